Source: an optimization exercise on an open RTL-to-GDS flow (aim: small area and a short achievable clock period). Production flows keep margins and buffers that such runs may drop.
In this exercise RTL edits were held to simulation tests only and were not proved equivalent to the original.
Runs are listed by start time; runs that overlapped did not see each other's results, and the first one shown may already differ from the original design.
Some runs may be left out. An edit can pass the tests and still lose a function that they never use.
Power and IR drop assume default switching activity.

==> design/flow/design.v <==
module divider_unsigned (
	input  wire        clk,
	input  wire        reset,
	input  wire        flush,
	input  wire [31:0] beichu,
	input  wire [31:0] chushu,
	output reg  [31:0] quotient,
	output reg  [31:0] remainder
);
	wire [0:0] i1_c = beichu[31];
	wire [1:0] i1_s = {1'b0, i1_c} - {1'b0, chushu[0:0]};
	wire i1_g = ~i1_s[1] & ~|chushu[31:1];
	wire [0:0] i1_r = i1_g ? i1_s[0:0] : i1_c;
	wire [1:0] i2_c = {i1_r, beichu[30]};
	wire [2:0] i2_s = {1'b0, i2_c} - {1'b0, chushu[1:0]};
	wire i2_g = ~i2_s[2] & ~|chushu[31:2];
	wire [1:0] i2_r = i2_g ? i2_s[1:0] : i2_c;
	reg  [1:0] s0_r;
	reg  [29:0] s0_n;
	reg  [1:0] s0_q;
	reg  [31:0] s0_d;
	reg         s0_v;
	always @(posedge clk) begin
		s0_r <= i2_r;
		s0_q <= {i1_g, i2_g};
		s0_n <= beichu[29:0];
		s0_d <= chushu;
	end
	always @(posedge clk or negedge reset) begin
		if (!reset) s0_v <= 1'b0;
		else s0_v <= ~flush & 1'b1;
	end
	wire [2:0] i3_c = {s0_r, s0_n[29]};
	wire [3:0] i3_s = {1'b0, i3_c} - {1'b0, s0_d[2:0]};
	wire i3_g = ~i3_s[3] & ~|s0_d[31:3];
	wire [2:0] i3_r = i3_g ? i3_s[2:0] : i3_c;
	wire [3:0] i4_c = {i3_r, s0_n[28]};
	wire [4:0] i4_s = {1'b0, i4_c} - {1'b0, s0_d[3:0]};
	wire i4_g = ~i4_s[4] & ~|s0_d[31:4];
	wire [3:0] i4_r = i4_g ? i4_s[3:0] : i4_c;
	reg  [3:0] s1_r;
	reg  [27:0] s1_n;
	reg  [3:0] s1_q;
	reg  [31:0] s1_d;
	reg         s1_v;
	always @(posedge clk) begin
		s1_r <= i4_r;
		s1_q <= {{s0_q, i3_g}, i4_g};
		s1_n <= s0_n[27:0];
		s1_d <= s0_d;
	end
	always @(posedge clk or negedge reset) begin
		if (!reset) s1_v <= 1'b0;
		else s1_v <= ~flush & s0_v & (|s0_d);
	end
	wire [4:0] i5_c = {s1_r, s1_n[27]};
	wire [5:0] i5_s = {1'b0, i5_c} - {1'b0, s1_d[4:0]};
	wire i5_g = ~i5_s[5] & ~|s1_d[31:5];
	wire [4:0] i5_r = i5_g ? i5_s[4:0] : i5_c;
	wire [5:0] i6_c = {i5_r, s1_n[26]};
	wire [6:0] i6_s = {1'b0, i6_c} - {1'b0, s1_d[5:0]};
	wire i6_g = ~i6_s[6] & ~|s1_d[31:6];
	wire [5:0] i6_r = i6_g ? i6_s[5:0] : i6_c;
	reg  [5:0] s2_r;
	reg  [25:0] s2_n;
	reg  [5:0] s2_q;
	reg  [31:0] s2_d;
	reg         s2_v;
	always @(posedge clk) begin
		s2_r <= i6_r;
		s2_q <= {{s1_q, i5_g}, i6_g};
		s2_n <= s1_n[25:0];
		s2_d <= s1_d;
	end
	always @(posedge clk or negedge reset) begin
		if (!reset) s2_v <= 1'b0;
		else s2_v <= ~flush & s1_v;
	end
	wire [6:0] i7_c = {s2_r, s2_n[25]};
	wire [7:0] i7_s = {1'b0, i7_c} - {1'b0, s2_d[6:0]};
	wire i7_g = ~i7_s[7] & ~|s2_d[31:7];
	wire [6:0] i7_r = i7_g ? i7_s[6:0] : i7_c;
	wire [7:0] i8_c = {i7_r, s2_n[24]};
	wire [8:0] i8_s = {1'b0, i8_c} - {1'b0, s2_d[7:0]};
	wire i8_g = ~i8_s[8] & ~|s2_d[31:8];
	wire [7:0] i8_r = i8_g ? i8_s[7:0] : i8_c;
	reg  [7:0] s3_r;
	reg  [23:0] s3_n;
	reg  [7:0] s3_q;
	reg  [31:0] s3_d;
	reg         s3_v;
	always @(posedge clk) begin
		s3_r <= i8_r;
		s3_q <= {{s2_q, i7_g}, i8_g};
		s3_n <= s2_n[23:0];
		s3_d <= s2_d;
	end
	always @(posedge clk or negedge reset) begin
		if (!reset) s3_v <= 1'b0;
		else s3_v <= ~flush & s2_v;
	end
	wire [8:0] i9_c = {s3_r, s3_n[23]};
	wire [9:0] i9_s = {1'b0, i9_c} - {1'b0, s3_d[8:0]};
	wire i9_g = ~i9_s[9] & ~|s3_d[31:9];
	wire [8:0] i9_r = i9_g ? i9_s[8:0] : i9_c;
	wire [9:0] i10_c = {i9_r, s3_n[22]};
	wire [10:0] i10_s = {1'b0, i10_c} - {1'b0, s3_d[9:0]};
	wire i10_g = ~i10_s[10] & ~|s3_d[31:10];
	wire [9:0] i10_r = i10_g ? i10_s[9:0] : i10_c;
	reg  [9:0] s4_r;
	reg  [21:0] s4_n;
	reg  [9:0] s4_q;
	reg  [31:0] s4_d;
	reg         s4_v;
	always @(posedge clk) begin
		s4_r <= i10_r;
		s4_q <= {{s3_q, i9_g}, i10_g};
		s4_n <= s3_n[21:0];
		s4_d <= s3_d;
	end
	always @(posedge clk or negedge reset) begin
		if (!reset) s4_v <= 1'b0;
		else s4_v <= ~flush & s3_v;
	end
	wire [10:0] i11_c = {s4_r, s4_n[21]};
	wire [11:0] i11_s = {1'b0, i11_c} - {1'b0, s4_d[10:0]};
	wire i11_g = ~i11_s[11] & ~|s4_d[31:11];
	wire [10:0] i11_r = i11_g ? i11_s[10:0] : i11_c;
	wire [11:0] i12_c = {i11_r, s4_n[20]};
	wire [12:0] i12_s = {1'b0, i12_c} - {1'b0, s4_d[11:0]};
	wire i12_g = ~i12_s[12] & ~|s4_d[31:12];
	wire [11:0] i12_r = i12_g ? i12_s[11:0] : i12_c;
	reg  [11:0] s5_r;
	reg  [19:0] s5_n;
	reg  [11:0] s5_q;
	reg  [31:0] s5_d;
	reg         s5_v;
	always @(posedge clk) begin
		s5_r <= i12_r;
		s5_q <= {{s4_q, i11_g}, i12_g};
		s5_n <= s4_n[19:0];
		s5_d <= s4_d;
	end
	always @(posedge clk or negedge reset) begin
		if (!reset) s5_v <= 1'b0;
		else s5_v <= ~flush & s4_v;
	end
	wire [12:0] i13_c = {s5_r, s5_n[19]};
	wire [13:0] i13_s = {1'b0, i13_c} - {1'b0, s5_d[12:0]};
	wire i13_g = ~i13_s[13] & ~|s5_d[31:13];
	wire [12:0] i13_r = i13_g ? i13_s[12:0] : i13_c;
	wire [13:0] i14_c = {i13_r, s5_n[18]};
	wire [14:0] i14_s = {1'b0, i14_c} - {1'b0, s5_d[13:0]};
	wire i14_g = ~i14_s[14] & ~|s5_d[31:14];
	wire [13:0] i14_r = i14_g ? i14_s[13:0] : i14_c;
	reg  [13:0] s6_r;
	reg  [17:0] s6_n;
	reg  [13:0] s6_q;
	reg  [31:0] s6_d;
	reg         s6_v;
	always @(posedge clk) begin
		s6_r <= i14_r;
		s6_q <= {{s5_q, i13_g}, i14_g};
		s6_n <= s5_n[17:0];
		s6_d <= s5_d;
	end
	always @(posedge clk or negedge reset) begin
		if (!reset) s6_v <= 1'b0;
		else s6_v <= ~flush & s5_v;
	end
	wire [14:0] i15_c = {s6_r, s6_n[17]};
	wire [15:0] i15_s = {1'b0, i15_c} - {1'b0, s6_d[14:0]};
	wire i15_g = ~i15_s[15] & ~|s6_d[31:15];
	wire [14:0] i15_r = i15_g ? i15_s[14:0] : i15_c;
	wire [15:0] i16_c = {i15_r, s6_n[16]};
	wire [16:0] i16_s = {1'b0, i16_c} - {1'b0, s6_d[15:0]};
	wire i16_g = ~i16_s[16] & ~|s6_d[31:16];
	wire [15:0] i16_r = i16_g ? i16_s[15:0] : i16_c;
	reg  [15:0] s7_r;
	reg  [15:0] s7_n;
	reg  [15:0] s7_q;
	reg  [31:0] s7_d;
	reg         s7_v;
	always @(posedge clk) begin
		s7_r <= i16_r;
		s7_q <= {{s6_q, i15_g}, i16_g};
		s7_n <= s6_n[15:0];
		s7_d <= s6_d;
	end
	always @(posedge clk or negedge reset) begin
		if (!reset) s7_v <= 1'b0;
		else s7_v <= ~flush & s6_v;
	end
	wire [16:0] i17_c = {s7_r, s7_n[15]};
	wire [17:0] i17_s = {1'b0, i17_c} - {1'b0, s7_d[16:0]};
	wire i17_g = ~i17_s[17] & ~|s7_d[31:17];
	wire [16:0] i17_r = i17_g ? i17_s[16:0] : i17_c;
	wire [17:0] i18_c = {i17_r, s7_n[14]};
	wire [18:0] i18_s = {1'b0, i18_c} - {1'b0, s7_d[17:0]};
	wire i18_g = ~i18_s[18] & ~|s7_d[31:18];
	wire [17:0] i18_r = i18_g ? i18_s[17:0] : i18_c;
	reg  [17:0] s8_r;
	reg  [13:0] s8_n;
	reg  [17:0] s8_q;
	reg  [31:0] s8_d;
	reg         s8_v;
	always @(posedge clk) begin
		s8_r <= i18_r;
		s8_q <= {{s7_q, i17_g}, i18_g};
		s8_n <= s7_n[13:0];
		s8_d <= s7_d;
	end
	always @(posedge clk or negedge reset) begin
		if (!reset) s8_v <= 1'b0;
		else s8_v <= ~flush & s7_v;
	end
	wire [18:0] i19_c = {s8_r, s8_n[13]};
	wire [19:0] i19_s = {1'b0, i19_c} - {1'b0, s8_d[18:0]};
	wire i19_g = ~i19_s[19] & ~|s8_d[31:19];
	wire [18:0] i19_r = i19_g ? i19_s[18:0] : i19_c;
	wire [19:0] i20_c = {i19_r, s8_n[12]};
	wire [20:0] i20_s = {1'b0, i20_c} - {1'b0, s8_d[19:0]};
	wire i20_g = ~i20_s[20] & ~|s8_d[31:20];
	wire [19:0] i20_r = i20_g ? i20_s[19:0] : i20_c;
	reg  [19:0] s9_r;
	reg  [11:0] s9_n;
	reg  [19:0] s9_q;
	reg  [31:0] s9_d;
	reg         s9_v;
	always @(posedge clk) begin
		s9_r <= i20_r;
		s9_q <= {{s8_q, i19_g}, i20_g};
		s9_n <= s8_n[11:0];
		s9_d <= s8_d;
	end
	always @(posedge clk or negedge reset) begin
		if (!reset) s9_v <= 1'b0;
		else s9_v <= ~flush & s8_v;
	end
	wire [20:0] i21_c = {s9_r, s9_n[11]};
	wire [21:0] i21_s = {1'b0, i21_c} - {1'b0, s9_d[20:0]};
	wire i21_g = ~i21_s[21] & ~|s9_d[31:21];
	wire [20:0] i21_r = i21_g ? i21_s[20:0] : i21_c;
	wire [21:0] i22_c = {i21_r, s9_n[10]};
	wire [22:0] i22_s = {1'b0, i22_c} - {1'b0, s9_d[21:0]};
	wire i22_g = ~i22_s[22] & ~|s9_d[31:22];
	wire [21:0] i22_r = i22_g ? i22_s[21:0] : i22_c;
	reg  [21:0] s10_r;
	reg  [9:0] s10_n;
	reg  [21:0] s10_q;
	reg  [31:0] s10_d;
	reg         s10_v;
	always @(posedge clk) begin
		s10_r <= i22_r;
		s10_q <= {{s9_q, i21_g}, i22_g};
		s10_n <= s9_n[9:0];
		s10_d <= s9_d;
	end
	always @(posedge clk or negedge reset) begin
		if (!reset) s10_v <= 1'b0;
		else s10_v <= ~flush & s9_v;
	end
	wire [22:0] i23_c = {s10_r, s10_n[9]};
	wire [23:0] i23_s = {1'b0, i23_c} - {1'b0, s10_d[22:0]};
	wire i23_g = ~i23_s[23] & ~|s10_d[31:23];
	wire [22:0] i23_r = i23_g ? i23_s[22:0] : i23_c;
	wire [23:0] i24_c = {i23_r, s10_n[8]};
	wire [24:0] i24_s = {1'b0, i24_c} - {1'b0, s10_d[23:0]};
	wire i24_g = ~i24_s[24] & ~|s10_d[31:24];
	wire [23:0] i24_r = i24_g ? i24_s[23:0] : i24_c;
	reg  [23:0] s11_r;
	reg  [7:0] s11_n;
	reg  [23:0] s11_q;
	reg  [31:0] s11_d;
	reg         s11_v;
	always @(posedge clk) begin
		s11_r <= i24_r;
		s11_q <= {{s10_q, i23_g}, i24_g};
		s11_n <= s10_n[7:0];
		s11_d <= s10_d;
	end
	always @(posedge clk or negedge reset) begin
		if (!reset) s11_v <= 1'b0;
		else s11_v <= ~flush & s10_v;
	end
	wire [24:0] i25_c = {s11_r, s11_n[7]};
	wire [25:0] i25_s = {1'b0, i25_c} - {1'b0, s11_d[24:0]};
	wire i25_g = ~i25_s[25] & ~|s11_d[31:25];
	wire [24:0] i25_r = i25_g ? i25_s[24:0] : i25_c;
	wire [25:0] i26_c = {i25_r, s11_n[6]};
	wire [26:0] i26_s = {1'b0, i26_c} - {1'b0, s11_d[25:0]};
	wire i26_g = ~i26_s[26] & ~|s11_d[31:26];
	wire [25:0] i26_r = i26_g ? i26_s[25:0] : i26_c;
	reg  [25:0] s12_r;
	reg  [5:0] s12_n;
	reg  [25:0] s12_q;
	reg  [31:0] s12_d;
	reg         s12_v;
	always @(posedge clk) begin
		s12_r <= i26_r;
		s12_q <= {{s11_q, i25_g}, i26_g};
		s12_n <= s11_n[5:0];
		s12_d <= s11_d;
	end
	always @(posedge clk or negedge reset) begin
		if (!reset) s12_v <= 1'b0;
		else s12_v <= ~flush & s11_v;
	end
	wire [26:0] i27_c = {s12_r, s12_n[5]};
	wire [27:0] i27_s = {1'b0, i27_c} - {1'b0, s12_d[26:0]};
	wire i27_g = ~i27_s[27] & ~|s12_d[31:27];
	wire [26:0] i27_r = i27_g ? i27_s[26:0] : i27_c;
	wire [27:0] i28_c = {i27_r, s12_n[4]};
	wire [28:0] i28_s = {1'b0, i28_c} - {1'b0, s12_d[27:0]};
	wire i28_g = ~i28_s[28] & ~|s12_d[31:28];
	wire [27:0] i28_r = i28_g ? i28_s[27:0] : i28_c;
	reg  [27:0] s13_r;
	reg  [3:0] s13_n;
	reg  [27:0] s13_q;
	reg  [31:0] s13_d;
	reg         s13_v;
	always @(posedge clk) begin
		s13_r <= i28_r;
		s13_q <= {{s12_q, i27_g}, i28_g};
		s13_n <= s12_n[3:0];
		s13_d <= s12_d;
	end
	always @(posedge clk or negedge reset) begin
		if (!reset) s13_v <= 1'b0;
		else s13_v <= ~flush & s12_v;
	end
	wire [28:0] i29_c = {s13_r, s13_n[3]};
	wire [29:0] i29_s = {1'b0, i29_c} - {1'b0, s13_d[28:0]};
	wire i29_g = ~i29_s[29] & ~|s13_d[31:29];
	wire [28:0] i29_r = i29_g ? i29_s[28:0] : i29_c;
	wire [29:0] i30_c = {i29_r, s13_n[2]};
	wire [30:0] i30_s = {1'b0, i30_c} - {1'b0, s13_d[29:0]};
	wire i30_g = ~i30_s[30] & ~|s13_d[31:30];
	wire [29:0] i30_r = i30_g ? i30_s[29:0] : i30_c;
	reg  [29:0] s14_r;
	reg  [1:0] s14_n;
	reg  [29:0] s14_q;
	reg  [31:0] s14_d;
	reg         s14_v;
	always @(posedge clk) begin
		s14_r <= i30_r;
		s14_q <= {{s13_q, i29_g}, i30_g};
		s14_n <= s13_n[1:0];
		s14_d <= s13_d;
	end
	always @(posedge clk or negedge reset) begin
		if (!reset) s14_v <= 1'b0;
		else s14_v <= ~flush & s13_v;
	end
	wire [30:0] i31_c = {s14_r, s14_n[1]};
	wire [31:0] i31_s = {1'b0, i31_c} - {1'b0, s14_d[30:0]};
	wire i31_g = ~i31_s[31] & ~|s14_d[31:31];
	wire [30:0] i31_r = i31_g ? i31_s[30:0] : i31_c;
	wire [31:0] i32_c = {i31_r, s14_n[0]};
	wire [32:0] i32_s = {1'b0, i32_c} - {1'b0, s14_d[31:0]};
	wire i32_g = ~i32_s[32];
	wire [31:0] i32_r = i32_g ? i32_s[31:0] : i32_c;
	wire ok = ~flush & s14_v;
	always @(posedge clk or negedge reset) begin
		if (!reset) begin
			quotient  <= 32'd0;
			remainder <= 32'd0;
		end else begin
			quotient  <= ok ? {{s14_q, i31_g}, i32_g} : 32'd0;
			remainder <= ok ? i32_r : 32'd0;
		end
	end
endmodule
==> design/flow/run.sh <==
#!/bin/bash
# synth_recipe.tcl (not shown) runs the flow's synth.tcl, then flattens the netlist and writes it again
# the make line also repeats each setting of config.mk as NAME=value (left out here)
make -C /OpenROAD-flow-scripts/flow DESIGN_CONFIG=/design/flow/config.mk WORK_HOME=/design/flow/orfs CLKGATE_MAP_FILE= SYNTH_SCRIPT=/design/flow/synth_recipe.tcl finish
==> design/flow/config.mk <==
export PLATFORM = sky130hd
export DESIGN_NAME = divider_unsigned
export DESIGN_NICKNAME = divider_unsigned
export VERILOG_FILES = /design/flow/design.v
export SDC_FILE = /design/flow/constraint.sdc
export NUM_CORES = 4
export LEC_CHECK = 0
export CAP_MARGIN = 20
export CORE_MARGIN = 2
export CORE_UTILIZATION = 45
export PLACE_DENSITY = 0.6
export SETUP_SLACK_MARGIN = 3.0
export SLEW_MARGIN = 20
==> design/flow/constraint.sdc <==
create_clock -name core_clock -period 7.5 [get_ports {clk}]
set_input_delay 1.5000 -clock core_clock [delete_from_list [all_inputs] [get_ports {clk}]]
set_output_delay 1.5000 -clock core_clock [all_outputs]
set_load 0.01 [all_outputs]
==> results of run 1 <==
## synth_stat cells (all sizes together), types with 24 or more instances
cell       n
or3       28
dfxtp   1200
nor2b     90
o21a      81
o21bai    45
o211ai    24
a21boi    33
nand4     31
nand3     79
a31oi     48
nor3      81
xor2     139
ha       527
nand2    295
buf       36
o21ai    307
o31ai     39
dfrtp     79
clkbuf    43
a21oi    386
mux2     298
mux2i     49
a211oi    39
inv      459
and3      41
xnor2    238
nor2     343
a21o     161
nor4      63
nand2b    63
fa        31
and2      55
## stage by stage
stage	instances	total power, mW	hold slack (ns)	utilization (%)
global placement	7389	10.8	0.310	49.1
global route	8158	19.7	0.286	60.8
floorplan	5667	10.1	0.310	-
detailed placement	7389	10.8	0.312	49.1
finish	8159	18.8	0.284	60.8
CTS	8025	18.6	0.279	58.6
## cell families (layout without fill, tap and decap cells)
| family | Yosys count | in the layout | share of synthesized area (%) |
|---|---|---|---|
| DFF | 1279 | 1279 | 45.6 |
| adders and majority gates | 558 | 558 | 12.6 |
| buffers and inverters | 542 | 1375 | 3.68 |
| other | 0 | 1 | 0 |
| muxes | 347 | 347 | 6.80 |
| AOI/OAI and AO/OA | 1338 | 1344 | 15.1 |
| and+or+nand+nor | 1226 | 1228 | 10.4 |
| xor gates and xnor gates | 377 | 377 | 5.79 |
## cell type report
class / count / area [sq um] / area share, %
Clock inverter: 67 / 1070 / 1.40
Sequential cell: 1279 / 26200 / 34.2
Inverter: 463 / 1870 / 2.44
Timing Repair Buffer: 656 / 6440 / 8.42
Timing Repair inverter: 11 / 196 / 0.257
Multi-Input combinational cell: 3854 / 34900 / 45.7
Tap cell: 1650 / 2060 / 2.70
Clock buffer: 178 / 3750 / 4.91
Antenna cell: 1 / 2.50 / 0.00327
## what timing repair did
| action | CTS | global route |
|---|---|---|
| cloned | 34 | 1 |
| buffers inserted | 357 | 132 |
| pin swaps | 261 | 275 |
| endpoints found under the hold margin | 0 | 0 |
| gates resized for setup | 793 | 402 |
| endpoints found under the setup margin | 273 | 277 |
## power breakdown
group	total [mW]	switching (mW)	internal [mW]
combinational	4.51	2.25	2.25
clock	6.97	2.90	4.07
sequential	7.33	0.215	7.11
## cells in the final DEF, fill, tap and decap left out, types with 157 or more instances in the layout
cell / instances
nor2_1: 284
a21oi_1: 295
a21o_1: 161
mux2_4: 174
ha_4: 157
inv_1: 404
buf_4: 374
xnor2_1: 237
dfxtp_1: 1120
ha_1: 343
o21ai_0: 164
nand2_1: 255
## layer usage
layer	GRT usage, %	part of all wire [%]
met3	3.48	4.0
met5	0	0
met1	27.0	44
met2	37.3	49
met4	6.99	3.2
## worst max-delay path: cells and delay by family (launching register included)
family / cells / cell delay, ns
and+or+nand+nor: 4 / 0.92
AOI/OAI and AO/OA: 11 / 2.21
DFF: 1 / 0.33
muxes: 2 / 0.62
buffers and inverters: 5 / 0.66
adders and majority gates: 2 / 0.65
## worst max-delay path by stage
stage          cells after the start      from        end  slack, ns
6_report                          24  s13_d[5]  s14_r[11]       1.98
3_5_place_dp                      23  s13_d[1]  s14_r[11]       1.09
5_1_grt                           25  s13_d[1]  s14_r[15]       1.82
3_3_place_gp                      23  s13_d[1]  s14_r[11]       1.11
4_1_cts                           24  s13_d[5]  s14_r[11]       2.06
2_1_floorplan                     25   s7_d[1]   s8_r[10]       2.44
==> reports/results.tsv, run 1 <==
metric	value	unit
ios	131	
crit_required	8.16	ns
worstReg2RegStart	s13_d[5]	
antenna_found_initial	2	
cts-root-buf	clkbuf_16	
period_share	73.7	%
maxSlewHeadroom	37.7	%
p_leak	33.4	nW
setup_viol	0	
vias_per_cell	5.27	
initial_core_util	45.4	%
synthDistinctLibCells	90	
die_w	360	microns
ant_nets	0	
grt.overflow.total	0	
holdCritStartpoint	s8_q[5]	
synth_area_leaders	dfxtp_1 (42%), ha_1 (12%), mux2_2 (5.6%)	
fin_skew	0.0511	ns
synth_nets	6292	
power_density	246	nW/um^2
status	finished clean	
ys_ff_latch	1279	
yosys.area.top_type	dfxtp_1	
synth_cells	5667	
min_to	s9_q[7]	
crit_path_max_fanout	7	
r2r_end	s14_r[11]	
port_buffers	130	
placed_cell_area	61800	sq um
grt_pass1_wl	224	mm
reg2reg_slack	1.98	ns
wirelength	145	mm
clock_path_buffers	3	
cts_buffers	134	
arrival	6.19	ns
ir_worst_vdd	0.000204	V
setup_slack	1.98	ns
hpwl	96.5	mm
core	126000	sq um
grt_max_degree	53	
yosysWarnings	1	
async_flop_share	6.18	%
core.rowCount	130	
fill_cells	10200	
netlist_area	57000	sq um
seq_area_frac_synth	45.6	%
cts_max_level	4	
drt_iter0_markers	2322	
dr.pass1.iters	5	
crit_path_start_kind	flip-flop	
grt_pass1_vias	42700	
max_stage_delay	0.48	ns
gp_congestion	0.880	
grt.total_usage	21.5	%
drive_above_1_share	29.6	%
clock.fmax	0.181	GHz
drc	0	
dp_slack	1.09	ns
worstSetupEndpointType	flip-flop	
die_area	130000	sq um
cp_slowest_cell	or4_4	
fin_setup_tns	0	ns
synth_edf_count	0	
avgSynthCellArea	10.1	sq um
drt-wirelength-per-cell	17.7	microns
cts_tree	built	
yosysTopAreaCellShare	42.1	%
cp_cell_sequence	inv_2 > ha_4 > or4_4 > o211a_1 > nand4_1 > a21oi_2 > o31ai_2 > o211ai_1 > a22oi_2 > buf_6 > buf_16 > mux2_4 > fa_2 > nor2b_4 > o31ai_4 > a21oi_4 > a21boi_2 > a21bo_2 > o21ai_4 > nand3b_1 > a2111o_2 > buf_12 > inv_16 > mux2_4	
cap_violations	0	
critical_path_class	flip-flop to flip-flop	
fin_nets	7024	
hold_violations	0	
path_clk_slew	0.06	ns
reg2regPathDepth	24	
cts_hold_buf	0	
ys.flop_type	dfxtp_1	
rsz0062_at_grt	yes	
clkLatencyLatePin	0.82	ns
area_growth	34.1	%
final_cell_area	76500	sq um
min_path_type	flip-flop to flip-flop	
crit_top_cell	mux2_4	
cts_sinks	1279	
timing.final.crit_period	5.52	ns
hold_depth	0	
die_h	360	microns
worst_slew_pin_slew	0.930	ns
slew_viol_final	0	
vias	43000	
==> run 2: changes to the inputs <==
==> design/flow/design.v (replaced) <==
module divider_unsigned (
	input  wire        clk,
	input  wire        reset,
	input  wire        flush,
	input  wire [31:0] beichu,
	input  wire [31:0] chushu,
	output reg  [31:0] quotient,
	output reg  [31:0] remainder
);
	wire [0:0] i1_c = beichu[31];
	wire [1:0] i1_x = {1'b0, i1_c} - {1'b0, chushu[0:0]};
	wire i1_b = ~i1_x[1];
	wire [0:0] i1_s = i1_x[0:0];
	wire i1_g = i1_b & ~|chushu[31:1];
	wire [0:0] i1_r = i1_g ? i1_s : i1_c;
	wire [1:0] i2_c = {i1_r, beichu[30]};
	wire [2:0] i2_x = {1'b0, i2_c} - {1'b0, chushu[1:0]};
	wire i2_b = ~i2_x[2];
	wire [1:0] i2_s = i2_x[1:0];
	wire i2_g = i2_b & ~|chushu[31:2];
	wire [1:0] i2_r = i2_g ? i2_s : i2_c;
	reg  [1:0] s0_r;
	reg  [29:0] s0_n;
	reg  [1:0] s0_q;
	reg  [31:0] s0_d;
	reg         s0_v;
	always @(posedge clk) begin
		s0_r <= i2_r;
		s0_q <= {i1_g, i2_g};
		s0_n <= beichu[29:0];
		s0_d <= chushu;
	end
	always @(posedge clk or negedge reset) begin
		if (!reset) s0_v <= 1'b0;
		else s0_v <= ~flush & 1'b1;
	end
	wire [2:0] i3_c = {s0_r, s0_n[29]};
	wire [3:0] i3_x = {1'b0, i3_c} - {1'b0, s0_d[2:0]};
	wire i3_b = ~i3_x[3];
	wire [2:0] i3_s = i3_x[2:0];
	wire i3_g = i3_b & ~|s0_d[31:3];
	wire [2:0] i3_r = i3_g ? i3_s : i3_c;
	wire [3:0] i4_c = {i3_r, s0_n[28]};
	wire [4:0] i4_x = {1'b0, i4_c} - {1'b0, s0_d[3:0]};
	wire i4_b = ~i4_x[4];
	wire [3:0] i4_s = i4_x[3:0];
	wire i4_g = i4_b & ~|s0_d[31:4];
	wire [3:0] i4_r = i4_g ? i4_s : i4_c;
	reg  [3:0] s1_r;
	reg  [27:0] s1_n;
	reg  [3:0] s1_q;
	reg  [31:0] s1_d;
	reg         s1_v;
	always @(posedge clk) begin
		s1_r <= i4_r;
		s1_q <= {{s0_q, i3_g}, i4_g};
		s1_n <= s0_n[27:0];
		s1_d <= s0_d;
	end
	always @(posedge clk or negedge reset) begin
		if (!reset) s1_v <= 1'b0;
		else s1_v <= ~flush & s0_v & (|s0_d);
	end
	wire [4:0] i5_c = {s1_r, s1_n[27]};
	wire [5:0] i5_x = {1'b0, i5_c} - {1'b0, s1_d[4:0]};
	wire i5_b = ~i5_x[5];
	wire [4:0] i5_s = i5_x[4:0];
	wire i5_g = i5_b & ~|s1_d[31:5];
	wire [4:0] i5_r = i5_g ? i5_s : i5_c;
	wire [5:0] i6_c = {i5_r, s1_n[26]};
	wire [6:0] i6_x = {1'b0, i6_c} - {1'b0, s1_d[5:0]};
	wire i6_b = ~i6_x[6];
	wire [5:0] i6_s = i6_x[5:0];
	wire i6_g = i6_b & ~|s1_d[31:6];
	wire [5:0] i6_r = i6_g ? i6_s : i6_c;
	reg  [5:0] s2_r;
	reg  [25:0] s2_n;
	reg  [5:0] s2_q;
	reg  [31:0] s2_d;
	reg         s2_v;
	always @(posedge clk) begin
		s2_r <= i6_r;
		s2_q <= {{s1_q, i5_g}, i6_g};
		s2_n <= s1_n[25:0];
		s2_d <= s1_d;
	end
	always @(posedge clk or negedge reset) begin
		if (!reset) s2_v <= 1'b0;
		else s2_v <= ~flush & s1_v;
	end
	wire [6:0] i7_c = {s2_r, s2_n[25]};
	wire [7:0] i7_x = {1'b0, i7_c} - {1'b0, s2_d[6:0]};
	wire i7_b = ~i7_x[7];
	wire [6:0] i7_s = i7_x[6:0];
	wire i7_g = i7_b & ~|s2_d[31:7];
	wire [6:0] i7_r = i7_g ? i7_s : i7_c;
	wire [7:0] i8_c = {i7_r, s2_n[24]};
	wire [8:0] i8_x = {1'b0, i8_c} - {1'b0, s2_d[7:0]};
	wire i8_b = ~i8_x[8];
	wire [7:0] i8_s = i8_x[7:0];
	wire i8_g = i8_b & ~|s2_d[31:8];
	wire [7:0] i8_r = i8_g ? i8_s : i8_c;
	reg  [7:0] s3_r;
	reg  [23:0] s3_n;
	reg  [7:0] s3_q;
	reg  [31:0] s3_d;
	reg         s3_v;
	always @(posedge clk) begin
		s3_r <= i8_r;
		s3_q <= {{s2_q, i7_g}, i8_g};
		s3_n <= s2_n[23:0];
		s3_d <= s2_d;
	end
	always @(posedge clk or negedge reset) begin
		if (!reset) s3_v <= 1'b0;
		else s3_v <= ~flush & s2_v;
	end
	wire [8:0] i9_c = {s3_r, s3_n[23]};
	wire [9:0] i9_x = {1'b0, i9_c} - {1'b0, s3_d[8:0]};
	wire i9_b = ~i9_x[9];
	wire [8:0] i9_s = i9_x[8:0];
	wire i9_g = i9_b & ~|s3_d[31:9];
	wire [8:0] i9_r = i9_g ? i9_s : i9_c;
	wire [9:0] i10_c = {i9_r, s3_n[22]};
	wire [10:0] i10_x = {1'b0, i10_c} - {1'b0, s3_d[9:0]};
	wire i10_b = ~i10_x[10];
	wire [9:0] i10_s = i10_x[9:0];
	wire i10_g = i10_b & ~|s3_d[31:10];
	wire [9:0] i10_r = i10_g ? i10_s : i10_c;
	reg  [9:0] s4_r;
	reg  [21:0] s4_n;
	reg  [9:0] s4_q;
	reg  [31:0] s4_d;
	reg         s4_v;
	always @(posedge clk) begin
		s4_r <= i10_r;
		s4_q <= {{s3_q, i9_g}, i10_g};
		s4_n <= s3_n[21:0];
		s4_d <= s3_d;
	end
	always @(posedge clk or negedge reset) begin
		if (!reset) s4_v <= 1'b0;
		else s4_v <= ~flush & s3_v;
	end
	wire [10:0] i11_c = {s4_r, s4_n[21]};
	wire [11:0] i11_x = {1'b0, i11_c} - {1'b0, s4_d[10:0]};
	wire i11_b = ~i11_x[11];
	wire [10:0] i11_s = i11_x[10:0];
	wire i11_g = i11_b & ~|s4_d[31:11];
	wire [10:0] i11_r = i11_g ? i11_s : i11_c;
	wire [11:0] i12_c = {i11_r, s4_n[20]};
	wire [12:0] i12_x = {1'b0, i12_c} - {1'b0, s4_d[11:0]};
	wire i12_b = ~i12_x[12];
	wire [11:0] i12_s = i12_x[11:0];
	wire i12_g = i12_b & ~|s4_d[31:12];
	wire [11:0] i12_r = i12_g ? i12_s : i12_c;
	reg  [11:0] s5_r;
	reg  [19:0] s5_n;
	reg  [11:0] s5_q;
	reg  [31:0] s5_d;
	reg         s5_v;
	always @(posedge clk) begin
		s5_r <= i12_r;
		s5_q <= {{s4_q, i11_g}, i12_g};
		s5_n <= s4_n[19:0];
		s5_d <= s4_d;
	end
	always @(posedge clk or negedge reset) begin
		if (!reset) s5_v <= 1'b0;
		else s5_v <= ~flush & s4_v;
	end
	wire [12:0] i13_c = {s5_r, s5_n[19]};
	wire [13:0] i13_x = {1'b0, i13_c} - {1'b0, s5_d[12:0]};
	wire i13_b = ~i13_x[13];
	wire [12:0] i13_s = i13_x[12:0];
	wire i13_g = i13_b & ~|s5_d[31:13];
	wire [12:0] i13_r = i13_g ? i13_s : i13_c;
	wire [13:0] i14_c = {i13_r, s5_n[18]};
	wire [14:0] i14_x = {1'b0, i14_c} - {1'b0, s5_d[13:0]};
	wire i14_b = ~i14_x[14];
	wire [13:0] i14_s = i14_x[13:0];
	wire i14_g = i14_b & ~|s5_d[31:14];
	wire [13:0] i14_r = i14_g ? i14_s : i14_c;
	reg  [13:0] s6_r;
	reg  [17:0] s6_n;
	reg  [13:0] s6_q;
	reg  [31:0] s6_d;
	reg         s6_v;
	always @(posedge clk) begin
		s6_r <= i14_r;
		s6_q <= {{s5_q, i13_g}, i14_g};
		s6_n <= s5_n[17:0];
		s6_d <= s5_d;
	end
	always @(posedge clk or negedge reset) begin
		if (!reset) s6_v <= 1'b0;
		else s6_v <= ~flush & s5_v;
	end
	wire [14:0] i15_c = {s6_r, s6_n[17]};
	wire [15:0] i15_x = {1'b0, i15_c} - {1'b0, s6_d[14:0]};
	wire i15_b = ~i15_x[15];
	wire [14:0] i15_s = i15_x[14:0];
	wire i15_g = i15_b & ~|s6_d[31:15];
	wire [14:0] i15_r = i15_g ? i15_s : i15_c;
	wire [15:0] i16_c = {i15_r, s6_n[16]};
	wire [16:0] i16_x = {1'b0, i16_c} - {1'b0, s6_d[15:0]};
	wire i16_b = ~i16_x[16];
	wire [15:0] i16_s = i16_x[15:0];
	wire i16_g = i16_b & ~|s6_d[31:16];
	wire [15:0] i16_r = i16_g ? i16_s : i16_c;
	reg  [15:0] s7_r;
	reg  [15:0] s7_n;
	reg  [15:0] s7_q;
	reg  [31:0] s7_d;
	reg         s7_v;
	always @(posedge clk) begin
		s7_r <= i16_r;
		s7_q <= {{s6_q, i15_g}, i16_g};
		s7_n <= s6_n[15:0];
		s7_d <= s6_d;
	end
	always @(posedge clk or negedge reset) begin
		if (!reset) s7_v <= 1'b0;
		else s7_v <= ~flush & s6_v;
	end
	wire [16:0] i17_c = {s7_r, s7_n[15]};
	wire [17:0] i17_x = {1'b0, i17_c} - {1'b0, s7_d[16:0]};
	wire i17_b = ~i17_x[17];
	wire [16:0] i17_s = i17_x[16:0];
	wire i17_g = i17_b & ~|s7_d[31:17];
	wire [16:0] i17_r = i17_g ? i17_s : i17_c;
	wire [17:0] i18_c = {i17_r, s7_n[14]};
	wire [18:0] i18_x = {1'b0, i18_c} - {1'b0, s7_d[17:0]};
	wire i18_b = ~i18_x[18];
	wire [17:0] i18_s = i18_x[17:0];
	wire i18_g = i18_b & ~|s7_d[31:18];
	wire [17:0] i18_r = i18_g ? i18_s : i18_c;
	reg  [17:0] s8_r;
	reg  [13:0] s8_n;
	reg  [17:0] s8_q;
	reg  [31:0] s8_d;
	reg         s8_v;
	always @(posedge clk) begin
		s8_r <= i18_r;
		s8_q <= {{s7_q, i17_g}, i18_g};
		s8_n <= s7_n[13:0];
		s8_d <= s7_d;
	end
	always @(posedge clk or negedge reset) begin
		if (!reset) s8_v <= 1'b0;
		else s8_v <= ~flush & s7_v;
	end
	wire [18:0] i19_c = {s8_r, s8_n[13]};
	wire [19:0] i19_x = {1'b0, i19_c} - {1'b0, s8_d[18:0]};
	wire i19_b = ~i19_x[19];
	wire [18:0] i19_s = i19_x[18:0];
	wire i19_g = i19_b & ~|s8_d[31:19];
	wire [18:0] i19_r = i19_g ? i19_s : i19_c;
	wire [19:0] i20_c = {i19_r, s8_n[12]};
	wire [20:0] i20_x = {1'b0, i20_c} - {1'b0, s8_d[19:0]};
	wire i20_b = ~i20_x[20];
	wire [19:0] i20_s = i20_x[19:0];
	wire i20_g = i20_b & ~|s8_d[31:20];
	wire [19:0] i20_r = i20_g ? i20_s : i20_c;
	reg  [19:0] s9_r;
	reg  [11:0] s9_n;
	reg  [19:0] s9_q;
	reg  [31:0] s9_d;
	reg         s9_v;
	always @(posedge clk) begin
		s9_r <= i20_r;
		s9_q <= {{s8_q, i19_g}, i20_g};
		s9_n <= s8_n[11:0];
		s9_d <= s8_d;
	end
	always @(posedge clk or negedge reset) begin
		if (!reset) s9_v <= 1'b0;
		else s9_v <= ~flush & s8_v;
	end
	wire [20:0] i21_c = {s9_r, s9_n[11]};
	wire [21:0] i21_x = {1'b0, i21_c} - {1'b0, s9_d[20:0]};
	wire i21_b = ~i21_x[21];
	wire [20:0] i21_s = i21_x[20:0];
	wire i21_g = i21_b & ~|s9_d[31:21];
	wire [20:0] i21_r = i21_g ? i21_s : i21_c;
	wire [21:0] i22_c = {i21_r, s9_n[10]};
	wire [22:0] i22_x = {1'b0, i22_c} - {1'b0, s9_d[21:0]};
	wire i22_b = ~i22_x[22];
	wire [21:0] i22_s = i22_x[21:0];
	wire i22_g = i22_b & ~|s9_d[31:22];
	wire [21:0] i22_r = i22_g ? i22_s : i22_c;
	reg  [21:0] s10_r;
	reg  [9:0] s10_n;
	reg  [21:0] s10_q;
	reg  [31:0] s10_d;
	reg         s10_v;
	always @(posedge clk) begin
		s10_r <= i22_r;
		s10_q <= {{s9_q, i21_g}, i22_g};
		s10_n <= s9_n[9:0];
		s10_d <= s9_d;
	end
	always @(posedge clk or negedge reset) begin
		if (!reset) s10_v <= 1'b0;
		else s10_v <= ~flush & s9_v;
	end
	wire [22:0] i23_c = {s10_r, s10_n[9]};
	wire [23:0] i23_x = {1'b0, i23_c} - {1'b0, s10_d[22:0]};
	wire i23_b = ~i23_x[23];
	wire [22:0] i23_s = i23_x[22:0];
	wire i23_g = i23_b & ~|s10_d[31:23];
	wire [22:0] i23_r = i23_g ? i23_s : i23_c;
	wire [23:0] i24_c = {i23_r, s10_n[8]};
	wire [24:0] i24_x = {1'b0, i24_c} - {1'b0, s10_d[23:0]};
	wire i24_b = ~i24_x[24];
	wire [23:0] i24_s = i24_x[23:0];
	wire i24_g = i24_b & ~|s10_d[31:24];
	wire [23:0] i24_r = i24_g ? i24_s : i24_c;
	reg  [23:0] s11_r;
	reg  [7:0] s11_n;
	reg  [23:0] s11_q;
	reg  [31:0] s11_d;
	reg         s11_v;
	always @(posedge clk) begin
		s11_r <= i24_r;
		s11_q <= {{s10_q, i23_g}, i24_g};
		s11_n <= s10_n[7:0];
		s11_d <= s10_d;
	end
	always @(posedge clk or negedge reset) begin
		if (!reset) s11_v <= 1'b0;
		else s11_v <= ~flush & s10_v;
	end
	wire [24:0] i25_c = {s11_r, s11_n[7]};
	wire [25:0] i25_x = {1'b0, i25_c} - {1'b0, s11_d[24:0]};
	wire i25_b = ~i25_x[25];
	wire [24:0] i25_s = i25_x[24:0];
	wire i25_g = i25_b & ~|s11_d[31:25];
	wire [24:0] i25_r = i25_g ? i25_s : i25_c;
	wire [25:0] i26_c = {i25_r, s11_n[6]};
	wire [26:0] i26_x = {1'b0, i26_c} - {1'b0, s11_d[25:0]};
	wire i26_b = ~i26_x[26];
	wire [25:0] i26_s = i26_x[25:0];
	wire i26_g = i26_b & ~|s11_d[31:26];
	wire [25:0] i26_r = i26_g ? i26_s : i26_c;
	reg  [25:0] s12_r;
	reg  [5:0] s12_n;
	reg  [25:0] s12_q;
	reg  [31:0] s12_d;
	reg         s12_v;
	always @(posedge clk) begin
		s12_r <= i26_r;
		s12_q <= {{s11_q, i25_g}, i26_g};
		s12_n <= s11_n[5:0];
		s12_d <= s11_d;
	end
	always @(posedge clk or negedge reset) begin
		if (!reset) s12_v <= 1'b0;
		else s12_v <= ~flush & s11_v;
	end
	wire [26:0] i27_c = {s12_r, s12_n[5]};
	wire [27:0] i27_x = {1'b0, i27_c} - {1'b0, s12_d[26:0]};
	wire i27_b = ~i27_x[27];
	wire [26:0] i27_s = i27_x[26:0];
	wire i27_g = i27_b & ~|s12_d[31:27];
	wire [26:0] i27_r = i27_g ? i27_s : i27_c;
	wire [27:0] i28_c = {i27_r, s12_n[4]};
	wire [28:0] i28_x = {1'b0, i28_c} - {1'b0, s12_d[27:0]};
	wire i28_b = ~i28_x[28];
	wire [27:0] i28_s = i28_x[27:0];
	wire i28_g = i28_b & ~|s12_d[31:28];
	wire [27:0] i28_r = i28_g ? i28_s : i28_c;
	reg  [27:0] s13_r;
	reg  [3:0] s13_n;
	reg  [27:0] s13_q;
	reg  [31:0] s13_d;
	reg         s13_v;
	always @(posedge clk) begin
		s13_r <= i28_r;
		s13_q <= {{s12_q, i27_g}, i28_g};
		s13_n <= s12_n[3:0];
		s13_d <= s12_d;
	end
	always @(posedge clk or negedge reset) begin
		if (!reset) s13_v <= 1'b0;
		else s13_v <= ~flush & s12_v;
	end
	wire [28:0] i29_c = {s13_r, s13_n[3]};
	wire [29:0] i29_x = {1'b0, i29_c} - {1'b0, s13_d[28:0]};
	wire i29_b = ~i29_x[29];
	wire [28:0] i29_s = i29_x[28:0];
	wire i29_g = i29_b & ~|s13_d[31:29];
	wire [28:0] i29_r = i29_g ? i29_s : i29_c;
	wire [29:0] i30_c = {i29_r, s13_n[2]};
	wire [30:0] i30_x = {1'b0, i30_c} - {1'b0, s13_d[29:0]};
	wire i30_b = ~i30_x[30];
	wire [29:0] i30_s = i30_x[29:0];
	wire i30_g = i30_b & ~|s13_d[31:30];
	wire [29:0] i30_r = i30_g ? i30_s : i30_c;
	reg  [29:0] s14_r;
	reg  [1:0] s14_n;
	reg  [29:0] s14_q;
	reg  [31:0] s14_d;
	reg         s14_v;
	always @(posedge clk) begin
		s14_r <= i30_r;
		s14_q <= {{s13_q, i29_g}, i30_g};
		s14_n <= s13_n[1:0];
		s14_d <= s13_d;
	end
	always @(posedge clk or negedge reset) begin
		if (!reset) s14_v <= 1'b0;
		else s14_v <= ~flush & s13_v;
	end
	wire [30:0] i31_c = {s14_r, s14_n[1]};
	wire [31:0] i31_x = {1'b0, i31_c} - {1'b0, s14_d[30:0]};
	wire i31_b = ~i31_x[31];
	wire [30:0] i31_s = i31_x[30:0];
	wire i31_g = i31_b & ~|s14_d[31:31];
	wire [30:0] i31_r = i31_g ? i31_s : i31_c;
	wire [31:0] i32_c = {i31_r, s14_n[0]};
	wire [32:0] i32_x = {1'b0, i32_c} - {1'b0, s14_d[31:0]};
	wire i32_b = ~i32_x[32];
	wire [31:0] i32_s = i32_x[31:0];
	wire i32_g = i32_b;
	wire [31:0] i32_r = i32_g ? i32_s : i32_c;
	wire ok = ~flush & s14_v;
	always @(posedge clk or negedge reset) begin
		if (!reset) begin
			quotient  <= 32'd0;
			remainder <= 32'd0;
		end else begin
			quotient  <= ok ? {{s14_q, i31_g}, i32_g} : 32'd0;
			remainder <= ok ? i32_r : 32'd0;
		end
	end
endmodule
--- a/design/flow/config.mk
+++ b/design/flow/config.mk
@@ -7,2 +7,3 @@
 export LEC_CHECK = 0
+export ABC_AREA = 1
 export CAP_MARGIN = 20
@@ -11,3 +12,2 @@
 export PLACE_DENSITY = 0.6
-export SETUP_SLACK_MARGIN = 3.0
 export SLEW_MARGIN = 20
==> run 2 against run 1 <==
Against the previous run: flip-flop and latch count unchanged; via count rose by 37%; sequential share of layout area is 0.22 points higher; synthesized area up 18%; first-iteration DRC count grew 100%; core utilization down 10 points; cell count rose by 42%; count of clock-buffer cells in the layout up 12; synthesized cell count is 65% higher; total power shrank 1.9%; non-clock buffer count is 512 lower.
==> reports/results.tsv, run 2 <==
metric	value	unit	change
p_leak	38.9	nW	was 33.4 nW
grt.total_usage	26.7	%	was 21.5%
setup_viol	0		unchanged
clkLatencyLatePin	0.79	ns	was 0.82 ns
netlist_area	67400	sq um	was 57,000 sq um
synth_nets	9980		was 6,292
worst_slew_pin_slew	1.09	ns	was 0.930 ns
vias	58900		was 43,000
core	149000	sq um	was 126,000 sq um
total_power	18.5	mW	was 18.8 mW
ant_nets	0		unchanged
path_delay_family	simple AND/OR/NAND/NOR gates		was compound AO/OA/AOI/OAI gates
post_cts_resized	0		was 793
grt.overflow.total	0		unchanged
crit_top_cell	nand2_1		was mux2_4
grt_max_degree	57		was 53
timing.final.crit_period	5.53	ns	was 5.52 ns
crit_path_max_fanout	24		was 7
cp_cell_sequence	inv_1 > ha_1 > nand2_1 > nor2_2 > nand2_1 > nor2_1 > nand2_1 > nand3_1 > nand2_1 > inv_2 > nand2_1 > and2_1 > ha_1 > nand2_1 > o21ai_0 > a21oi_1 > o21ai_1 > nand2_1 > nand2_1 > nand2_1 > buf_4 > inv_1 > nand2_1 > nand2_1		was inv_2 > ha_4 > or4_4 > o211a_1 > nand4_1 > a21oi_2 > o31ai_2 > o211ai_1 > a22oi_2 > buf_6 > buf_16 > mux2_4 > fa_2 > nor2b_4 > o31ai_4 > a21oi_4 > a21boi_2 > a21bo_2 > o21ai_4 > nand3b_1 > a2111o_2 > buf_12 > inv_16 > mux2_4
yosysTopAreaCellShare	35.6	%	was 42.1%
cts_max_level	4		unchanged
fin_nets	10200		was 7,024
path_clk_slew	0.06	ns	about the same
hold_violations	0		unchanged
yosysWarnings	1		unchanged
initial_core_util	45.2	%	was 45.4%
synth_area_leaders	dfxtp_1 (36%), nand2_1 (16%), ha_1 (9.8%)		was dfxtp_1 (42%), ha_1 (12%), mux2_2 (5.6%)
drt_iter0_markers	4637		was 2,322
period_share	73.7	%	about the same
final_cell_mix	nand2_1 (2,858), inv_1 (1,374), dfxtp_1 (1,200), nand3_1 (667), nor2_1 (638)		was dfxtp_1 (1,120), inv_1 (404), buf_4 (374), ha_1 (343), a21oi_1 (295)
core.rowCount	142		was 130
cts_tree	built		unchanged
async_flop_share	6.18	%	unchanged
ios	131		unchanged
power.net_switching	5.80	mW	was 5.37 mW
clock_power_share	38.4	%	was 37.1%
fin_skew	0.0530	ns	was 0.0511 ns
rsz0062_at_grt	no		was yes
fin_setup_tns	0	ns	unchanged
critical_path_class	flip-flop to flip-flop		unchanged
seq_area_frac_synth	38.6	%	was 45.6%
die_h	391	microns	was 360 microns
port_buffers	130		unchanged
cts-root-buf	clkbuf_16		unchanged
gp_congestion	0.989		was 0.880
cts_hold_buf	0		unchanged
ys.flop_type	dfxtp_1		unchanged
yosys.area.top_type	dfxtp_1		unchanged
cts_setup_buffers	0		was 357
clock_path_buffers	3		unchanged
power_density	244	nW/um^2	was 246 nW/um^2
die_area	153000	sq um	was 130,000 sq um
status	finished clean		unchanged
intPower	12.6	mW	was 13.4 mW
max_stage_delay	0.55	ns	was 0.48 ns
pwr-share-comb	21.7	%	was 24.0%
crit_path_start_kind	flip-flop		unchanged
antenna_found_initial	15		was 2
cap_violations	0		unchanged
ir_worst_vdd	0.000204	V	about the same
arrival	6.22	ns	was 6.19 ns
cts_sinks	1279		unchanged
fill_cells	15000		was 10,200
clock.fmax	0.181	GHz	about the same
post-route-util	50.6	%	was 60.8%
synth_commonest_cells	nand2_1 (2,859), inv_1 (1,374), dfxtp_1 (1,200), nand3_1 (667), nor2_1 (638)		was dfxtp_1 (1,200), ha_1 (527), inv_1 (458), a21oi_1 (384), nor2_1 (343)
critPathBufInv	4		was 5
layout_commonest_cell	nand2_1		was dfxtp_1
vias_per_cell	5.07		was 5.27
drive_above_1_share	4.17	%	was 29.6%
drc	0		unchanged
crit_required	8.19	ns	was 8.16 ns
synth.most_common_cell	nand2_1		was dfxtp_1
grt_pass1_vias	55700		was 42,700
hpwl	173	mm	was 96.5 mm
place_inst	11300		was 7,389
synth_edf_count	0		unchanged
final_cells	11600		was 8,159
cp_slowest_cell	nand2_1		was or4_4
wirelength	208	mm	was 145 mm
p_sw_share	31.4	%	was 28.6%
grt_pass1_wl	317	mm	was 224 mm
holdWs	0.302	ns	was 0.284 ns
dr.pass1.iters	8		was 5
area_growth	12.0	%	was 34.1%
synthDistinctLibCells	58		was 90
die_w	391	microns	was 360 microns
min_path_type	flip-flop to flip-flop		unchanged
avgSynthCellArea	7.21	sq um	was 10.1 sq um
maxSlewHeadroom	27.3	%	was 37.7%
cts_buffers	136		was 134
ys_ff_latch	1279		unchanged
drt-wirelength-per-cell	17.9	microns	was 17.7 microns
worstSetupEndpointType	flip-flop		unchanged
synth_cells	9355		was 5,667
seqPwrFrac	39.9	%	was 39.0%
slew_viol_final	0		unchanged
## run 2: layer usage
metal  wire [microns]  global-route usage, %
met1            97100                   37.0
met2            92700                   42.9
met3            11900                   4.03
met4             5900                   8.00
met5                0                      0
## run 2: logic make-up after synthesis
logic type / synth area share [%]
buf+inv: 8.66
xor+xnor: 3.65
flops: 38.6
simple gates: 30.7
compound gates: 7.72
fa+ha+maj: 10.7
## run 2: path summary, 6_finish.rpt
path	start	endpoint	slack [ns]	cells past startpoint
setup / recovery	s9_d[8]	s10_r[16]	1.97	24
hold / removal	s6_q[0]	s7_q[2]	0.30	0
min in group asynchronous	reset	quotient[20]	0.72	1
max in group asynchronous	reset	quotient[10]	5.48	2
setup reg to reg	s9_d[8]	s10_r[16]	1.97	24
hold reg to reg	s6_q[0]	s7_q[2]	0.30	0
## run 2: final cells by class
type,instances,area [sq um],share of cell area (%)
multi-input combinational,6591,35600,47.1
inverter,1391,5220,6.92
sequential,1279,26000,34.4
clock inverter,61,937,1.24
tap,1944,2430,3.22
timing repair buffer,144,1410,1.87
clock buffer,190,3930,5.20
antenna,6,15.0,0.0199
## run 2: power by group through the flow
stage	Combinational [mW]	Sequential, mW	Clock, mW
floorplan	2.94	7.35	0
CTS	3.96	7.36	7.25
global placement	3.93	7.51	0
detailed placement	3.93	7.51	0
finish	4.01	7.36	7.08
global route	4.51	7.38	7.53
## run 2: metrics by stage
step	instance area [sq um]	worst slack, ns
final	75500	1.97
after global routing	75500	1.31
after CTS	75500	1.91
after detailed placement	70600	1.95
after global placement	70600	1.94
after floorplan	67400	3.80
==> run 3: changes to the inputs <==
==> design/flow/design.v (replaced) <==
module divider_unsigned (
	input  wire        clk,
	input  wire        reset,
	input  wire        flush,
	input  wire [31:0] beichu,
	input  wire [31:0] chushu,
	output reg  [31:0] quotient,
	output reg  [31:0] remainder
);
	wire [1:0] x0 = beichu[31:30];
	wire x0_h1 = ~|chushu[31:1];
	wire x0_h2 = ~|chushu[31:2];
	wire [2:0] x0_t1 = {1'b0, x0} - {1'b0, chushu[1:0]};
	wire [1:0] x0_t2h = {1'b0, x0[1:1]} - {1'b0, chushu[0:0]};
	wire [3:0] x0_a = {2'b0, x0};
	wire [3:0] x0_b = ~{3'b0, chushu[0:0]};
	wire [3:0] x0_e = ~{2'b0, chushu[0:0], 1'b0};
	wire [3:0] x0_s = x0_a ^ x0_b ^ x0_e;
	wire [3:0] x0_c = (x0_a & x0_b) | (x0_a & x0_e) | (x0_b & x0_e);
	wire [3:0] x0_t3 = x0_s + {x0_c[2:0], 1'b1} + 4'd1;
	wire x0_g1 = x0_h2 & ~x0_t1[2];
	wire x0_g2 = x0_h1 & ~x0_t2h[1];
	wire x0_g3 = x0_h1 & ~x0_t3[3];
	wire [1:0] x0_r = x0_g3 ? x0_t3[1:0] : x0_g2 ? {x0_t2h[0:0], x0[0]} : x0_g1 ? x0_t1[1:0] : x0;
	wire [1:0] x0_q = {x0_g2, x0_g3 | (x0_g1 & ~x0_g2)};
	reg  [1:0] s0_r;
	reg  [29:0] s0_n;
	reg  [1:0] s0_q;
	reg  [31:0] s0_d;
	reg         s0_v;
	always @(posedge clk) begin
		s0_r <= x0_r;
		s0_q <= x0_q;
		s0_n <= beichu[29:0];
		s0_d <= chushu;
	end
	always @(posedge clk or negedge reset) begin
		if (!reset) s0_v <= 1'b0;
		else s0_v <= ~flush & 1'b1;
	end
	wire [3:0] x1 = {s0_r, s0_n[29:28]};
	wire x1_h1 = ~|s0_d[31:3];
	wire x1_h2 = ~|s0_d[31:4];
	wire [4:0] x1_t1 = {1'b0, x1} - {1'b0, s0_d[3:0]};
	wire [3:0] x1_t2h = {1'b0, x1[3:1]} - {1'b0, s0_d[2:0]};
	wire [5:0] x1_a = {2'b0, x1};
	wire [5:0] x1_b = ~{3'b0, s0_d[2:0]};
	wire [5:0] x1_e = ~{2'b0, s0_d[2:0], 1'b0};
	wire [5:0] x1_s = x1_a ^ x1_b ^ x1_e;
	wire [5:0] x1_c = (x1_a & x1_b) | (x1_a & x1_e) | (x1_b & x1_e);
	wire [5:0] x1_t3 = x1_s + {x1_c[4:0], 1'b1} + 6'd1;
	wire x1_g1 = x1_h2 & ~x1_t1[4];
	wire x1_g2 = x1_h1 & ~x1_t2h[3];
	wire x1_g3 = x1_h1 & ~x1_t3[5];
	wire [3:0] x1_r = x1_g3 ? x1_t3[3:0] : x1_g2 ? {x1_t2h[2:0], x1[0]} : x1_g1 ? x1_t1[3:0] : x1;
	wire [1:0] x1_q = {x1_g2, x1_g3 | (x1_g1 & ~x1_g2)};
	reg  [3:0] s1_r;
	reg  [27:0] s1_n;
	reg  [3:0] s1_q;
	reg  [31:0] s1_d;
	reg         s1_v;
	always @(posedge clk) begin
		s1_r <= x1_r;
		s1_q <= {s0_q, x1_q};
		s1_n <= s0_n[27:0];
		s1_d <= s0_d;
	end
	always @(posedge clk or negedge reset) begin
		if (!reset) s1_v <= 1'b0;
		else s1_v <= ~flush & s0_v & (|s0_d);
	end
	wire [5:0] x2 = {s1_r, s1_n[27:26]};
	wire x2_h1 = ~|s1_d[31:5];
	wire x2_h2 = ~|s1_d[31:6];
	wire [6:0] x2_t1 = {1'b0, x2} - {1'b0, s1_d[5:0]};
	wire [5:0] x2_t2h = {1'b0, x2[5:1]} - {1'b0, s1_d[4:0]};
	wire [7:0] x2_a = {2'b0, x2};
	wire [7:0] x2_b = ~{3'b0, s1_d[4:0]};
	wire [7:0] x2_e = ~{2'b0, s1_d[4:0], 1'b0};
	wire [7:0] x2_s = x2_a ^ x2_b ^ x2_e;
	wire [7:0] x2_c = (x2_a & x2_b) | (x2_a & x2_e) | (x2_b & x2_e);
	wire [7:0] x2_t3 = x2_s + {x2_c[6:0], 1'b1} + 8'd1;
	wire x2_g1 = x2_h2 & ~x2_t1[6];
	wire x2_g2 = x2_h1 & ~x2_t2h[5];
	wire x2_g3 = x2_h1 & ~x2_t3[7];
	wire [5:0] x2_r = x2_g3 ? x2_t3[5:0] : x2_g2 ? {x2_t2h[4:0], x2[0]} : x2_g1 ? x2_t1[5:0] : x2;
	wire [1:0] x2_q = {x2_g2, x2_g3 | (x2_g1 & ~x2_g2)};
	reg  [5:0] s2_r;
	reg  [25:0] s2_n;
	reg  [5:0] s2_q;
	reg  [31:0] s2_d;
	reg         s2_v;
	always @(posedge clk) begin
		s2_r <= x2_r;
		s2_q <= {s1_q, x2_q};
		s2_n <= s1_n[25:0];
		s2_d <= s1_d;
	end
	always @(posedge clk or negedge reset) begin
		if (!reset) s2_v <= 1'b0;
		else s2_v <= ~flush & s1_v;
	end
	wire [7:0] x3 = {s2_r, s2_n[25:24]};
	wire x3_h1 = ~|s2_d[31:7];
	wire x3_h2 = ~|s2_d[31:8];
	wire [8:0] x3_t1 = {1'b0, x3} - {1'b0, s2_d[7:0]};
	wire [7:0] x3_t2h = {1'b0, x3[7:1]} - {1'b0, s2_d[6:0]};
	wire [9:0] x3_a = {2'b0, x3};
	wire [9:0] x3_b = ~{3'b0, s2_d[6:0]};
	wire [9:0] x3_e = ~{2'b0, s2_d[6:0], 1'b0};
	wire [9:0] x3_s = x3_a ^ x3_b ^ x3_e;
	wire [9:0] x3_c = (x3_a & x3_b) | (x3_a & x3_e) | (x3_b & x3_e);
	wire [9:0] x3_t3 = x3_s + {x3_c[8:0], 1'b1} + 10'd1;
	wire x3_g1 = x3_h2 & ~x3_t1[8];
	wire x3_g2 = x3_h1 & ~x3_t2h[7];
	wire x3_g3 = x3_h1 & ~x3_t3[9];
	wire [7:0] x3_r = x3_g3 ? x3_t3[7:0] : x3_g2 ? {x3_t2h[6:0], x3[0]} : x3_g1 ? x3_t1[7:0] : x3;
	wire [1:0] x3_q = {x3_g2, x3_g3 | (x3_g1 & ~x3_g2)};
	reg  [7:0] s3_r;
	reg  [23:0] s3_n;
	reg  [7:0] s3_q;
	reg  [31:0] s3_d;
	reg         s3_v;
	always @(posedge clk) begin
		s3_r <= x3_r;
		s3_q <= {s2_q, x3_q};
		s3_n <= s2_n[23:0];
		s3_d <= s2_d;
	end
	always @(posedge clk or negedge reset) begin
		if (!reset) s3_v <= 1'b0;
		else s3_v <= ~flush & s2_v;
	end
	wire [9:0] x4 = {s3_r, s3_n[23:22]};
	wire x4_h1 = ~|s3_d[31:9];
	wire x4_h2 = ~|s3_d[31:10];
	wire [10:0] x4_t1 = {1'b0, x4} - {1'b0, s3_d[9:0]};
	wire [9:0] x4_t2h = {1'b0, x4[9:1]} - {1'b0, s3_d[8:0]};
	wire [11:0] x4_a = {2'b0, x4};
	wire [11:0] x4_b = ~{3'b0, s3_d[8:0]};
	wire [11:0] x4_e = ~{2'b0, s3_d[8:0], 1'b0};
	wire [11:0] x4_s = x4_a ^ x4_b ^ x4_e;
	wire [11:0] x4_c = (x4_a & x4_b) | (x4_a & x4_e) | (x4_b & x4_e);
	wire [11:0] x4_t3 = x4_s + {x4_c[10:0], 1'b1} + 12'd1;
	wire x4_g1 = x4_h2 & ~x4_t1[10];
	wire x4_g2 = x4_h1 & ~x4_t2h[9];
	wire x4_g3 = x4_h1 & ~x4_t3[11];
	wire [9:0] x4_r = x4_g3 ? x4_t3[9:0] : x4_g2 ? {x4_t2h[8:0], x4[0]} : x4_g1 ? x4_t1[9:0] : x4;
	wire [1:0] x4_q = {x4_g2, x4_g3 | (x4_g1 & ~x4_g2)};
	reg  [9:0] s4_r;
	reg  [21:0] s4_n;
	reg  [9:0] s4_q;
	reg  [31:0] s4_d;
	reg         s4_v;
	always @(posedge clk) begin
		s4_r <= x4_r;
		s4_q <= {s3_q, x4_q};
		s4_n <= s3_n[21:0];
		s4_d <= s3_d;
	end
	always @(posedge clk or negedge reset) begin
		if (!reset) s4_v <= 1'b0;
		else s4_v <= ~flush & s3_v;
	end
	wire [11:0] x5 = {s4_r, s4_n[21:20]};
	wire x5_h1 = ~|s4_d[31:11];
	wire x5_h2 = ~|s4_d[31:12];
	wire [12:0] x5_t1 = {1'b0, x5} - {1'b0, s4_d[11:0]};
	wire [11:0] x5_t2h = {1'b0, x5[11:1]} - {1'b0, s4_d[10:0]};
	wire [13:0] x5_a = {2'b0, x5};
	wire [13:0] x5_b = ~{3'b0, s4_d[10:0]};
	wire [13:0] x5_e = ~{2'b0, s4_d[10:0], 1'b0};
	wire [13:0] x5_s = x5_a ^ x5_b ^ x5_e;
	wire [13:0] x5_c = (x5_a & x5_b) | (x5_a & x5_e) | (x5_b & x5_e);
	wire [13:0] x5_t3 = x5_s + {x5_c[12:0], 1'b1} + 14'd1;
	wire x5_g1 = x5_h2 & ~x5_t1[12];
	wire x5_g2 = x5_h1 & ~x5_t2h[11];
	wire x5_g3 = x5_h1 & ~x5_t3[13];
	wire [11:0] x5_r = x5_g3 ? x5_t3[11:0] : x5_g2 ? {x5_t2h[10:0], x5[0]} : x5_g1 ? x5_t1[11:0] : x5;
	wire [1:0] x5_q = {x5_g2, x5_g3 | (x5_g1 & ~x5_g2)};
	reg  [11:0] s5_r;
	reg  [19:0] s5_n;
	reg  [11:0] s5_q;
	reg  [31:0] s5_d;
	reg         s5_v;
	always @(posedge clk) begin
		s5_r <= x5_r;
		s5_q <= {s4_q, x5_q};
		s5_n <= s4_n[19:0];
		s5_d <= s4_d;
	end
	always @(posedge clk or negedge reset) begin
		if (!reset) s5_v <= 1'b0;
		else s5_v <= ~flush & s4_v;
	end
	wire [13:0] x6 = {s5_r, s5_n[19:18]};
	wire x6_h1 = ~|s5_d[31:13];
	wire x6_h2 = ~|s5_d[31:14];
	wire [14:0] x6_t1 = {1'b0, x6} - {1'b0, s5_d[13:0]};
	wire [13:0] x6_t2h = {1'b0, x6[13:1]} - {1'b0, s5_d[12:0]};
	wire [15:0] x6_a = {2'b0, x6};
	wire [15:0] x6_b = ~{3'b0, s5_d[12:0]};
	wire [15:0] x6_e = ~{2'b0, s5_d[12:0], 1'b0};
	wire [15:0] x6_s = x6_a ^ x6_b ^ x6_e;
	wire [15:0] x6_c = (x6_a & x6_b) | (x6_a & x6_e) | (x6_b & x6_e);
	wire [15:0] x6_t3 = x6_s + {x6_c[14:0], 1'b1} + 16'd1;
	wire x6_g1 = x6_h2 & ~x6_t1[14];
	wire x6_g2 = x6_h1 & ~x6_t2h[13];
	wire x6_g3 = x6_h1 & ~x6_t3[15];
	wire [13:0] x6_r = x6_g3 ? x6_t3[13:0] : x6_g2 ? {x6_t2h[12:0], x6[0]} : x6_g1 ? x6_t1[13:0] : x6;
	wire [1:0] x6_q = {x6_g2, x6_g3 | (x6_g1 & ~x6_g2)};
	reg  [13:0] s6_r;
	reg  [17:0] s6_n;
	reg  [13:0] s6_q;
	reg  [31:0] s6_d;
	reg         s6_v;
	always @(posedge clk) begin
		s6_r <= x6_r;
		s6_q <= {s5_q, x6_q};
		s6_n <= s5_n[17:0];
		s6_d <= s5_d;
	end
	always @(posedge clk or negedge reset) begin
		if (!reset) s6_v <= 1'b0;
		else s6_v <= ~flush & s5_v;
	end
	wire [15:0] x7 = {s6_r, s6_n[17:16]};
	wire x7_h1 = ~|s6_d[31:15];
	wire x7_h2 = ~|s6_d[31:16];
	wire [16:0] x7_t1 = {1'b0, x7} - {1'b0, s6_d[15:0]};
	wire [15:0] x7_t2h = {1'b0, x7[15:1]} - {1'b0, s6_d[14:0]};
	wire [17:0] x7_a = {2'b0, x7};
	wire [17:0] x7_b = ~{3'b0, s6_d[14:0]};
	wire [17:0] x7_e = ~{2'b0, s6_d[14:0], 1'b0};
	wire [17:0] x7_s = x7_a ^ x7_b ^ x7_e;
	wire [17:0] x7_c = (x7_a & x7_b) | (x7_a & x7_e) | (x7_b & x7_e);
	wire [17:0] x7_t3 = x7_s + {x7_c[16:0], 1'b1} + 18'd1;
	wire x7_g1 = x7_h2 & ~x7_t1[16];
	wire x7_g2 = x7_h1 & ~x7_t2h[15];
	wire x7_g3 = x7_h1 & ~x7_t3[17];
	wire [15:0] x7_r = x7_g3 ? x7_t3[15:0] : x7_g2 ? {x7_t2h[14:0], x7[0]} : x7_g1 ? x7_t1[15:0] : x7;
	wire [1:0] x7_q = {x7_g2, x7_g3 | (x7_g1 & ~x7_g2)};
	reg  [15:0] s7_r;
	reg  [15:0] s7_n;
	reg  [15:0] s7_q;
	reg  [31:0] s7_d;
	reg         s7_v;
	always @(posedge clk) begin
		s7_r <= x7_r;
		s7_q <= {s6_q, x7_q};
		s7_n <= s6_n[15:0];
		s7_d <= s6_d;
	end
	always @(posedge clk or negedge reset) begin
		if (!reset) s7_v <= 1'b0;
		else s7_v <= ~flush & s6_v;
	end
	wire [17:0] x8 = {s7_r, s7_n[15:14]};
	wire x8_h1 = ~|s7_d[31:17];
	wire x8_h2 = ~|s7_d[31:18];
	wire [18:0] x8_t1 = {1'b0, x8} - {1'b0, s7_d[17:0]};
	wire [17:0] x8_t2h = {1'b0, x8[17:1]} - {1'b0, s7_d[16:0]};
	wire [19:0] x8_a = {2'b0, x8};
	wire [19:0] x8_b = ~{3'b0, s7_d[16:0]};
	wire [19:0] x8_e = ~{2'b0, s7_d[16:0], 1'b0};
	wire [19:0] x8_s = x8_a ^ x8_b ^ x8_e;
	wire [19:0] x8_c = (x8_a & x8_b) | (x8_a & x8_e) | (x8_b & x8_e);
	wire [19:0] x8_t3 = x8_s + {x8_c[18:0], 1'b1} + 20'd1;
	wire x8_g1 = x8_h2 & ~x8_t1[18];
	wire x8_g2 = x8_h1 & ~x8_t2h[17];
	wire x8_g3 = x8_h1 & ~x8_t3[19];
	wire [17:0] x8_r = x8_g3 ? x8_t3[17:0] : x8_g2 ? {x8_t2h[16:0], x8[0]} : x8_g1 ? x8_t1[17:0] : x8;
	wire [1:0] x8_q = {x8_g2, x8_g3 | (x8_g1 & ~x8_g2)};
	reg  [17:0] s8_r;
	reg  [13:0] s8_n;
	reg  [17:0] s8_q;
	reg  [31:0] s8_d;
	reg         s8_v;
	always @(posedge clk) begin
		s8_r <= x8_r;
		s8_q <= {s7_q, x8_q};
		s8_n <= s7_n[13:0];
		s8_d <= s7_d;
	end
	always @(posedge clk or negedge reset) begin
		if (!reset) s8_v <= 1'b0;
		else s8_v <= ~flush & s7_v;
	end
	wire [19:0] x9 = {s8_r, s8_n[13:12]};
	wire x9_h1 = ~|s8_d[31:19];
	wire x9_h2 = ~|s8_d[31:20];
	wire [20:0] x9_t1 = {1'b0, x9} - {1'b0, s8_d[19:0]};
	wire [19:0] x9_t2h = {1'b0, x9[19:1]} - {1'b0, s8_d[18:0]};
	wire [21:0] x9_a = {2'b0, x9};
	wire [21:0] x9_b = ~{3'b0, s8_d[18:0]};
	wire [21:0] x9_e = ~{2'b0, s8_d[18:0], 1'b0};
	wire [21:0] x9_s = x9_a ^ x9_b ^ x9_e;
	wire [21:0] x9_c = (x9_a & x9_b) | (x9_a & x9_e) | (x9_b & x9_e);
	wire [21:0] x9_t3 = x9_s + {x9_c[20:0], 1'b1} + 22'd1;
	wire x9_g1 = x9_h2 & ~x9_t1[20];
	wire x9_g2 = x9_h1 & ~x9_t2h[19];
	wire x9_g3 = x9_h1 & ~x9_t3[21];
	wire [19:0] x9_r = x9_g3 ? x9_t3[19:0] : x9_g2 ? {x9_t2h[18:0], x9[0]} : x9_g1 ? x9_t1[19:0] : x9;
	wire [1:0] x9_q = {x9_g2, x9_g3 | (x9_g1 & ~x9_g2)};
	reg  [19:0] s9_r;
	reg  [11:0] s9_n;
	reg  [19:0] s9_q;
	reg  [31:0] s9_d;
	reg         s9_v;
	always @(posedge clk) begin
		s9_r <= x9_r;
		s9_q <= {s8_q, x9_q};
		s9_n <= s8_n[11:0];
		s9_d <= s8_d;
	end
	always @(posedge clk or negedge reset) begin
		if (!reset) s9_v <= 1'b0;
		else s9_v <= ~flush & s8_v;
	end
	wire [21:0] x10 = {s9_r, s9_n[11:10]};
	wire x10_h1 = ~|s9_d[31:21];
	wire x10_h2 = ~|s9_d[31:22];
	wire [22:0] x10_t1 = {1'b0, x10} - {1'b0, s9_d[21:0]};
	wire [21:0] x10_t2h = {1'b0, x10[21:1]} - {1'b0, s9_d[20:0]};
	wire [23:0] x10_a = {2'b0, x10};
	wire [23:0] x10_b = ~{3'b0, s9_d[20:0]};
	wire [23:0] x10_e = ~{2'b0, s9_d[20:0], 1'b0};
	wire [23:0] x10_s = x10_a ^ x10_b ^ x10_e;
	wire [23:0] x10_c = (x10_a & x10_b) | (x10_a & x10_e) | (x10_b & x10_e);
	wire [23:0] x10_t3 = x10_s + {x10_c[22:0], 1'b1} + 24'd1;
	wire x10_g1 = x10_h2 & ~x10_t1[22];
	wire x10_g2 = x10_h1 & ~x10_t2h[21];
	wire x10_g3 = x10_h1 & ~x10_t3[23];
	wire [21:0] x10_r = x10_g3 ? x10_t3[21:0] : x10_g2 ? {x10_t2h[20:0], x10[0]} : x10_g1 ? x10_t1[21:0] : x10;
	wire [1:0] x10_q = {x10_g2, x10_g3 | (x10_g1 & ~x10_g2)};
	reg  [21:0] s10_r;
	reg  [9:0] s10_n;
	reg  [21:0] s10_q;
	reg  [31:0] s10_d;
	reg         s10_v;
	always @(posedge clk) begin
		s10_r <= x10_r;
		s10_q <= {s9_q, x10_q};
		s10_n <= s9_n[9:0];
		s10_d <= s9_d;
	end
	always @(posedge clk or negedge reset) begin
		if (!reset) s10_v <= 1'b0;
		else s10_v <= ~flush & s9_v;
	end
	wire [23:0] x11 = {s10_r, s10_n[9:8]};
	wire x11_h1 = ~|s10_d[31:23];
	wire x11_h2 = ~|s10_d[31:24];
	wire [24:0] x11_t1 = {1'b0, x11} - {1'b0, s10_d[23:0]};
	wire [23:0] x11_t2h = {1'b0, x11[23:1]} - {1'b0, s10_d[22:0]};
	wire [25:0] x11_a = {2'b0, x11};
	wire [25:0] x11_b = ~{3'b0, s10_d[22:0]};
	wire [25:0] x11_e = ~{2'b0, s10_d[22:0], 1'b0};
	wire [25:0] x11_s = x11_a ^ x11_b ^ x11_e;
	wire [25:0] x11_c = (x11_a & x11_b) | (x11_a & x11_e) | (x11_b & x11_e);
	wire [25:0] x11_t3 = x11_s + {x11_c[24:0], 1'b1} + 26'd1;
	wire x11_g1 = x11_h2 & ~x11_t1[24];
	wire x11_g2 = x11_h1 & ~x11_t2h[23];
	wire x11_g3 = x11_h1 & ~x11_t3[25];
	wire [23:0] x11_r = x11_g3 ? x11_t3[23:0] : x11_g2 ? {x11_t2h[22:0], x11[0]} : x11_g1 ? x11_t1[23:0] : x11;
	wire [1:0] x11_q = {x11_g2, x11_g3 | (x11_g1 & ~x11_g2)};
	reg  [23:0] s11_r;
	reg  [7:0] s11_n;
	reg  [23:0] s11_q;
	reg  [31:0] s11_d;
	reg         s11_v;
	always @(posedge clk) begin
		s11_r <= x11_r;
		s11_q <= {s10_q, x11_q};
		s11_n <= s10_n[7:0];
		s11_d <= s10_d;
	end
	always @(posedge clk or negedge reset) begin
		if (!reset) s11_v <= 1'b0;
		else s11_v <= ~flush & s10_v;
	end
	wire [25:0] x12 = {s11_r, s11_n[7:6]};
	wire x12_h1 = ~|s11_d[31:25];
	wire x12_h2 = ~|s11_d[31:26];
	wire [26:0] x12_t1 = {1'b0, x12} - {1'b0, s11_d[25:0]};
	wire [25:0] x12_t2h = {1'b0, x12[25:1]} - {1'b0, s11_d[24:0]};
	wire [27:0] x12_a = {2'b0, x12};
	wire [27:0] x12_b = ~{3'b0, s11_d[24:0]};
	wire [27:0] x12_e = ~{2'b0, s11_d[24:0], 1'b0};
	wire [27:0] x12_s = x12_a ^ x12_b ^ x12_e;
	wire [27:0] x12_c = (x12_a & x12_b) | (x12_a & x12_e) | (x12_b & x12_e);
	wire [27:0] x12_t3 = x12_s + {x12_c[26:0], 1'b1} + 28'd1;
	wire x12_g1 = x12_h2 & ~x12_t1[26];
	wire x12_g2 = x12_h1 & ~x12_t2h[25];
	wire x12_g3 = x12_h1 & ~x12_t3[27];
	wire [25:0] x12_r = x12_g3 ? x12_t3[25:0] : x12_g2 ? {x12_t2h[24:0], x12[0]} : x12_g1 ? x12_t1[25:0] : x12;
	wire [1:0] x12_q = {x12_g2, x12_g3 | (x12_g1 & ~x12_g2)};
	reg  [25:0] s12_r;
	reg  [5:0] s12_n;
	reg  [25:0] s12_q;
	reg  [31:0] s12_d;
	reg         s12_v;
	always @(posedge clk) begin
		s12_r <= x12_r;
		s12_q <= {s11_q, x12_q};
		s12_n <= s11_n[5:0];
		s12_d <= s11_d;
	end
	always @(posedge clk or negedge reset) begin
		if (!reset) s12_v <= 1'b0;
		else s12_v <= ~flush & s11_v;
	end
	wire [27:0] x13 = {s12_r, s12_n[5:4]};
	wire x13_h1 = ~|s12_d[31:27];
	wire x13_h2 = ~|s12_d[31:28];
	wire [28:0] x13_t1 = {1'b0, x13} - {1'b0, s12_d[27:0]};
	wire [27:0] x13_t2h = {1'b0, x13[27:1]} - {1'b0, s12_d[26:0]};
	wire [29:0] x13_a = {2'b0, x13};
	wire [29:0] x13_b = ~{3'b0, s12_d[26:0]};
	wire [29:0] x13_e = ~{2'b0, s12_d[26:0], 1'b0};
	wire [29:0] x13_s = x13_a ^ x13_b ^ x13_e;
	wire [29:0] x13_c = (x13_a & x13_b) | (x13_a & x13_e) | (x13_b & x13_e);
	wire [29:0] x13_t3 = x13_s + {x13_c[28:0], 1'b1} + 30'd1;
	wire x13_g1 = x13_h2 & ~x13_t1[28];
	wire x13_g2 = x13_h1 & ~x13_t2h[27];
	wire x13_g3 = x13_h1 & ~x13_t3[29];
	wire [27:0] x13_r = x13_g3 ? x13_t3[27:0] : x13_g2 ? {x13_t2h[26:0], x13[0]} : x13_g1 ? x13_t1[27:0] : x13;
	wire [1:0] x13_q = {x13_g2, x13_g3 | (x13_g1 & ~x13_g2)};
	reg  [27:0] s13_r;
	reg  [3:0] s13_n;
	reg  [27:0] s13_q;
	reg  [31:0] s13_d;
	reg         s13_v;
	always @(posedge clk) begin
		s13_r <= x13_r;
		s13_q <= {s12_q, x13_q};
		s13_n <= s12_n[3:0];
		s13_d <= s12_d;
	end
	always @(posedge clk or negedge reset) begin
		if (!reset) s13_v <= 1'b0;
		else s13_v <= ~flush & s12_v;
	end
	wire [29:0] x14 = {s13_r, s13_n[3:2]};
	wire x14_h1 = ~|s13_d[31:29];
	wire x14_h2 = ~|s13_d[31:30];
	wire [30:0] x14_t1 = {1'b0, x14} - {1'b0, s13_d[29:0]};
	wire [29:0] x14_t2h = {1'b0, x14[29:1]} - {1'b0, s13_d[28:0]};
	wire [31:0] x14_a = {2'b0, x14};
	wire [31:0] x14_b = ~{3'b0, s13_d[28:0]};
	wire [31:0] x14_e = ~{2'b0, s13_d[28:0], 1'b0};
	wire [31:0] x14_s = x14_a ^ x14_b ^ x14_e;
	wire [31:0] x14_c = (x14_a & x14_b) | (x14_a & x14_e) | (x14_b & x14_e);
	wire [31:0] x14_t3 = x14_s + {x14_c[30:0], 1'b1} + 32'd1;
	wire x14_g1 = x14_h2 & ~x14_t1[30];
	wire x14_g2 = x14_h1 & ~x14_t2h[29];
	wire x14_g3 = x14_h1 & ~x14_t3[31];
	wire [29:0] x14_r = x14_g3 ? x14_t3[29:0] : x14_g2 ? {x14_t2h[28:0], x14[0]} : x14_g1 ? x14_t1[29:0] : x14;
	wire [1:0] x14_q = {x14_g2, x14_g3 | (x14_g1 & ~x14_g2)};
	reg  [29:0] s14_r;
	reg  [1:0] s14_n;
	reg  [29:0] s14_q;
	reg  [31:0] s14_d;
	reg         s14_v;
	always @(posedge clk) begin
		s14_r <= x14_r;
		s14_q <= {s13_q, x14_q};
		s14_n <= s13_n[1:0];
		s14_d <= s13_d;
	end
	always @(posedge clk or negedge reset) begin
		if (!reset) s14_v <= 1'b0;
		else s14_v <= ~flush & s13_v;
	end
	wire [31:0] x15 = {s14_r, s14_n[1:0]};
	wire x15_h1 = ~|s14_d[31:31];
	wire x15_h2 = 1'b1;
	wire [32:0] x15_t1 = {1'b0, x15} - {1'b0, s14_d[31:0]};
	wire [31:0] x15_t2h = {1'b0, x15[31:1]} - {1'b0, s14_d[30:0]};
	wire [33:0] x15_a = {2'b0, x15};
	wire [33:0] x15_b = ~{3'b0, s14_d[30:0]};
	wire [33:0] x15_e = ~{2'b0, s14_d[30:0], 1'b0};
	wire [33:0] x15_s = x15_a ^ x15_b ^ x15_e;
	wire [33:0] x15_c = (x15_a & x15_b) | (x15_a & x15_e) | (x15_b & x15_e);
	wire [33:0] x15_t3 = x15_s + {x15_c[32:0], 1'b1} + 34'd1;
	wire x15_g1 = x15_h2 & ~x15_t1[32];
	wire x15_g2 = x15_h1 & ~x15_t2h[31];
	wire x15_g3 = x15_h1 & ~x15_t3[33];
	wire [31:0] x15_r = x15_g3 ? x15_t3[31:0] : x15_g2 ? {x15_t2h[30:0], x15[0]} : x15_g1 ? x15_t1[31:0] : x15;
	wire [1:0] x15_q = {x15_g2, x15_g3 | (x15_g1 & ~x15_g2)};
	wire ok = ~flush & s14_v;
	always @(posedge clk or negedge reset) begin
		if (!reset) begin
			quotient  <= 32'd0;
			remainder <= 32'd0;
		end else begin
			quotient  <= ok ? {s14_q, x15_q} : 32'd0;
			remainder <= ok ? x15_r : 32'd0;
		end
	end
endmodule
==> run 3 against run 2 <==
Against the previous run: sequential share of layout area fell by 6.0 points; total power rose by 22%; die area rose by 22%; cell area rose by 21%; clock power rose by 7.2%; fmax rose by 28%; synthesized cell count rose by 19%; flip-flop and latch count did not move; largest power group is now the clock network; non-clock buffer count fell by 3; highest routed layer is now met5; count of clock-buffer cells in the layout rose by 2; clock skew rose by 0.0048 ns.
==> reports/results.tsv, run 3 <==
metric	value	unit	change
clock_path_buffers	3		unchanged
reg2regPathDepth	16		was 24
cts_hold_buf	0		unchanged
cts_buffers	140		was 136
grt_max_degree	55		was 57
drive_above_1_share	3.51	%	was 4.17%
synth_edf_count	0		unchanged
hold_violations	0		unchanged
ys.flop_type	dfxtp_1		unchanged
synth.most_common_cell	nand2_1		unchanged
crit_required	8.18	ns	was 8.19 ns
antenna_found_initial	10		was 15
drc	0		unchanged
fin_setup_tns	0	ns	unchanged
area_growth	10.8	%	was 12.0%
status	finished clean		unchanged
dr.pass1.iters	6		was 8
vias_per_cell	5.39		was 5.07
gp_congestion	1.03		was 0.989
intPower	14.2	mW	was 12.6 mW
cts_tree	built		unchanged
crit_path_max_fanout	24		unchanged
pwr-share-comb	32.6	%	was 21.7%
fill_cells	18100		was 15,000
rsz0062_at_grt	no		unchanged
clock_power_share	33.8	%	was 38.4%
ir_worst_vdd	0.000209	V	was 0.000204 V
die_h	433	microns	was 391 microns
worstReg2RegStart	s11_n[7]		was s9_d[8]
power.net_switching	8.29	mW	was 5.80 mW
use_met1	38.7	%	was 37.0%
arrival	5.00	ns	was 6.22 ns
grt.total_usage	29.1	%	was 26.7%
cts-root-buf	clkbuf_16		unchanged
post-route-util	50.1	%	was 50.6%
die_area	187000	sq um	was 153,000 sq um
path_clk_slew	0.06	ns	about the same
cap_violations	0		unchanged
cts_sinks	1279		unchanged
p_sw_share	36.9	%	was 31.4%
wirelength	277	mm	was 208 mm
fin_nets	12400		was 10,200
multiInputGateArea	51300	sq um	was 35,600 sq um
avgSynthCellArea	7.45	sq um	was 7.21 sq um
synth_nets	12200		was 9,980
use_met2	47.3	%	was 42.9%
hpwl	228	mm	was 173 mm
timing.final.crit_period	4.32	ns	was 5.53 ns
grt_pass1_vias	72100		was 55,700
drt_iter0_markers	5840		was 4,637
post_cts_resized	0		unchanged
final_cell_mix	nand2_1 (2,752), inv_1 (1,211), dfxtp_1 (1,200), nor2_1 (1,015), a21oi_1 (918)		was nand2_1 (2,858), inv_1 (1,374), dfxtp_1 (1,200), nand3_1 (667), nor2_1 (638)
p_leak	44.1	nW	was 38.9 nW
synth_commonest_cells	nand2_1 (2,753), inv_1 (1,211), dfxtp_1 (1,200), nor2_1 (1,015), a21oi_1 (919)		was nand2_1 (2,859), inv_1 (1,374), dfxtp_1 (1,200), nand3_1 (667), nor2_1 (638)
worst_slew_pin_slew	1.11	ns	was 1.09 ns
synthDistinctLibCells	68		was 58
clock.fmax	0.231	GHz	was 0.181 GHz
core.rowCount	157		was 142
fin_skew	0.0578	ns	was 0.0530 ns
hold_depth	0		unchanged
initial_core_util	45.2	%	about the same
ios	131		unchanged
slew_viol_final	0		unchanged
worstSetupEndpointType	flip-flop		unchanged
grt.overflow.total	0		unchanged
clkLatencyLatePin	0.83	ns	was 0.79 ns
seq_area_frac_synth	31.4	%	was 38.6%
setup_viol	0		unchanged
seqCellArea	26000	sq um	unchanged
period_share	57.7	%	was 73.7%
grt_use_met3	4.51	%	was 4.03%
layout_commonest_cell	nand2_1		unchanged
die_w	433	microns	was 391 microns
synth_cells	11100		was 9,355
async_flop_share	6.18	%	unchanged
netlist_area	82700	sq um	was 67,400 sq um
busiest_layer	met2		unchanged
cts_max_level	4		unchanged
cp-startpoint	s11_n[7]		was s9_d[8]
holdCritStartpoint	s2_n[2]		was s6_q[0]
core	183000	sq um	was 149,000 sq um
ys_ff_latch	1279		unchanged
vias	74600		was 58,900
crit_path_start_kind	flip-flop		unchanged
ant_nets	0		unchanged
yosysTopAreaCellShare	29.1	%	was 35.6%
drt-wirelength-per-cell	20.0	microns	was 17.9 microns
min_path_type	flip-flop to flip-flop		unchanged
critical_path_class	flip-flop to flip-flop		unchanged
port_buffers	130		unchanged
cts_setup_buffers	0		unchanged
grt_pass1_wl	422	mm	was 317 mm
yosysWarnings	1		unchanged
synth_area_leaders	dfxtp_1 (29%), nand2_1 (12%), ha_1 (12%)		was dfxtp_1 (36%), nand2_1 (16%), ha_1 (9.8%)
maxSlewHeadroom	25.7	%	was 27.3%
seqPwrFrac	33.6	%	was 39.9%
yosys.area.top_type	dfxtp_1		unchanged
power_density	245	nW/um^2	was 244 nW/um^2
==> run 3: final cells by class <==
class                           count  area share [%]
Tap cell                         2464            3.37
Clock buffer                      192            4.41
Timing Repair Buffer              141            1.51
Clock inverter                     66            1.29
Inverter                         1237            5.08
Multi-Input combinational cell   8455            56.0
Antenna cell                        5          0.0137
Sequential cell                  1279            28.4
==> run 3: worst max-delay path: stages, from the launching register on <==
cell and delay, ns:
dfxtp_1 0.41, inv_1 0.11, fa_1 0.57, ha_1 0.16
inv_1 0.06, fa_1 0.41, nand3_1 0.10, nand2_1 0.09
a21oi_1 0.30, o21ai_1 0.21, nand4_1 0.12, nand2_1 0.06
nand2_1 0.58, buf_4 0.38, clkinv_1 0.37, nand3_1 0.20
nand2_1 0.07
==> run 3: final timing paths <==
kind                            endpoint  slack (ns)
max                            s12_r[20]        3.18
min                              s3_n[2]        0.28
max in group asynchronous   remainder[2]        5.52
max reg2reg                    s12_r[20]        3.18
min in group asynchronous  remainder[31]        0.75
min reg2reg                      s3_n[2]        0.28
==> run 3: metal layers <==
| layer | share of wire [%] | up-vias |
|---|---|---|
| li1 | - | 36900 |
| met2 | 45 | 2249 |
| met4 | 4.2 | 10 |
| met5 | 0.027 | - |
| met3 | 6.0 | 448 |
| met1 | 45 | 35000 |
==> run 3: metrics by stage <==
step                      setup WS, ns  power, mW  hold slack, ns  area (sq um)  instances
final                             3.18       22.5           0.279         91600      13800
after global routing              2.84       23.8           0.276         91600      13800
after CTS                         3.18       22.5           0.275         91600      13800
after detailed placement          2.85       14.8           0.312         86400      13600
after global placement            2.71       14.8           0.310         86400      13600
after floorplan                   4.54       12.7           0.310         82700      11100
==> run 3: cell families after synthesis <==
family	Yosys count	share of synthesized area [%]
AND/OR/NAND/NOR	4986	25.2
AO/OA/AOI/OAI	1919	12.9
buffers and inverters	1361	6.57
flip-flops	1279	31.4
adder cells (fa/ha/maj)	1083	19.0
XOR/XNOR	467	4.95
==> run 3: power by group through the flow <==
| stage | logic, mW | clock network [mW] | registers (mW) |
|---|---|---|---|
| 2_1_floorplan | 5.28 | 0 | 7.45 |
| 3_3_place_gp | 7.10 | 0 | 7.70 |
| 3_5_place_dp | 7.13 | 0 | 7.70 |
| 4_1_cts | 7.18 | 7.77 | 7.55 |
| 5_1_grt | 8.14 | 8.06 | 7.58 |
| 6_report | 7.32 | 7.59 | 7.55 |

## static timing again, ports no longer ideal
The results above use ideal ports. As a check the final layouts listed here were re-extracted and re-timed, cells and wires unchanged. Step 1: set_driving_cell puts a clkbuf_16 on clk and a buf_2 on each other input, an assumption about the parent block. Step 2 also shifts input and output timing later by t, the mid clock arrival at the registers, as if the neighbouring blocks saw the same clock. Slacks: ideal / step 1 / step 2; pairs: ideal / step 1.
run | t (ns) | setup slack, ns | worst hold slack (ns) | worst register clock-pin slew, ns | pins driven straight from the clock port
run 1 | 0.855 | 1.975 / 1.975 / 1.975 | 0.284 / 0.284 / 0.284 | 0.07 / 0.07 | 1
run 2 | 0.839 | 1.972 / 1.972 / 1.972 | 0.302 / 0.302 / 0.302 | 0.07 / 0.07 | 1
run 3 | 0.881 | 3.176 / 3.176 / 2.878 | 0.279 / 0.279 / 0.279 | 0.07 / 0.07 | 1
After both steps setup and hold are still met in every run listed. The setup slack of run 3, which loses most, moves by 0.000 ns with the drivers and by -0.298 ns with both steps.
